Background: an optimization exercise with open tools, aiming at a short achievable clock period and few clock cycles per item. Do not read the settings as production practice. The RTL was checked by simulation tests, not by an equivalence proof against the original design. Order is by start time. A run may have started before the one above it ended, and the first run may already hold edits. The series may have gaps, and a smaller design here may also do less where the tests do not look.

===== constraint.sdc =====
create_clock -name core_clock -period 8.0 [get_ports {clk}]
set_input_delay 1.6000 -clock core_clock [delete_from_list [all_inputs] [get_ports {clk}]]
set_output_delay 1.6000 -clock core_clock [all_outputs]
set_load 0.01 [all_outputs]

===== run.sh =====
#!/bin/bash
# synth_recipe.tcl (not shown) runs the flow's synth.tcl, then flattens the netlist and writes it again
# the make line also repeats each setting of config.mk as NAME=value (left out here)
make -C /OpenROAD-flow-scripts/flow DESIGN_CONFIG=/design/flow/config.mk WORK_HOME=/design/flow/orfs CLKGATE_MAP_FILE= SYNTH_SCRIPT=/design/flow/synth_recipe.tcl finish

===== config.mk =====
export PLATFORM = sky130hd
export DESIGN_NAME = ALU
export DESIGN_NICKNAME = ALU
export VERILOG_FILES = /design/flow/design.v
export SDC_FILE = /design/flow/constraint.sdc
export NUM_CORES = 4
export LEC_CHECK = 0
export CAP_MARGIN = 20
export CORE_MARGIN = 2
export CORE_UTILIZATION = 40
export SLEW_MARGIN = 20

===== design.v =====
module ALU(
    clk,
    rst_n,
    valid,
    ready,
    mode,
    in_A,
    in_B,
    out
);
    input         clk, rst_n;
    input         valid;
    input  [1:0]  mode;  
    output        ready;
    input  [31:0] in_A, in_B;
    output [63:0] out;
    parameter IDLE = 3'd0;
    parameter MUL  = 3'd1;
    parameter DIV  = 3'd2;
    parameter AND = 3'd3;
    parameter OR = 3'd4;
    parameter OUT  = 3'd5;
    reg  [ 2:0] state, state_nxt;
    reg  [ 4:0] counter, counter_nxt;
    reg  [63:0] shreg, shreg_nxt;
    reg  [31:0] alu_in, alu_in_nxt;
    reg  [32:0] alu_out;
    reg         ready;
    assign out = shreg;
    always @(*) begin
        if(state==OUT) ready = 1;
        else ready = 0;
    end
    always @(*) begin
        case(state)
            IDLE: begin
                if(!valid)                state_nxt = IDLE;
                else if(valid && mode==0) state_nxt = MUL;
                else if(valid && mode==1) state_nxt = DIV;
                else if(valid && mode==2) state_nxt = AND;
                else                      state_nxt = OR;
            end
            MUL : state_nxt = (counter==31) ? OUT : MUL;
            DIV : state_nxt = (counter==31) ? OUT : DIV;
            AND : state_nxt = OUT;
            OR  : state_nxt = OUT;
            OUT : state_nxt = IDLE;
            default : state_nxt = IDLE;
        endcase
    end
    always @(*) begin
        if(state==MUL && counter<31) begin
            counter_nxt = counter + 1;
        end
        else if(state==DIV && counter<31) begin
            counter_nxt = counter + 1;
        end
        else begin
            counter_nxt = 0;
        end
    end
    always @(*) begin
        case(state)
            IDLE: begin
                if (valid) begin
                    alu_in_nxt = in_B;
                end
                else begin
                    alu_in_nxt = 0;
                end
            end
            OUT : begin
                alu_in_nxt = 0;
            end
            default: begin
                alu_in_nxt = alu_in;
            end
        endcase
    end
    always @(*) begin
        case(state)
            IDLE: alu_out = 0;
            MUL : begin
                if(shreg[0]==1)
                    alu_out = alu_in + shreg[63:32];
                else
                    alu_out = shreg[63:32];
            end
            DIV : begin
                if(shreg[62:31]>=alu_in) begin
                    alu_out = shreg[62:31] - alu_in;
                end
                else begin 
                    alu_out = shreg[62:31];
                end
            end
            AND : alu_out = shreg[31:0] & alu_in;
            OR  : alu_out = shreg[31:0] | alu_in;
            OUT : alu_out = 0;
            default : alu_out = 0;
        endcase
    end
    always @(*) begin
        case(state)
            IDLE: begin
                if (valid) begin
                    shreg_nxt[31:0] = in_A;
                    shreg_nxt[63:32] = 32'b0;
                end
                else begin
                    shreg_nxt[31:0] = 0;
                    shreg_nxt[63:32] = 32'b0;
                end
            end
            MUL : begin
                shreg_nxt = {alu_out, shreg[31:1]};
            end
            DIV : begin
                shreg_nxt = {alu_out[31:0], shreg[30:0], (shreg[62:31]>=alu_in)};
            end
            AND : shreg_nxt = {31'b0, alu_out};
            OR  : shreg_nxt = {31'b0, alu_out};
            OUT :  
            shreg_nxt = shreg;
            default :  
            shreg_nxt = shreg;
        endcase
    end
    always @(posedge clk or negedge rst_n) begin
        if (!rst_n) begin
            state <= IDLE;
            counter <= 0;
            shreg <= 0;
            alu_in <= 0;
        end
        else begin
            state <= state_nxt;
            counter <= counter_nxt;
            shreg <= shreg_nxt;
            alu_in <= alu_in_nxt;
        end
    end
endmodule

==> results.py, run 1 <==
metrics = {
    "setup_path": {
        "end_kind": "output port",
        "reg2reg_setup_slack_ns": 4.37,
        "worst_path_max_delay_cell": "sky130_fd_sc_hd__dfrtp_1",
        "cp_cell_sequence": "inv_1 > nor3_1 > clkdlybuf4s50_1",
        "worstPathBufferInverterCount": 2,
        "timing.critical_path.slowest_cell_delay_ns": 0.91,
        "cp_data_arrival_time_ns": 2.90,
        "startpoint_type": "register",
        "reg_to_reg_startpoint": "alu_in[18]",
        "crit_required_ns": 6.40,
        "worstPathMaxFanout": 25,
        "critical_path.top_delay_family": "buffers and inverters",
        "r2r_end": "shreg[39]",
        "critPathKind": "register to output port",
        "worst-r2r-cell-count": 11,
    },
    "yosys": {
        "synthesized_netlist_cell_count": 1129,
        "most_area_consuming_cells_after_synthesis": "sky130_fd_sc_hd__dfrtp_1 28%, sky130_fd_sc_hd__ha_1 9.0%, sky130_fd_sc_hd__a21oi_1 8.4%",
        "synth.ff_latch_count": 104,
        "postSynthAreaPerCell_um2": 8.12,
        "yosysSeqAreaShare": 0.284,
        "ys_dominant_reg_cell": "sky130_fd_sc_hd__dfrtp_1",
        "post-synth-top-area-fraction": 0.284,
        "synth-edff-count": 0,
        "mappedNetlistArea_um2": 9160,
        "ys_types": 67,
        "cell_taking_the_most_area_after_synthesis": "sky130_fd_sc_hd__dfrtp_1",
        "async_reset_ff_frac": 1.00,
        "yosys_warnings": 1,
        "synth_fp_nets": 1266,
    },
    "timing": {
        "final-hold-violation-count": 0,
        "minimum_setup_slack_in_the_final_design_ns": 3.50,
        "skew_ns": 0.0161,
        "setup_repair_after_global_routing_missed_its_margin": "no",
        "slew_headroom": 0.318,
        "finalSetupViolations": 0,
        "period_minus_slack_ns": 4.50,
        "final_max_slew_viol_count": 0,
        "final_critical_path_share_of_the_clock_period": 0.563,
        "highest_attainable_clock_frequency_ghz": 0.222,
        "fin_tns_setup_ns": 0,
        "worst_pin_slew_ns": 1.02,
    },
    "place": {
        "place.gp.congestion": 0.890,
        "detailed_place_hpwl_um": 22900,
        "numPortBuffers": 133,
        "dp_worst_setup_slack_ns": 3.96,
    },
    "clocking": {
        "cts_hold_repair.buffers": 0,
        "clock_tree_from_tritoncts": "yes",
        "htree_levels": 3,
        "clkTransAtPathRegs_ns": 0.09,
        "post_cts_resized": 0,
        "cts_buffer_count": 9,
        "numClockSinks": 104,
        "clk_latency_ns": 0.38,
        "clk_root_buffer_cell": "sky130_fd_sc_hd__clkbuf_16",
        "cts.path.max_buffers": 2,
        "post-cts-setup-buffers": 0,
    },
    "run": {
        "maxCapViolCount": 0,
    },
    "layout": {
        "layout.nets": 1361,
        "mostFrequentLayoutCells": "153 x sky130_fd_sc_hd__a21oi_1, 132 x sky130_fd_sc_hd__clkdlybuf4s50_1, 106 x sky130_fd_sc_hd__nand2_1, 104 x sky130_fd_sc_hd__dfrtp_1, 79 x sky130_fd_sc_hd__nor2_1",
        "final_layout_size_suffix_gt1_frac": 0.0464,
        "fillerInstances": 2232,
        "most_common_cell_after_layout_fill_and_taps_aside": "sky130_fd_sc_hd__a21oi_1",
        "antenna_cells_inserted": 0,
        "final_util": 0.489,
        "area_growth_pct": 20.6,
    },
    "route": {
        "drt_iter0_markers": 650,
        "firstDrtPassIters": 5,
        "ant_nets": 0,
        "wire_per_inst_um": 20.9,
        "vias": 9245,
        "avgViaCountPerCell": 6.11,
        "drc_errors": 0,
        "routed_wl_um": 31600,
    },
    "global_routing": {
        "globalRouteOverflowTotal": 0,
        "grt_util_all_layers": 0.261,
        "grt_max_degree": 74,
        "grt_first_pass_wirelength_um": 49700,
        "antenna_found_initial": 0,
        "grt_pass1_vias": 8707,
    },
    "floorplanning": {
        "die_area_um2": 24100,
        "design.portCount": 134,
        "floorplan.initialDensity": 0.406,
        "chipWidth_um": 155,
        "fp.coreArea_um2": 22600,
        "die_height_um": 155,
        "floorplan.rows": 55,
    },
    "worst_hold_path": {
        "hold_path_class": "register to register",
        "hp-start": "counter[0]",
        "hold_depth": 1,
        "hold-path-endpoint": "counter[0]",
    },
    "outcome": {
        "status": "finished clean",
    },
}
cell usage after synthesis (all sizes together), types with 4 or more instances:
cell type and n:
dfrtp 104, nand4 9, clkbuf 56, nand3 14
o221ai 16, and2 10, nand2 106, mux2i 24
a22oi 6, a21o 21, nand2b 10, o41ai 4
nor2b 5, o21ai 82, o21a 16, xnor2 33
nor3 17, o22ai 17, a31oi 11, nor2 81
o2111ai 5, a211oi 16, a22o 35, o211ai 32
a21oi 154, a221o 21, o31ai 4, a32oi 7
ha 66, and3 22, inv 51, a221oi 5
buf 10, xor2 24
cell families after synthesis:
family / synth area share
and+or+nand+nor: 0.142
muxes: 0.0274
AOI/OAI and AO/OA: 0.347
buffers and inverters: 0.0505
adders and majority gates: 0.0945
xor gates and xnor gates: 0.0545
DFF: 0.284
sequential cells by signal (all words and copies together) (netlist names):
| signal | cells |
|---|---|
| shreg | 64 |
| alu_in | 32 |
| counter | 5 |
| state | 3 |
worst max-delay path by stage:
stage              from  endpoint  slack [ns]  cells after the start
6_report       state[0]     ready        3.50                      3
5_1_grt        state[0]     ready        3.37                      3
4_1_cts        state[0]     ready        3.56                      3
3_5_place_dp   state[0]     ready        3.96                      3
3_3_place_gp   state[0]     ready        4.04                      3
2_1_floorplan  state[0]     ready        5.03                      5
layer usage:
layer	up-vias	track usage	part of all wire
li1	4435	-	-
met1	4483	0.388	0.48
met2	292	0.397	0.44
met3	35	0.0326	0.056
met4	0	0.0738	0.021
met5	-	0	0
stage by stage:
step | cells | hold slack [ns] | instance area [um2]
5_1_grt | 1514 | 0.508 | 11000
3_5_place_dp | 1497 | 0.474 | 10700
2_1_floorplan | 1129 | 0.447 | 9160
4_1_cts | 1513 | 0.486 | 11000
6_report | 1514 | 0.485 | 11000
3_3_place_gp | 1497 | 0.471 | 10700
area by class of cell:
class                           count  area, um2  area share
Multi-Input combinational cell    908       6120       0.554
Timing Repair Buffer              150       1480       0.134
Clock buffer                        9        225      0.0204
Inverter                           51        191      0.0173
Clock inverter                      7       70.1     0.00634
Sequential cell                   104       2600       0.236
Tap cell                          285        357      0.0323
Testbench counts, summed over its fixed seeds: cycles 35,675, items 1,920.
Power of run 1 is not shown: the default activity estimate is doubtful for this run.
## Run 2: large edit since run 1, in outline
design.v: 143 -> 1914 lines; modules unchanged: 0
  ALU: edited, 143 -> 1914 lines, shown in part
==> module ALU, changes in run 2, first 52 of 2011 lines <==
@@ -16,126 +16,1897 @@
     output [63:0] out;
-    parameter IDLE = 3'd0;
-    parameter MUL  = 3'd1;
-    parameter DIV  = 3'd2;
-    parameter AND = 3'd3;
-    parameter OR = 3'd4;
-    parameter OUT  = 3'd5;
-    reg  [ 2:0] state, state_nxt;
-    reg  [ 4:0] counter, counter_nxt;
-    reg  [63:0] shreg, shreg_nxt;
-    reg  [31:0] alu_in, alu_in_nxt;
-    reg  [32:0] alu_out;
-    reg         ready;
-    assign out = shreg;
-    always @(*) begin
-        if(state==OUT) ready = 1;
-        else ready = 0;
-    end
-    always @(*) begin
-        case(state)
-            IDLE: begin
-                if(!valid)                state_nxt = IDLE;
-                else if(valid && mode==0) state_nxt = MUL;
-                else if(valid && mode==1) state_nxt = DIV;
-                else if(valid && mode==2) state_nxt = AND;
-                else                      state_nxt = OR;
-            end
-            MUL : state_nxt = (counter==31) ? OUT : MUL;
-            DIV : state_nxt = (counter==31) ? OUT : DIV;
-            AND : state_nxt = OUT;
-            OR  : state_nxt = OUT;
-            OUT : state_nxt = IDLE;
-            default : state_nxt = IDLE;
-        endcase
-    end
-    always @(*) begin
-        if(state==MUL && counter<31) begin
-            counter_nxt = counter + 1;
+    localparam IDLE = 2'd0, MUL2 = 2'd1, DIVN = 2'd2, DIVD = 2'd3;
+    reg  [1:0]  state;
+    reg         ready_r;
+    reg  [63:0] out_r;
+    reg  [3:0]  cnt;
+    wire idle = (state == IDLE);
+    wire [34:0] bx = {2'b00, in_B, 1'b0};
+    wire [33:0] ax = {1'b0, in_A, 1'b0};   
+    wire [16:0] bone, btwo, bneg;
+    genvar gi;
+    generate
+        for (gi = 0; gi < 17; gi = gi + 1) begin : g_booth
+            assign bone[gi] = bx[2*gi+1] ^ bx[2*gi];
--- a/config.mk
+++ b/config.mk
@@ -7,5 +7,7 @@
 export LEC_CHECK = 0
-export CAP_MARGIN = 20
+export CAP_MARGIN = 30
 export CORE_MARGIN = 2
-export CORE_UTILIZATION = 40
-export SLEW_MARGIN = 20
+export CORE_UTILIZATION = 55
+export PLACE_DENSITY = 0.7
+export SETUP_SLACK_MARGIN = 3.5
+export SLEW_MARGIN = 30
==> results.py, run 2 <==
metrics = {
    "floorplanning": {
        "floorplan.initialDensity": 0.555,
        "design.portCount": 134,
        "die_height_um": 413,
        "chipWidth_um": 413,
        "floorplan.rows": 149,
        "fp.coreArea_um2": 165000,
        "die_area_um2": 170000,
    },
    "run": {
        "maxCapViolCount": 0,
    },
    "route": {
        "ant_nets": 0,
        "vias": 99400,
        "drt_iter0_markers": 16600,
        "wire_per_inst_um": 32.5,
        "firstDrtPassIters": 17,
        "avgViaCountPerCell": 7.15,
        "routed_wl_um": 452000,
        "drc_errors": 0,
    },
    "global_routing": {
        "grt_max_degree": 64,
        "grt_first_pass_wirelength_um": 642000,
        "busiest_layer": "met2",
        "grt_use_met2": 0.763,
        "grt_pass1_vias": 95700,
        "use_met3": 0.195,
        "antenna_found_initial": 31,
        "globalRouteMet1Util": 0.582,
        "globalRouteOverflowTotal": 0,
        "grt_util_all_layers": 0.513,
    },
    "setup_path": {
        "worstPathMaxFanout": 6,
        "worst-r2r-cell-count": 18,
        "critPathCapture": "out_r[63]",
        "critPathKind": "register to register",
        "reg_to_reg_startpoint": "mp_31_0",
        "cp_cell_sequence": "inv_1 > fa_1 > fa_1 > inv_1 > fa_1 > ha_2 > and3_1 > nand4_1 > o22ai_2 > a31oi_2 > nor4bb_4 > o311ai_2 > buf_4 > a31oi_4 > a211oi_2 > xnor2_1 > a221oi_2 > a31oi_1",
        "startpoint_type": "register",
        "timing.critical_path.slowest_cell_delay_ns": 0.56,
        "reg2reg_setup_slack_ns": 2.63,
        "r2r_end": "out_r[63]",
        "crit_required_ns": 8.62,
        "cpMostUsedCell": "sky130_fd_sc_hd__fa_1",
        "worst_path_max_delay_cell": "sky130_fd_sc_hd__fa_1",
        "critical_path.startpoint": "mp_31_0",
        "end_kind": "register",
        "cp_data_arrival_time_ns": 6.00,
    },
    "yosys": {
        "synth.most_common_cell": "sky130_fd_sc_hd__inv_1",
        "yosys_warnings": 1,
        "synth_fp_nets": 13200,
        "postSynthAreaPerCell_um2": 7.94,
        "post-synth-top-area-fraction": 0.146,
        "ys_types": 106,
        "synth.ff_latch_count": 716,
        "synth_top_cells_by_count": "1120 x sky130_fd_sc_hd__inv_1, 1074 x sky130_fd_sc_hd__ha_1, 1054 x sky130_fd_sc_hd__a21oi_1",
        "synthesized_netlist_cell_count": 11600,
        "most_area_consuming_cells_after_synthesis": "sky130_fd_sc_hd__ha_1 15%, sky130_fd_sc_hd__dfxtp_1 14%, sky130_fd_sc_hd__fa_1 12%",
        "yosysSeqAreaShare": 0.164,
        "cell_taking_the_most_area_after_synthesis": "sky130_fd_sc_hd__ha_1",
        "async_reset_ff_frac": 0.00978,
        "mappedNetlistArea_um2": 91800,
        "synth-edff-count": 71,
        "ys_dominant_reg_cell": "sky130_fd_sc_hd__dfxtp_1",
    },
    "outcome": {
        "status": "finished clean",
    },
    "place": {
        "numPortBuffers": 133,
        "detailed_place_hpwl_um": 323000,
        "place.gp.congestion": 1.11,
    },
    "layout": {
        "most_common_cell_after_layout_fill_and_taps_aside": "sky130_fd_sc_hd__inv_1",
        "final_layout_size_suffix_gt1_frac": 0.126,
        "top_register": "out_r",
        "area_growth_pct": 14.4,
        "largest_reg_flops": 64,
        "layout.nets": 13300,
        "mostFrequentLayoutCells": "1076 x sky130_fd_sc_hd__inv_1, 1017 x sky130_fd_sc_hd__ha_1, 993 x sky130_fd_sc_hd__nor2_1, 987 x sky130_fd_sc_hd__a21oi_1, 649 x sky130_fd_sc_hd__o21ai_0",
        "biggestRegsByFlops": "out_r: 64 flops, m15_r: 36 flops, m13_r: 35 flops",
    },
    "clocking": {
        "clkTransAtPathRegs_ns": 0.07,
        "cts_hold_repair.buffers": 0,
        "numClockSinks": 716,
        "clk_latency_ns": 0.80,
        "cts_buffer_count": 94,
        "cts.path.max_buffers": 3,
        "clk_root_buffer_cell": "sky130_fd_sc_hd__clkbuf_16",
        "clock_tree_from_tritoncts": "yes",
        "htree_levels": 3,
    },
    "timing": {
        "slew_headroom": 0.234,
        "skew_ns": 0.0377,
        "final_critical_path_share_of_the_clock_period": 0.672,
        "fin_tns_setup_ns": 0,
        "final_max_slew_viol_count": 0,
        "worst_pin_slew_ns": 1.14,
        "final-hold-violation-count": 0,
        "setup_repair_after_global_routing_missed_its_margin": "yes",
        "finalSetupViolations": 0,
        "highest_attainable_clock_frequency_ghz": 0.186,
        "period_minus_slack_ns": 5.37,
    },
    "worst_hold_path": {
        "hold_path_class": "register to register",
    },
}
[run 2: per-stage QoR]
step / util / instance area (um2) / hold slack (ns) / cells / setup slack [ns]
2_1_floorplan: - / 92300 / 0.472 / 11600 / 3.01
3_3_place_gp: 0.579 / 95800 / 0.442 / 13500 / 1.15
3_5_place_dp: 0.580 / 95900 / 0.444 / 13500 / 1.13
4_1_cts: 0.624 / 103000 / 0.440 / 13800 / 2.75
5_1_grt: 0.635 / 105000 / 0.469 / 13900 / 2.46
6_report: 0.635 / 105000 / 0.432 / 13900 / 2.63
[run 2: timing repair]
action                     4_1_cts  5_1_grt
buffers inserted               160       79
gates resized for setup        632      251
setup endpoints to repair      224      143
gates cloned                     5        3
hold endpoints to repair         0        0
pin swaps                      189      162
[run 2: how the worst min path moves through the flow]
stage / cells after the start / endpoint / start / slack, ns
6_report: 2 / out_r[22] / out_r[18] / 0.43
5_1_grt: 2 / out_r[12] / out_r[8] / 0.47
4_1_cts: 2 / out_r[22] / out_r[18] / 0.44
3_5_place_dp: 2 / out_r[17] / out_r[13] / 0.44
3_3_place_gp: 2 / out_r[11] / out_r[7] / 0.44
2_1_floorplan: 2 / out_r[6] / out_r[2] / 0.47
[run 2: cell families after synthesis]
group,Yosys count,synth area share
XOR/XNOR,736,0.0702
multiplexers,17,0.00191
AND/OR/NAND/NOR,2414,0.120
AO/OA/AOI/OAI,4145,0.302
buffers and inverters,1921,0.0792
adder cells (fa/ha/maj),1609,0.263
flip-flops,716,0.164
[run 2: final cells by class]
cell class | instances | area, um2
timing repair inverter | 2 | 13.8
clock inverter | 51 | 568
antenna | 20 | 50.0
tap | 2189 | 2740
timing repair buffer | 731 | 6200
sequential | 716 | 15100
clock buffer | 123 | 2650
multi-input combinational | 8927 | 73300
fill | 14300 | 60300
inverter | 1145 | 4450
[run 2: metal layers]
layer  wire length, um  vias to the layer above
met1            151000                    46700
li1                  -                    41700
met5               268                        -
met4             49300                       24
met3             64600                     2725
met2            186000                     8157
[run 2: worst max-delay path, delay by kind of cell, from the launching register on]
kind | cells | cell delay (ns)
compound gates | 7 | 1.31
flops | 1 | 0.34
buf+inv | 3 | 0.33
simple gates | 3 | 1.06
xor+xnor | 1 | 0.15
fa+ha+maj | 4 | 1.97
Testbench counts for the RTL of run 2, summed over its fixed seeds: cycles 5,002, items 1,920.
Power of run 2 is left out: the tool's default activity adds up to more than one toggle a clock period on the data nets, which glitch-free logic cannot reach.
==> run 3, diff against run 2 <==
--- a/design.v
+++ b/design.v
@@ -16,3 +16,3 @@
     output [63:0] out;
-    localparam IDLE = 2'd0, MUL2 = 2'd1, DIVN = 2'd2, DIVD = 2'd3;
+    localparam IDLE = 2'd0, MUL2 = 2'd1, DIVD = 2'd2;
     reg  [1:0]  state;
@@ -1787,31 +1787,31 @@
     wire [63:0] mul_res = mrow_a + mrow_b;
-    reg  [31:0] a_r;
-    reg  [35:0] b_r;
-    reg  [6:0]  fits_r;
-    wire [6:0]  fits;    
-    generate
-        for (gi = 1; gi < 8; gi = gi + 1) begin : g_fit
-            assign fits[gi-1] = (in_A >> (4*gi)) < in_B;
-        end
-    endgenerate
+    wire [34:0] b1 = {3'b0, in_B};
+    reg  [34:0] b_r, m3_r, m5_r, m7_r;
     always @(posedge clk) begin
         if (idle) begin
-            a_r    <= in_A;
-            b_r    <= {4'b0, in_B};
-            fits_r <= fits;
+            b_r  <= b1;
+            m3_r <= (b1 << 1) + b1;
+            m5_r <= (b1 << 2) + b1;
+            m7_r <= (b1 << 3) - b1;
         end
     end
-    reg  [35:0] m3_r, m5_r, m7_r, m9_r, m11_r, m13_r, m15_r;
-    always @(posedge clk) begin
-        m3_r  <= (b_r << 1) + b_r;
-        m5_r  <= (b_r << 2) + b_r;
-        m7_r  <= (b_r << 3) - b_r;
-        m9_r  <= (b_r << 3) + b_r;
-        m11_r <= (b_r << 3) + (b_r << 1) + b_r;
-        m13_r <= (b_r << 3) + (b_r << 2) + b_r;
-        m15_r <= (b_r << 4) - b_r;
-    end
-    wire [7:0] fa8  = {1'b1, fits_r};
-    wire [7:0] dsel = fa8 & ~{fa8[6:0], 1'b0};    
-    reg  [63:0] ashift;
+    wire [31:0] bhi;    
+    generate
+        for (gi = 0; gi < 32; gi = gi + 1) begin : g_bhi
+            if (gi == 31) begin : g_top
+                assign bhi[gi] = 1'b0;
+            end else begin : g_rest
+                assign bhi[gi] = |in_B[31:gi+1];
+            end
+        end
+    endgenerate
+    wire [10:0] fits;    
+    generate
+        for (gi = 1; gi < 11; gi = gi + 1) begin : g_fit
+            assign fits[gi-1] = ~|((in_A >> (3*gi)) & ~bhi) & |in_B;
+        end
+    endgenerate
+    assign fits[10] = 1'b1;
+    wire [10:0] dsel = fits & ~{fits[9:0], 1'b0};    
+    reg  [64:0] ashift;     
     reg  [3:0]  ndig;
@@ -1819,6 +1819,6 @@
     always @(*) begin
-        ashift = 64'b0;
+        ashift = 65'b0;
         ndig   = 4'd0;
-        for (dk = 0; dk < 8; dk = dk + 1) begin
-            ashift = ashift | ({64{dsel[dk]}} & ({32'b0, a_r} << (28 - 4*dk)));
+        for (dk = 0; dk < 11; dk = dk + 1) begin
+            ashift = ashift | ({65{dsel[dk]}} & ({33'b0, in_A} << (30 - 3*dk)));
             ndig   = ndig   | ({4{dsel[dk]}} & (dk + 1));
@@ -1829,34 +1829,19 @@
     wire [31:0] a_minus_b = in_A - in_B;
-    wire [63:0] div0_val = {(ge1 ? a_minus_b : in_A), 31'b0, ge1};
-    wire [35:0] w = {out_r[63:32], out_r[31:28]};
-    wire [36:0] t1  = {1'b0, w} - {1'b0, b_r};
-    wire [36:0] t2  = {1'b0, w} - {1'b0, b_r << 1};
-    wire [36:0] t3  = {1'b0, w} - {1'b0, m3_r};
-    wire [36:0] t4  = {1'b0, w} - {1'b0, b_r << 2};
-    wire [36:0] t5  = {1'b0, w} - {1'b0, m5_r};
-    wire [36:0] t6  = {1'b0, w} - {1'b0, m3_r << 1};
-    wire [36:0] t7  = {1'b0, w} - {1'b0, m7_r};
-    wire [36:0] t8  = {1'b0, w} - {1'b0, b_r << 3};
-    wire [36:0] t9  = {1'b0, w} - {1'b0, m9_r};
-    wire [36:0] t10 = {1'b0, w} - {1'b0, m5_r << 1};
-    wire [36:0] t11 = {1'b0, w} - {1'b0, m11_r};
-    wire [36:0] t12 = {1'b0, w} - {1'b0, m3_r << 2};
-    wire [36:0] t13 = {1'b0, w} - {1'b0, m13_r};
-    wire [36:0] t14 = {1'b0, w} - {1'b0, m7_r << 1};
-    wire [36:0] t15 = {1'b0, w} - {1'b0, m15_r};
-    wire [15:0] ge = {~t15[36], ~t14[36], ~t13[36], ~t12[36], ~t11[36], ~t10[36], ~t9[36], ~t8[36],
-                      ~t7[36], ~t6[36], ~t5[36], ~t4[36], ~t3[36], ~t2[36], ~t1[36], 1'b1};
-    wire [15:0] sel = ge & ~{1'b0, ge[15:1]};
-    wire [3:0]  qd = {ge[8], ge[12] | (ge[4] & ~ge[8]),
-                      ge[14] | (ge[10] & ~ge[12]) | (ge[6] & ~ge[8]) | (ge[2] & ~ge[4]),
-                      sel[15] | sel[13] | sel[11] | sel[9] | sel[7] | sel[5] | sel[3] | sel[1]};
-    wire [31:0] rd = ({32{sel[0]}}  & w[31:0])    | ({32{sel[1]}}  & t1[31:0])  |
-                     ({32{sel[2]}}  & t2[31:0])   | ({32{sel[3]}}  & t3[31:0])  |
-                     ({32{sel[4]}}  & t4[31:0])   | ({32{sel[5]}}  & t5[31:0])  |
-                     ({32{sel[6]}}  & t6[31:0])   | ({32{sel[7]}}  & t7[31:0])  |
-                     ({32{sel[8]}}  & t8[31:0])   | ({32{sel[9]}}  & t9[31:0])  |
-                     ({32{sel[10]}} & t10[31:0])  | ({32{sel[11]}} & t11[31:0]) |
-                     ({32{sel[12]}} & t12[31:0])  | ({32{sel[13]}} & t13[31:0]) |
-                     ({32{sel[14]}} & t14[31:0])  | ({32{sel[15]}} & t15[31:0]);
-    wire [63:0] divd_val = {rd, out_r[27:0], qd};
+    wire [64:0] div0_val = qsmall ? {(ge1 ? a_minus_b : in_A), 32'b0, ge1} : ashift;
+    reg         qtop_r;
+    wire [34:0] w = {out_r[63:32], qtop_r, out_r[31:30]};
+    wire [35:0] t1 = {1'b0, w} - {1'b0, b_r};
+    wire [35:0] t2 = {1'b0, w} - {1'b0, b_r << 1};
+    wire [35:0] t3 = {1'b0, w} - {1'b0, m3_r};
+    wire [35:0] t4 = {1'b0, w} - {1'b0, b_r << 2};
+    wire [35:0] t5 = {1'b0, w} - {1'b0, m5_r};
+    wire [35:0] t6 = {1'b0, w} - {1'b0, m3_r << 1};
+    wire [35:0] t7 = {1'b0, w} - {1'b0, m7_r};
+    wire [7:0]  ge = {~t7[35], ~t6[35], ~t5[35], ~t4[35], ~t3[35], ~t2[35], ~t1[35], 1'b1};
+    wire [7:0]  sel = ge & ~{1'b0, ge[7:1]};
+    wire [2:0]  qd = {ge[4], ge[6] | (ge[2] & ~ge[4]), sel[7] | sel[5] | sel[3] | sel[1]};
+    wire [31:0] rd = ({32{sel[0]}} & w[31:0])  | ({32{sel[1]}} & t1[31:0]) |
+                     ({32{sel[2]}} & t2[31:0]) | ({32{sel[3]}} & t3[31:0]) |
+                     ({32{sel[4]}} & t4[31:0]) | ({32{sel[5]}} & t5[31:0]) |
+                     ({32{sel[6]}} & t6[31:0]) | ({32{sel[7]}} & t7[31:0]);
     wire [31:0] logic_res;
@@ -1867,12 +1852,22 @@
     endgenerate
+    reg [63:0] mul_r;
     always @(posedge clk) begin
         case (state)
-            IDLE:    out_r <= mode[1] ? {32'b0, logic_res} : div0_val;
-            MUL2:    out_r <= mul_res;
-            DIVN:    out_r <= ashift;
-            default: out_r <= divd_val;
+            IDLE: begin
+                out_r  <= mode[1] ? {32'b0, logic_res} : {div0_val[64:33], div0_val[31:0]};
+                qtop_r <= div0_val[32];
+            end
+            MUL2: begin
+                out_r  <= 64'b0;
+                qtop_r <= 1'b0;
+            end
+            default: begin
+                out_r  <= {rd, out_r[28:0], qd};
+                qtop_r <= out_r[29];
+            end
         endcase
+        mul_r <= (state == MUL2) ? mul_res : 64'b0;
     end
     assign ready = ready_r;
-    assign out   = out_r;
+    assign out   = out_r | mul_r;
     always @(posedge clk or negedge rst_n) begin
@@ -1886,2 +1881,3 @@
                 IDLE: begin
+                    cnt <= ndig;
                     if (valid) begin
@@ -1890,3 +1886,3 @@
                         else if (mode == 2'd1 && !qsmall)
-                            state <= DIVN;
+                            state <= DIVD;
                         else
@@ -1899,6 +1895,2 @@
                 end
-                DIVN: begin
-                    state <= DIVD;
-                    cnt   <= ndig;
-                end
                 default: begin
--- a/config.mk
+++ b/config.mk
@@ -9,4 +9,4 @@
 export CORE_MARGIN = 2
-export CORE_UTILIZATION = 55
-export PLACE_DENSITY = 0.7
+export CORE_UTILIZATION = 45
+export PLACE_DENSITY = 0.6
 export SETUP_SLACK_MARGIN = 3.5
==> results.py, run 3 <==
metrics = {
    "timing": {
        "finalSetupViolations": 0,
        "final_critical_path_share_of_the_clock_period": 0.601,
        "final-hold-violation-count": 0,
        "slew_headroom": 0.156,
        "highest_attainable_clock_frequency_ghz": 0.208,
        "setup_repair_after_global_routing_missed_its_margin": "yes",
        "final_max_slew_viol_count": 0,
        "skew_ns": 0.0369,
        "period_minus_slack_ns": 4.81,
        "holdWs_ns": 0.479,
        "worst_pin_slew_ns": 1.25,
        "fin_tns_setup_ns": 0,
    },
    "yosys": {
        "postSynthAreaPerCell_um2": 8.79,
        "synth_fp_nets": 8601,
        "synth_top_cells_by_count": "818 x sky130_fd_sc_hd__inv_1, 730 x sky130_fd_sc_hd__xnor2_1, 632 x sky130_fd_sc_hd__ha_1",
        "yosys_warnings": 1,
        "most_area_consuming_cells_after_synthesis": "sky130_fd_sc_hd__dfxtp_1 14%, sky130_fd_sc_hd__fa_1 14%, sky130_fd_sc_hd__ha_1 12%",
        "mappedNetlistArea_um2": 65300,
        "post-synth-top-area-fraction": 0.143,
        "synth-edff-count": 131,
        "async_reset_ff_frac": 0.0116,
        "ys_types": 100,
        "synthesized_netlist_cell_count": 7433,
        "synth.ff_latch_count": 606,
        "cell_taking_the_most_area_after_synthesis": "sky130_fd_sc_hd__dfxtp_1",
        "synth.most_common_cell": "sky130_fd_sc_hd__inv_1",
        "ys_dominant_reg_cell": "sky130_fd_sc_hd__dfxtp_1",
        "yosysSeqAreaShare": 0.206,
    },
    "floorplanning": {
        "chipWidth_um": 385,
        "die_height_um": 385,
        "die_area_um2": 148000,
        "fp.coreArea_um2": 144000,
        "design.portCount": 134,
        "floorplan.initialDensity": 0.454,
        "floorplan.rows": 139,
    },
    "route": {
        "drc_errors": 0,
        "routed_wl_um": 304000,
        "drt_iter0_markers": 8794,
        "vias": 62300,
        "wire_per_inst_um": 31.9,
        "ant_nets": 0,
        "avgViaCountPerCell": 6.53,
        "firstDrtPassIters": 10,
    },
    "clocking": {
        "clk_root_buffer_cell": "sky130_fd_sc_hd__clkbuf_16",
        "clkTransAtPathRegs_ns": 0.06,
        "cts.path.max_buffers": 3,
        "htree_levels": 3,
        "cts_hold_repair.buffers": 0,
        "clock_tree_from_tritoncts": "yes",
        "clk_latency_ns": 0.74,
        "cts_buffer_count": 79,
        "numClockSinks": 606,
    },
    "global_routing": {
        "grt_max_degree": 62,
        "grt_pass1_vias": 60500,
        "globalRouteOverflowTotal": 0,
        "grt_first_pass_wirelength_um": 432000,
        "grt_util_all_layers": 0.402,
        "antenna_found_initial": 29,
    },
    "setup_path": {
        "crit_required_ns": 8.66,
        "end_kind": "register",
        "cp_data_arrival_time_ns": 5.47,
        "startpoint_type": "register",
        "worst-r2r-cell-count": 19,
        "critPathKind": "register to register",
        "worstPathMaxFanout": 4,
    },
    "run": {
        "maxCapViolCount": 0,
    },
    "layout": {
        "most_common_cell_after_layout_fill_and_taps_aside": "sky130_fd_sc_hd__inv_1",
        "area_growth_pct": 17.1,
        "layout.nets": 8729,
        "area.sequential_um2": 13500,
        "multi_input_area_um2": 49800,
        "final_layout_size_suffix_gt1_frac": 0.152,
        "biggestRegsByFlops": "mul_r: 64 flops, out_r: 64 flops, m5_r: 35 flops",
        "mostFrequentLayoutCells": "776 x sky130_fd_sc_hd__inv_1, 728 x sky130_fd_sc_hd__xnor2_1, 557 x sky130_fd_sc_hd__ha_1, 528 x sky130_fd_sc_hd__a22oi_1, 456 x sky130_fd_sc_hd__fa_1",
        "fillerInstances": 13300,
    },
    "place": {
        "place.gp.congestion": 1.04,
        "numPortBuffers": 133,
        "detailed_place_hpwl_um": 215000,
    },
    "worst_hold_path": {
        "hold_depth": 1,
        "hold_path_class": "register to register",
    },
    "outcome": {
        "status": "finished clean",
    },
}
run 3: changes by cell type in the layout (fill, tap and decap cells not counted), sizes merged, moves of 305 or more:
cell,before,now
ha,1074,632
o21ai,735,305
nor2,1030,372
a21oi,1056,394
a211oi,364,59
inv,1121,805
a221oi,509,45
run 3: routing by layer:
metal / track usage / vias to the layer above / part of all wire
met3: 0.119 / 1005 / 0.13
met5: 0 / - / 0.00070
met1: 0.540 / 30600 / 0.40
li1: - / 26400 / -
met2: 0.576 / 4208 / 0.41
met4: 0.217 / 24 / 0.065
run 3: area by class of cell:
| type | instances | area share |
|---|---|---|
| multi-input cells | 5524 | 0.651 |
| well taps | 1903 | 0.0311 |
| clock buffers | 104 | 0.0300 |
| clock inverters | 43 | 0.00646 |
| repair buffers | 521 | 0.0611 |
| repair inverters | 2 | 0.000327 |
| flip-flops and latches | 606 | 0.177 |
| inverters | 827 | 0.0435 |
| diodes | 8 | 0.000262 |
run 3: timing repair:
item / in CTS / in global routing
setup buffers: 133 / 65
gates resized for setup: 511 / 223
endpoints found under the setup margin: 305 / 147
gates cloned: 7 / 2
pin swaps: 148 / 116
run 3: final timing paths:
check,slack [ns],endpoint,from
hold / removal,0.48,out_r[29],out_r[26]
min in group asynchronous,1.39,ready_r,rst_n
setup reg to reg,3.19,mul_r[60],mp_16_1
setup / recovery,3.19,mul_r[60],mp_16_1
max in group asynchronous,5.97,state[1],rst_n
hold reg to reg,0.48,out_r[29],out_r[26]
run 3: logic make-up (layout without fill, tap and decap cells):
logic type                 after synthesis  in the layout  synth area share
AOI/OAI and AO/OA                     2143           2144             0.229
xor gates and xnor gates               863            863             0.116
adders and majority gates             1101           1101             0.264
buffers and inverters                 1306           1497            0.0758
DFF                                    606            606             0.206
muxes                                   24             24           0.00406
other                                    0              8                 0
and+or+nand+nor                       1390           1392             0.105
run 3: stage by stage:
stage / cells / util / setup slack, ns / area (um2)
finish: 9538 / 0.532 / 3.19 / 76500
global route: 9533 / 0.532 / 3.05 / 76500
CTS: 9463 / 0.522 / 3.28 / 75100
detailed placement: 9176 / 0.479 / 1.18 / 68900
global placement: 9175 / 0.479 / 1.19 / 68800
floorplan: 7433 / - / 3.06 / 66500
run 3: critical path, stage by stage, from the launching register on:
cell                        delay (ns)
sky130_fd_sc_hd__dfxtp_2          0.32
sky130_fd_sc_hd__inv_2            0.04
sky130_fd_sc_hd__fa_1             0.53
sky130_fd_sc_hd__fa_1             0.56
sky130_fd_sc_hd__inv_1            0.05
sky130_fd_sc_hd__fa_1             0.50
sky130_fd_sc_hd__ha_4             0.30
sky130_fd_sc_hd__nand4_1          0.15
sky130_fd_sc_hd__nor2_2           0.17
sky130_fd_sc_hd__nand3_2          0.14
sky130_fd_sc_hd__a211oi_4         0.40
sky130_fd_sc_hd__o211ai_1         0.14
sky130_fd_sc_hd__buf_4            0.22
sky130_fd_sc_hd__a2111oi_4        0.32
sky130_fd_sc_hd__buf_4            0.21
sky130_fd_sc_hd__nor3_4           0.06
sky130_fd_sc_hd__o21ai_2          0.20
sky130_fd_sc_hd__nor3b_2          0.08
sky130_fd_sc_hd__a21oi_2          0.17
sky130_fd_sc_hd__mux2i_1          0.20
Testbench counts for the RTL of run 3, summed over its fixed seeds: cycles 5,003, items 1,920.
Power of run 3 is not shown: the default activity estimate is doubtful for this run.
==> run 4, diff against run 3 <==
--- a/design.v
+++ b/design.v
@@ -1786,3 +1786,6 @@
     wire [63:0] mrow_b = {s1053, s1051, s1049, s1047, s1045, s1043, s1041, s1039, s1037, s1035, s1033, s1031, s1029, s1027, s1025, s1023, s1021, s1019, s1017, s1015, s1013, s1011, s1009, s1007, s1005, s1003, s1001, s999, s997, s995, s993, s991, s989, s987, s985, s983, s981, s979, s977, s975, s973, s971, s969, s967, s965, s963, s961, s959, s957, s955, s953, s951, s949, s947, s945, s943, s941, s939, s937, s935, s933, mp_2_2, 1'b0, mp_0_1};
-    wire [63:0] mul_res = mrow_a + mrow_b;
+    wire [32:0] mul_lo  = {1'b0, mrow_a[31:0]} + {1'b0, mrow_b[31:0]};
+    wire [31:0] mul_hi0 = mrow_a[63:32] + mrow_b[63:32];
+    wire [32:0] mul_hi1x = {mrow_a[63:32], 1'b1} + {mrow_b[63:32], 1'b1};
+    wire [31:0] mul_hi1 = mul_hi1x[32:1];
     wire [34:0] b1 = {3'b0, in_B};
@@ -1852,3 +1855,4 @@
     endgenerate
-    reg [63:0] mul_r;
+    reg [31:0] mlo_r, mhi0_r, mhi1_r;
+    reg        mc_r;
     always @(posedge clk) begin
@@ -1868,6 +1872,9 @@
         endcase
-        mul_r <= (state == MUL2) ? mul_res : 64'b0;
+        mlo_r  <= (state == MUL2) ? mul_lo[31:0] : 32'b0;
+        mhi0_r <= (state == MUL2) ? mul_hi0 : 32'b0;
+        mhi1_r <= (state == MUL2) ? mul_hi1 : 32'b0;
+        mc_r   <= mul_lo[32];
     end
     assign ready = ready_r;
-    assign out   = out_r | mul_r;
+    assign out   = out_r | {(mc_r ? mhi1_r : mhi0_r), mlo_r};
     always @(posedge clk or negedge rst_n) begin
--- a/config.mk
+++ b/config.mk
@@ -11,3 +11,3 @@
 export PLACE_DENSITY = 0.6
-export SETUP_SLACK_MARGIN = 3.5
+export SETUP_SLACK_MARGIN = 4
 export SLEW_MARGIN = 30
==> results.py, run 4 <==
metrics = {
    "clocking": {
        "cts.path.max_buffers": 3,
        "cts_hold_repair.buffers": 0,
        "cts_buffer_count": 79,
        "numClockSinks": 639,
        "clk_root_buffer_cell": "sky130_fd_sc_hd__clkbuf_16",
        "clkTransAtPathRegs_ns": 0.06,
        "htree_levels": 3,
        "clock_tree_from_tritoncts": "yes",
        "clk_latency_ns": 0.74,
    },
    "route": {
        "firstDrtPassIters": 14,
        "wire_per_inst_um": 32.6,
        "routed_wl_um": 330000,
        "ant_nets": 0,
        "drt_iter0_markers": 9160,
        "avgViaCountPerCell": 6.52,
        "drc_errors": 0,
        "vias": 66100,
    },
    "setup_path": {
        "timing.critical_path.slowest_cell_delay_ns": 0.56,
        "crit_required_ns": 8.58,
        "critical_path.top_delay_family": "compound AO/OA/AOI/OAI gates",
        "reg2reg_setup_slack_ns": 3.33,
        "worst_path_max_delay_cell": "sky130_fd_sc_hd__fa_1",
        "cp_data_arrival_time_ns": 5.25,
        "critPathKind": "register to register",
        "cp_cell_sequence": "fa_1 > inv_2 > fa_1 > inv_2 > fa_1 > ha_4 > a21o_1 > a21o_1 > a21oi_2 > o41ai_4 > a31oi_4 > o21ai_4 > o41a_1 > a41o_1 > o41a_1 > xnor2_2 > nor2_1",
        "end_kind": "register",
        "worstPathMaxFanout": 3,
        "worstPathBufferInverterCount": 2,
        "startpoint_type": "register",
        "cpMostUsedCell": "sky130_fd_sc_hd__fa_1",
    },
    "timing": {
        "setup_repair_after_global_routing_missed_its_margin": "yes",
        "final_max_slew_viol_count": 0,
        "finalSetupViolations": 0,
        "worst_pin_slew_ns": 1.32,
        "final_critical_path_share_of_the_clock_period": 0.584,
        "highest_attainable_clock_frequency_ghz": 0.214,
        "slew_headroom": 0.113,
        "final-hold-violation-count": 0,
        "fin_tns_setup_ns": 0,
        "skew_ns": 0.0376,
        "period_minus_slack_ns": 4.67,
    },
    "floorplanning": {
        "fp.coreArea_um2": 148000,
        "floorplan.rows": 141,
        "chipWidth_um": 390,
        "design.portCount": 134,
        "die_area_um2": 152000,
        "floorplan.initialDensity": 0.454,
        "die_height_um": 390,
    },
    "layout": {
        "largest_reg_flops": 64,
        "fillerInstances": 12900,
        "biggestRegsByFlops": "out_r: 64 flops, m5_r: 35 flops",
        "layout.nets": 9303,
        "multi_input_area_um2": 54300,
        "area_growth_pct": 29.0,
        "final_layout_size_suffix_gt1_frac": 0.255,
        "top_register": "out_r",
        "mostFrequentLayoutCells": "742 x sky130_fd_sc_hd__inv_1, 731 x sky130_fd_sc_hd__xnor2_1, 489 x sky130_fd_sc_hd__buf_4, 478 x sky130_fd_sc_hd__dfxtp_1, 474 x sky130_fd_sc_hd__ha_1",
        "most_common_cell_after_layout_fill_and_taps_aside": "sky130_fd_sc_hd__inv_1",
        "area.sequential_um2": 14200,
    },
    "run": {
        "maxCapViolCount": 0,
    },
    "yosys": {
        "synth.ff_latch_count": 639,
        "ys_dominant_reg_cell": "sky130_fd_sc_hd__dfxtp_1",
        "synth_mux_area_frac": 0.00427,
        "cell_taking_the_most_area_after_synthesis": "sky130_fd_sc_hd__dfxtp_1",
        "synthesized_netlist_cell_count": 7657,
        "synth.most_common_cell": "sky130_fd_sc_hd__inv_1",
        "area_share_of_fa_ha_maj_cells_after_synthesis": 0.258,
        "most_area_consuming_cells_after_synthesis": "sky130_fd_sc_hd__dfxtp_1 15%, sky130_fd_sc_hd__fa_1 14%, sky130_fd_sc_hd__ha_1 12%",
        "yosys_warnings": 1,
        "yosys.area_share.xor_xnor": 0.118,
        "post-synth-top-area-fraction": 0.149,
        "ys_types": 108,
        "synth_compound_gate_area_share": 0.231,
        "synth-edff-count": 131,
        "synthesized_area_fraction_occupied_by_and_or_nand_nor_cells": 0.101,
        "async_reset_ff_frac": 0.0110,
        "mappedNetlistArea_um2": 67200,
        "combinational_family_with_the_most_area_after_synthesis": "adder cells",
        "yosysSeqAreaShare": 0.210,
        "synth_fp_nets": 8827,
        "synth_top_cells_by_count": "848 x sky130_fd_sc_hd__inv_1, 765 x sky130_fd_sc_hd__xnor2_1, 632 x sky130_fd_sc_hd__ha_1",
        "postSynthAreaPerCell_um2": 8.77,
    },
    "global_routing": {
        "grt_pass1_vias": 64200,
        "antenna_found_initial": 29,
        "grt_first_pass_wirelength_um": 464000,
        "globalRouteOverflowTotal": 0,
        "grt_max_degree": 77,
        "grt_util_all_layers": 0.421,
    },
    "place": {
        "detailed_place_hpwl_um": 221000,
        "place.gp.congestion": 1.01,
        "numPortBuffers": 133,
    },
    "outcome": {
        "status": "finished clean",
    },
    "worst_hold_path": {
        "hold_path_class": "register to register",
    },
}
==> run 4: layout make-up <==
| type | count | area share |
|---|---|---|
| Timing Repair Buffer | 872 | 0.106 |
| Inverter | 858 | 0.0422 |
| Multi-Input combinational cell | 5677 | 0.627 |
| Tap cell | 1930 | 0.0279 |
| Antenna cell | 18 | 0.000520 |
| Clock buffer | 106 | 0.0260 |
| Clock inverter | 38 | 0.00637 |
| Timing Repair inverter | 6 | 0.000693 |
| Sequential cell | 639 | 0.164 |
==> run 4: stage by stage <==
stage / setup WS [ns] / util / area, um2 / std cells / hold WS [ns]
global placement: 1.74 / 0.486 / 71900 / 9382 / 0.472
detailed placement: 1.68 / 0.486 / 71900 / 9382 / 0.461
finish: 3.33 / 0.586 / 86700 / 10100 / 0.490
CTS: 3.29 / 0.561 / 83000 / 9957 / 0.489
global route: 3.18 / 0.585 / 86600 / 10100 / 0.508
floorplan: 3.52 / - / 70700 / 7657 / 0.423
==> run 4: logic make-up (layout without fill, tap and decap cells) <==
group           after synthesis  count (layout)
flops                       639             639
compound gates             2222            2222
buf+inv                    1360            1880
xor+xnor                    906             906
mux                          26              38
fa+ha+maj                  1103            1103
simple gates               1401            1408
other cells                   0              18
==> run 4: path summary, 6_finish.rpt <==
path,startpoint,end,cells after the start
max,mp_9_0,mlo_r[30],17
min,out_r[5],out_r[8],1
max reg2reg,mp_9_0,mlo_r[30],17
min reg2reg,out_r[5],out_r[8],1
max in group asynchronous,rst_n,state[1],1
min in group asynchronous,rst_n,cnt[2],1
==> run 4: metal layers <==
layer  GRT usage  share of wire  vias to the layer above
met4       0.288          0.086                       22
met1       0.544           0.38                    32500
met3       0.115           0.12                     1247
met5     0.00287        0.00060                        -
li1            -              -                    27900
met2       0.610           0.41                     4476
==> run 4: timing repair <==
action / in CTS / in global routing
setup buffers: 392 / 164
cloned: 39 / 5
pin swaps: 304 / 359
endpoints found under the setup margin: 399 / 210
gates resized for setup: 955 / 489
Testbench counts for the RTL of run 4, summed over its fixed seeds: cycles 5,003, items 1,920.
Power of run 4 is not shown: default switching activity piles up to over one toggle a cycle in this logic, so the estimate is an artifact.
==> run 5, diff against run 4 <==
--- a/design.v
+++ b/design.v
@@ -20,3 +20,3 @@
     reg  [63:0] out_r;
-    reg  [3:0]  cnt;
+    reg  [10:0] cnt;    
     wire idle = (state == IDLE);
@@ -1819,3 +1819,2 @@
     reg  [64:0] ashift;     
-    reg  [3:0]  ndig;
     integer dk;
@@ -1823,6 +1822,4 @@
         ashift = 65'b0;
-        ndig   = 4'd0;
         for (dk = 0; dk < 11; dk = dk + 1) begin
             ashift = ashift | ({65{dsel[dk]}} & ({33'b0, in_A} << (30 - 3*dk)));
-            ndig   = ndig   | ({4{dsel[dk]}} & (dk + 1));
         end
@@ -1832,3 +1829,3 @@
     wire [31:0] a_minus_b = in_A - in_B;
-    wire [64:0] div0_val = qsmall ? {(ge1 ? a_minus_b : in_A), 32'b0, ge1} : ashift;
+    wire [64:0] div0_val = ashift;
     reg         qtop_r;
@@ -1855,26 +1852,28 @@
     endgenerate
-    reg [31:0] mlo_r, mhi0_r, mhi1_r;
-    reg        mc_r;
+    reg [31:0] lg_r;                   
+    reg [31:0] amb_r, a_r;             
+    reg [31:0] mlo_r, mhi0_r, mhi1_r;  
+    reg        os_lg, os_s0, os_s1, os_dv, os_m, os_m0, os_m1;
     always @(posedge clk) begin
-        case (state)
-            IDLE: begin
-                out_r  <= mode[1] ? {32'b0, logic_res} : {div0_val[64:33], div0_val[31:0]};
-                qtop_r <= div0_val[32];
-            end
-            MUL2: begin
-                out_r  <= 64'b0;
-                qtop_r <= 1'b0;
-            end
-            default: begin
-                out_r  <= {rd, out_r[28:0], qd};
-                qtop_r <= out_r[29];
-            end
-        endcase
-        mlo_r  <= (state == MUL2) ? mul_lo[31:0] : 32'b0;
-        mhi0_r <= (state == MUL2) ? mul_hi0 : 32'b0;
-        mhi1_r <= (state == MUL2) ? mul_hi1 : 32'b0;
-        mc_r   <= mul_lo[32];
+        lg_r   <= logic_res;
+        amb_r  <= a_minus_b;
+        a_r    <= in_A;
+        mlo_r  <= mul_lo[31:0];
+        mhi0_r <= mul_hi0;
+        mhi1_r <= mul_hi1;
+        if (idle) begin
+            out_r  <= {div0_val[64:33], div0_val[31:0]};
+            qtop_r <= div0_val[32];
+        end else begin
+            out_r  <= {rd, out_r[28:0], qd};
+            qtop_r <= out_r[29];
+        end
     end
     assign ready = ready_r;
-    assign out   = out_r | {(mc_r ? mhi1_r : mhi0_r), mlo_r};
+    assign out[63:32] = ({32{os_s1}} & amb_r) | ({32{os_s0}} & a_r) |
+                        ({32{os_dv}} & out_r[63:32]) |
+                        ({32{os_m0}} & mhi0_r) | ({32{os_m1}} & mhi1_r);
+    assign out[31:0]  = ({32{os_lg}} & lg_r) | {31'b0, os_s1} |
+                        ({32{os_dv}} & out_r[31:0]) | ({32{os_m}} & mlo_r);
+    wire go = idle & valid;
     always @(posedge clk or negedge rst_n) begin
@@ -1883,4 +1882,18 @@
             ready_r <= 1'b0;
-            cnt     <= 4'd0;
+            cnt     <= 11'd0;
+            os_lg   <= 1'b0;
+            os_s0   <= 1'b0;
+            os_s1   <= 1'b0;
+            os_m    <= 1'b0;
+            os_dv   <= 1'b0;
+            os_m0   <= 1'b0;
+            os_m1   <= 1'b0;
         end else begin
+            os_lg <= go & mode[1];
+            os_s0 <= go & (mode == 2'd1) & qsmall & ~ge1;
+            os_s1 <= go & (mode == 2'd1) & qsmall & ge1;
+            os_m  <= (state == MUL2);
+            os_dv <= (state == DIVD) & cnt[0];
+            os_m0 <= (state == MUL2) & ~mul_lo[32];
+            os_m1 <= (state == MUL2) & mul_lo[32];
             ready_r <= 1'b0;
@@ -1888,3 +1901,3 @@
                 IDLE: begin
-                    cnt <= ndig;
+                    cnt <= dsel;
                     if (valid) begin
@@ -1903,4 +1916,4 @@
                 default: begin
-                    cnt <= cnt - 4'd1;
-                    if (cnt == 4'd1) begin
+                    cnt <= cnt >> 1;
+                    if (cnt[0]) begin
                         state   <= IDLE;
==> results.py, run 5 <==
metrics = {
    "outcome": {
        "status": "finished clean",
    },
    "layout": {
        "final_layout_size_suffix_gt1_frac": 0.223,
        "layout.nets": 9204,
        "biggestRegsByFlops": "out_r: 64 flops, m5_r: 35 flops, m7_r: 34 flops",
        "mostFrequentLayoutCells": "835 x sky130_fd_sc_hd__inv_1, 760 x sky130_fd_sc_hd__xnor2_1, 567 x sky130_fd_sc_hd__dfxtp_1, 514 x sky130_fd_sc_hd__ha_1, 463 x sky130_fd_sc_hd__a22oi_1",
        "most_common_cell_after_layout_fill_and_taps_aside": "sky130_fd_sc_hd__inv_1",
        "area_growth_pct": 25.0,
        "largest_reg_flops": 64,
        "top_register": "out_r",
    },
    "yosys": {
        "cell_taking_the_most_area_after_synthesis": "sky130_fd_sc_hd__dfxtp_1",
        "most_area_consuming_cells_after_synthesis": "sky130_fd_sc_hd__dfxtp_1 17%, sky130_fd_sc_hd__fa_1 14%, sky130_fd_sc_hd__ha_1 11%",
        "synthesized_netlist_cell_count": 7660,
        "synth.ff_latch_count": 748,
        "yosysSeqAreaShare": 0.237,
        "ys_dominant_reg_cell": "sky130_fd_sc_hd__dfxtp_1",
        "ys_types": 117,
        "mappedNetlistArea_um2": 69000,
        "synth_top_cells_by_count": "906 x sky130_fd_sc_hd__inv_1, 775 x sky130_fd_sc_hd__xnor2_1, 631 x sky130_fd_sc_hd__ha_1",
        "yosys_warnings": 1,
        "async_reset_ff_frac": 0.0281,
        "synth_fp_nets": 8829,
        "synth.most_common_cell": "sky130_fd_sc_hd__inv_1",
        "postSynthAreaPerCell_um2": 9.01,
        "synth-edff-count": 131,
        "post-synth-top-area-fraction": 0.173,
    },
    "floorplanning": {
        "die_height_um": 396,
        "chipWidth_um": 396,
        "fp.coreArea_um2": 152000,
        "floorplan.rows": 143,
        "floorplan.initialDensity": 0.454,
        "die_area_um2": 157000,
        "design.portCount": 134,
    },
    "route": {
        "firstDrtPassIters": 10,
        "ant_nets": 0,
        "vias": 66400,
        "routed_wl_um": 339000,
        "drt_iter0_markers": 9524,
        "wire_per_inst_um": 33.3,
        "drc_errors": 0,
        "avgViaCountPerCell": 6.53,
    },
    "clocking": {
        "clock_tree_from_tritoncts": "yes",
        "cts.path.max_buffers": 3,
        "numClockSinks": 748,
        "clk_root_buffer_cell": "sky130_fd_sc_hd__clkbuf_16",
        "cts_buffer_count": 95,
        "clk_latency_ns": 0.77,
        "clkTransAtPathRegs_ns": 0.06,
        "cts_hold_repair.buffers": 0,
        "htree_levels": 3,
    },
    "setup_path": {
        "reg_to_reg_startpoint": "mp_10_0",
        "reg2reg_setup_slack_ns": 3.73,
        "worstPathMaxFanout": 11,
        "cp_data_arrival_time_ns": 2.89,
        "cp_cell_sequence": "buf_12 > a222oi_1 > nand2_1 > buf_2",
        "timing.critical_path.slowest_cell_delay_ns": 0.82,
        "startpoint_type": "register",
        "critPathKind": "register to output port",
        "worstPathBufferInverterCount": 2,
        "crit_required_ns": 6.40,
        "worst_path_max_delay_cell": "sky130_fd_sc_hd__a222oi_1",
        "critical_path.top_delay_family": "compound AO/OA/AOI/OAI gates",
        "critical_path.startpoint": "os_s1",
        "end_kind": "output port",
    },
    "global_routing": {
        "grt_pass1_vias": 63100,
        "grt_util_all_layers": 0.409,
        "grt_max_degree": 84,
        "grt_first_pass_wirelength_um": 463000,
        "globalRouteOverflowTotal": 0,
        "antenna_found_initial": 30,
    },
    "timing": {
        "worst_pin_slew_ns": 1.03,
        "setup_repair_after_global_routing_missed_its_margin": "yes",
        "final-hold-violation-count": 0,
        "final_critical_path_share_of_the_clock_period": 0.562,
        "slew_headroom": 0.315,
        "highest_attainable_clock_frequency_ghz": 0.223,
        "finalSetupViolations": 0,
        "period_minus_slack_ns": 4.49,
        "fin_tns_setup_ns": 0,
        "skew_ns": 0.0506,
        "final_max_slew_viol_count": 0,
    },
    "worst_hold_path": {
        "hold_path_class": "register to register",
        "hp-start": "mp_0_1",
    },
    "place": {
        "place.gp.congestion": 1.00,
        "detailed_place_hpwl_um": 218000,
        "numPortBuffers": 133,
    },
    "run": {
        "maxCapViolCount": 0,
    },
}
-- run 5: final timing paths --
path | endpoint | cells after the start
worst min register to register | mlo_r[0] | 1
max in group asynchronous | os_m1 | 2
worst min-delay path | mlo_r[0] | 1
worst max register to register | os_m0 | 14
min in group asynchronous | ready_r | 2
worst max-delay path | out[40] | 4
-- run 5: through the flow --
stage,hold WS (ns),setup slack [ns],instance area [um2],std cells,utilization
floorplan,0.420,3.47,72200,7660,-
global placement,0.427,1.67,73500,9479,0.484
detailed placement,0.440,1.65,73600,9482,0.484
CTS,0.455,3.59,82400,9930,0.542
global route,0.474,3.59,86200,10200,0.567
finish,0.453,3.51,86300,10200,0.567
-- run 5: cells by family (layout without fill, tap and decap cells) --
logic type	after synthesis	after routing	share of synthesized area
AOI/OAI and AO/OA	2275	2277	0.231
xor gates and xnor gates	896	896	0.114
adders and majority gates	1102	1102	0.251
buffers and inverters	1407	1838	0.0797
DFF	748	748	0.237
muxes	31	46	0.00484
other	0	20	0
and+or+nand+nor	1201	1208	0.0825
-- run 5: worst register-to-register path: cells and delay by family (launching register included) --
family                   cells  cell delay, ns
buffers and inverters        2            0.10
AO/OA/AOI/OAI                6            1.53
AND/OR/NAND/NOR              2            0.49
adder cells (fa/ha/maj)      4            1.71
flip-flops                   1            0.32
-- run 5: cell type report --
| class | count | area [um2] |
|---|---|---|
| Clock inverter | 47 | 642 |
| Sequential cell | 748 | 16500 |
| Tap cell | 2030 | 2540 |
| Timing Repair Buffer | 741 | 7740 |
| Timing Repair inverter | 5 | 53.8 |
| Inverter | 915 | 3790 |
| Clock buffer | 130 | 2790 |
| Multi-Input combinational cell | 5529 | 52200 |
| Fill cell | 13500 | 65800 |
| Antenna cell | 20 | 50.0 |
-- run 5: metal layers --
metal,up-vias,wire (um),GRT usage
met2,4876,136000,0.582
met5,-,319,0.00185
li1,27700,-,-
met4,18,28300,0.277
met3,1296,45400,0.131
met1,32500,128000,0.527
-- run 5: what timing repair did --
action | CTS | global route
resized for setup | 851 | 507
pin swaps | 224 | 306
setup endpoints to repair | 448 | 229
setup buffers | 232 | 196
endpoints found under the hold margin | 0 | 0
cloned | 39 | 19
Testbench counts for the RTL of run 5, summed over its fixed seeds: cycles 5,003, items 1,920.
Power of run 5 is not shown: the default activity estimate is doubtful for this run.
==> run 6, diff against run 5 <==
--- a/config.mk
+++ b/config.mk
@@ -11,3 +11,3 @@
 export PLACE_DENSITY = 0.6
-export SETUP_SLACK_MARGIN = 4
+export SETUP_SLACK_MARGIN = 4.6
 export SLEW_MARGIN = 30
==> results.py, run 6 <==
metrics = {
    "yosys": {
        "most_area_consuming_cells_after_synthesis": "sky130_fd_sc_hd__dfxtp_1 17%, sky130_fd_sc_hd__fa_1 14%, sky130_fd_sc_hd__ha_1 11%",
        "synthesized_netlist_cell_count": 7660,
        "synth-edff-count": 131,
        "mappedNetlistArea_um2": 69000,
        "yosys_warnings": 1,
        "synth_fp_nets": 8829,
        "synth.most_common_cell": "sky130_fd_sc_hd__inv_1",
        "synth_top_cells_by_count": "906 x sky130_fd_sc_hd__inv_1, 775 x sky130_fd_sc_hd__xnor2_1, 631 x sky130_fd_sc_hd__ha_1",
        "post-synth-top-area-fraction": 0.173,
        "postSynthAreaPerCell_um2": 9.01,
        "synth.ff_latch_count": 748,
        "ys_dominant_reg_cell": "sky130_fd_sc_hd__dfxtp_1",
        "ys_types": 117,
        "yosysSeqAreaShare": 0.237,
        "cell_taking_the_most_area_after_synthesis": "sky130_fd_sc_hd__dfxtp_1",
        "async_reset_ff_frac": 0.0281,
    },
    "run": {
        "maxCapViolCount": 0,
    },
    "worst_hold_path": {
        "hold-path-endpoint": "mlo_r[0]",
        "hold_path_class": "register to register",
        "hold_depth": 1,
        "hp-start": "mp_0_1",
    },
    "floorplanning": {
        "die_area_um2": 157000,
        "floorplan.rows": 143,
        "die_height_um": 396,
        "floorplan.initialDensity": 0.454,
        "fp.coreArea_um2": 152000,
        "chipWidth_um": 396,
        "design.portCount": 134,
    },
    "timing": {
        "highest_attainable_clock_frequency_ghz": 0.217,
        "fin_tns_setup_ns": 0,
        "setup_repair_after_global_routing_missed_its_margin": "yes",
        "slew_headroom": 0.210,
        "final-hold-violation-count": 0,
        "worst_pin_slew_ns": 1.18,
        "period_minus_slack_ns": 4.60,
        "final_max_slew_viol_count": 0,
        "skew_ns": 0.0657,
        "finalSetupViolations": 0,
        "final_critical_path_share_of_the_clock_period": 0.576,
    },
    "clocking": {
        "numClockSinks": 748,
        "clkTransAtPathRegs_ns": 0.07,
        "cts_buffer_count": 91,
        "clk_root_buffer_cell": "sky130_fd_sc_hd__clkbuf_16",
        "clk_latency_ns": 0.79,
        "clock_tree_from_tritoncts": "yes",
        "cts.path.max_buffers": 3,
        "htree_levels": 3,
        "cts_hold_repair.buffers": 0,
    },
    "route": {
        "drc_errors": 0,
        "ant_nets": 0,
        "avgViaCountPerCell": 6.66,
        "drt_iter0_markers": 11000,
        "vias": 70600,
        "wire_per_inst_um": 35.6,
        "firstDrtPassIters": 17,
        "routed_wl_um": 377000,
    },
    "global_routing": {
        "grt_max_degree": 77,
        "grt_first_pass_wirelength_um": 510000,
        "globalRouteOverflowTotal": 0,
        "grt_pass1_vias": 66700,
        "antenna_found_initial": 34,
        "grt_util_all_layers": 0.459,
    },
    "setup_path": {
        "r2r_end": "os_m0",
        "worst-r2r-cell-count": 18,
        "worstPathBufferInverterCount": 2,
        "end_kind": "output port",
        "cp_data_arrival_time_ns": 3.00,
        "startpoint_type": "register",
        "worstPathMaxFanout": 11,
        "worst_path_max_delay_cell": "sky130_fd_sc_hd__a222oi_1",
        "timing.critical_path.slowest_cell_delay_ns": 1.02,
        "crit_required_ns": 6.40,
        "cp_cell_sequence": "buf_12 > a222oi_1 > nand2_2 > buf_6",
        "reg_to_reg_startpoint": "mp_13_2",
        "critical_path.top_delay_family": "compound AO/OA/AOI/OAI gates",
        "critPathKind": "register to output port",
        "reg2reg_setup_slack_ns": 3.72,
    },
    "place": {
        "place.gp.congestion": 0.995,
        "detailed_place_hpwl_um": 220000,
        "numPortBuffers": 133,
    },
    "layout": {
        "final_layout_size_suffix_gt1_frac": 0.347,
        "biggestRegsByFlops": "out_r: 64 flops, m5_r: 35 flops, m7_r: 34 flops",
        "fillerInstances": 12300,
        "largest_reg_flops": 64,
        "top_register": "out_r",
        "area.sequential_um2": 16500,
        "mostFrequentLayoutCells": "737 x sky130_fd_sc_hd__inv_1, 681 x sky130_fd_sc_hd__xnor2_1, 558 x sky130_fd_sc_hd__dfxtp_1, 558 x sky130_fd_sc_hd__buf_4, 467 x sky130_fd_sc_hd__ha_1",
        "multi_input_area_um2": 56400,
        "layout.nets": 9628,
        "area_growth_pct": 38.8,
        "most_common_cell_after_layout_fill_and_taps_aside": "sky130_fd_sc_hd__inv_1",
    },
    "outcome": {
        "status": "finished clean",
    },
}
run 6: cell counts after synthesis:
Identical to the previous run, type by type.
run 6: routing by layer:
metal / vias to the layer above / global-route usage / wire (um)
li1: 28600 / - / -
met4: 37 / 0.319 / 34000
met2: 5679 / 0.638 / 149000
met3: 1693 / 0.191 / 56300
met5: - / 0.0523 / 917
met1: 34600 / 0.569 / 137000
run 6: repair_timing:
| item | CTS | global route |
|---|---|---|
| buffers inserted | 617 | 208 |
| endpoints found under the setup margin | 613 | 467 |
| resized for setup | 1723 | 589 |
| pin swaps | 716 | 551 |
| hold endpoints to repair | 0 | 0 |
| gates cloned | 76 | 11 |
run 6: cells by family (layout without fill, tap and decap cells):
group           after synthesis  count (layout)  synth area share
compound gates             2275            2277             0.231
buf+inv                    1407            2250            0.0797
simple gates               1201            1211            0.0825
fa+ha+maj                  1102            1102             0.251
xor+xnor                    896             896             0.114
flops                       748             748             0.237
mux                          31              52           0.00484
other cells                   0              44                 0
run 6: worst max path at each step:
stage	start	end	slack [ns]	cells after the start
floorplan	in_A[0]	os_s0	3.48	17
global placement	in_B[10]	out_r[45]	1.82	14
detailed placement	in_B[2]	m5_r[32]	1.82	15
CTS	os_s1	out[40]	3.64	4
global route	mp_13_2	os_m0	3.54	18
finish	os_s1	out[34]	3.40	4
run 6: final cells by class:
class	count	share of cell area
diodes	44	0.00115
inverters	915	0.0394
repair inverters	6	0.000679
repair buffers	1159	0.138
multi-input cells	5538	0.589
clock inverters	43	0.00601
well taps	2030	0.0265
flip-flops and latches	748	0.172
clock buffers	127	0.0271
run 6: per-stage QoR:
stage	hold WS [ns]	setup slack [ns]	utilization	instances	area, um2
global route	0.475	3.54	0.630	10600	95800
global placement	0.428	1.82	0.493	9479	74900
detailed placement	0.443	1.82	0.493	9482	75000
CTS	0.457	3.64	0.600	10300	91200
finish	0.453	3.40	0.630	10600	95800
floorplan	0.420	3.48	-	7660	74200
Power of run 6 is not shown: default switching activity piles up to over one toggle a cycle in this logic, so the estimate is an artifact.
==> run 7, diff against run 6 <==
--- a/design.v
+++ b/design.v
@@ -1853,9 +1853,8 @@
     reg [31:0] lg_r;                   
-    reg [31:0] amb_r, a_r;             
+    reg [31:0] scr_r;                  
     reg [31:0] mlo_r, mhi0_r, mhi1_r;  
-    reg        os_lg, os_s0, os_s1, os_dv, os_m, os_m0, os_m1;
+    reg        os_lg, os_sc, os_s1, os_dv, os_m, os_m0, os_m1;
     always @(posedge clk) begin
         lg_r   <= logic_res;
-        amb_r  <= a_minus_b;
-        a_r    <= in_A;
+        scr_r  <= ge1 ? a_minus_b : in_A;
         mlo_r  <= mul_lo[31:0];
@@ -1872,3 +1871,3 @@
     assign ready = ready_r;
-    assign out[63:32] = ({32{os_s1}} & amb_r) | ({32{os_s0}} & a_r) |
+    assign out[63:32] = ({32{os_sc}} & scr_r) |
                         ({32{os_dv}} & out_r[63:32]) |
@@ -1884,3 +1883,3 @@
             os_lg   <= 1'b0;
-            os_s0   <= 1'b0;
+            os_sc   <= 1'b0;
             os_s1   <= 1'b0;
@@ -1892,3 +1891,3 @@
             os_lg <= go & mode[1];
-            os_s0 <= go & (mode == 2'd1) & qsmall & ~ge1;
+            os_sc <= go & (mode == 2'd1) & qsmall;
             os_s1 <= go & (mode == 2'd1) & qsmall & ge1;
--- a/config.mk
+++ b/config.mk
@@ -11,3 +11,3 @@
 export PLACE_DENSITY = 0.6
-export SETUP_SLACK_MARGIN = 4.6
+export SETUP_SLACK_MARGIN = 4
 export SLEW_MARGIN = 30
==> results.py, run 7 <==
metrics = {
    "clocking": {
        "cts_buffer_count": 91,
        "clkTransAtPathRegs_ns": 0.06,
        "cts_hold_repair.buffers": 0,
        "numClockSinks": 716,
        "htree_levels": 3,
        "cts.path.max_buffers": 3,
        "clock_tree_from_tritoncts": "yes",
        "clk_latency_ns": 0.78,
        "clk_root_buffer_cell": "sky130_fd_sc_hd__clkbuf_16",
    },
    "timing": {
        "finalSetupViolations": 0,
        "worst_pin_slew_ns": 1.06,
        "final_critical_path_share_of_the_clock_period": 0.535,
        "final-hold-violation-count": 0,
        "final_max_slew_viol_count": 0,
        "highest_attainable_clock_frequency_ghz": 0.234,
        "skew_ns": 0.0586,
        "slew_headroom": 0.291,
        "minimum_setup_slack_in_the_final_design_ns": 3.72,
        "fin_tns_setup_ns": 0,
        "setup_repair_after_global_routing_missed_its_margin": "yes",
        "period_minus_slack_ns": 4.28,
    },
    "floorplanning": {
        "fp.coreArea_um2": 152000,
        "die_height_um": 395,
        "chipWidth_um": 395,
        "floorplan.initialDensity": 0.453,
        "floorplan.rows": 143,
        "design.portCount": 134,
        "die_area_um2": 156000,
    },
    "layout": {
        "area_growth_pct": 24.4,
        "largest_reg_flops": 64,
        "final_layout_size_suffix_gt1_frac": 0.215,
        "top_register": "out_r",
        "layout.nets": 9259,
        "biggestRegsByFlops": "out_r: 64 flops, m5_r: 35 flops",
        "mostFrequentLayoutCells": "860 x sky130_fd_sc_hd__inv_1, 772 x sky130_fd_sc_hd__xnor2_1, 534 x sky130_fd_sc_hd__dfxtp_1, 496 x sky130_fd_sc_hd__ha_1, 472 x sky130_fd_sc_hd__a22oi_1",
        "most_common_cell_after_layout_fill_and_taps_aside": "sky130_fd_sc_hd__inv_1",
        "final_util": 0.563,
        "layout.cell_area.non_filler_um2": 85600,
        "fillerInstances": 13400,
    },
    "place": {
        "dp_worst_setup_slack_ns": 1.49,
        "postPlaceCellArea_um2": 73300,
        "numPortBuffers": 133,
        "place.gp.congestion": 1.01,
        "detailed_place_hpwl_um": 222000,
    },
    "route": {
        "wire_per_inst_um": 33.4,
        "ant_nets": 0,
        "drt_iter0_markers": 9361,
        "firstDrtPassIters": 13,
        "avgViaCountPerCell": 6.57,
        "routed_wl_um": 341000,
        "vias": 67100,
        "drc_errors": 0,
    },
    "yosys": {
        "async_reset_ff_frac": 0.0293,
        "ys_dominant_reg_cell": "sky130_fd_sc_hd__dfxtp_1",
        "synth_fp_nets": 8892,
        "most_area_consuming_cells_after_synthesis": "sky130_fd_sc_hd__dfxtp_1 16%, sky130_fd_sc_hd__fa_1 14%, sky130_fd_sc_hd__ha_1 11%",
        "synth_top_cells_by_count": "929 x sky130_fd_sc_hd__inv_1, 786 x sky130_fd_sc_hd__xnor2_1, 631 x sky130_fd_sc_hd__ha_1",
        "postSynthAreaPerCell_um2": 8.90,
        "synth.ff_latch_count": 716,
        "synth.most_common_cell": "sky130_fd_sc_hd__inv_1",
        "yosys_warnings": 1,
        "ys_types": 98,
        "synth-edff-count": 131,
        "synthesized_netlist_cell_count": 7723,
        "post-synth-top-area-fraction": 0.164,
        "yosysSeqAreaShare": 0.229,
        "mappedNetlistArea_um2": 68800,
        "cell_taking_the_most_area_after_synthesis": "sky130_fd_sc_hd__dfxtp_1",
    },
    "global_routing": {
        "globalRouteOverflowTotal": 0,
        "grt_max_degree": 99,
        "antenna_found_initial": 27,
        "grt_first_pass_wirelength_um": 472000,
        "grt_util_all_layers": 0.419,
        "grt_pass1_vias": 64300,
    },
    "setup_path": {
        "end_kind": "output port",
        "cp_data_arrival_time_ns": 2.68,
        "worst_path_max_delay_cell": "sky130_fd_sc_hd__a222oi_1",
        "reg2reg_setup_slack_ns": 3.81,
        "worstPathBufferInverterCount": 5,
        "worstPathMaxFanout": 3,
        "startpoint_type": "register",
        "crit_required_ns": 6.40,
        "worst-r2r-cell-count": 17,
        "critical_path.top_delay_family": "compound AO/OA/AOI/OAI gates",
        "cp_cell_sequence": "buf_12 > buf_16 > buf_8 > a222oi_1 > inv_1 > buf_2",
        "reg_to_reg_startpoint": "mp_8_2",
        "critPathKind": "register to output port",
        "r2r_end": "mlo_r[31]",
        "timing.critical_path.slowest_cell_delay_ns": 0.79,
    },
    "outcome": {
        "status": "finished clean",
    },
    "worst_hold_path": {
        "hold-path-endpoint": "mlo_r[0]",
        "hold_path_class": "register to register",
        "hp-start": "mp_0_1",
        "hold_depth": 1,
    },
    "run": {
        "maxCapViolCount": 0,
    },
}
==> run 7: repair_timing <==
| action | CTS | global route |
|---|---|---|
| endpoints found under the setup margin | 494 | 238 |
| cloned | 30 | 10 |
| resized for setup | 810 | 506 |
| setup buffers | 257 | 165 |
| pin swaps | 205 | 304 |
==> run 7: area by class of cell <==
cell class / count / area (um2) / area share
diodes: 18 / 45.0 / 0.000526
repair buffers: 747 / 7630 / 0.0891
multi-input cells: 5594 / 52400 / 0.613
clock inverters: 31 / 455 / 0.00532
well taps: 2030 / 2540 / 0.0297
clock buffers: 135 / 2710 / 0.0317
inverters: 937 / 3930 / 0.0460
repair inverters: 3 / 36.3 / 0.000424
flip-flops and latches: 716 / 15800 / 0.185
==> run 7: how the worst max path moves through the flow <==
stage / startpoint / slack (ns) / cells after the start / endpoint
finish: os_dv / 3.72 / 6 / out[28]
global route: mp_8_2 / 3.73 / 17 / mlo_r[31]
CTS: os_dv / 3.66 / 4 / out[17]
detailed placement: in_B[2] / 1.49 / 14 / scr_r[12]
global placement: in_B[2] / 1.59 / 12 / out_r[54]
floorplan: in_A[0] / 3.45 / 17 / scr_r[0]
==> run 7: logic make-up after synthesis <==
group                    share of synthesized area
AO/OA/AOI/OAI                                0.231
XOR/XNOR                                     0.113
adder cells (fa/ha/maj)                      0.252
buffers and inverters                       0.0797
flip-flops                                   0.229
multiplexers                               0.00937
AND/OR/NAND/NOR                             0.0856
==> run 7: per-stage QoR <==
stage / std cells / hold WS, ns
2_1_floorplan: 7723 / 0.420
3_3_place_gp: 9557 / 0.432
3_5_place_dp: 9563 / 0.427
4_1_cts: 10000 / 0.448
5_1_grt: 10200 / 0.478
6_report: 10200 / 0.448
==> run 7: metal layers <==
metal	track usage	wire length, um	vias up
li1	-	-	27900
met1	0.527	126000	32500
met2	0.597	137000	5089
met3	0.136	45600	1508
met4	0.308	32200	24
met5	0.00739	287	-
Testbench counts for the RTL of run 7, summed over its fixed seeds: cycles 5,003, items 1,920.
Power of run 7 is not shown: the default activity estimate is doubtful for this run.
==> run 8, diff against run 7 <==
--- a/config.mk
+++ b/config.mk
@@ -9,4 +9,4 @@
 export CORE_MARGIN = 2
-export CORE_UTILIZATION = 45
-export PLACE_DENSITY = 0.6
+export CORE_UTILIZATION = 40
+export PLACE_DENSITY = 0.55
 export SETUP_SLACK_MARGIN = 4
==> results.py, run 8 <==
metrics = {
    "setup_path": {
        "end_kind": "output port",
        "cp_cell_sequence": "buf_12 > buf_12 > buf_16 > a222oi_1 > inv_1 > buf_6",
        "critPathKind": "register to output port",
        "worstPathMaxFanout": 4,
        "crit_required_ns": 6.40,
        "timing.critical_path.slowest_cell_delay_ns": 0.89,
        "startpoint_type": "register",
        "cp_data_arrival_time_ns": 2.82,
        "cpMostUsedCell": "sky130_fd_sc_hd__buf_12",
        "worst_path_max_delay_cell": "sky130_fd_sc_hd__a222oi_1",
    },
    "global_routing": {
        "grt_first_pass_wirelength_um": 476000,
        "grt_max_degree": 95,
        "globalRouteOverflowTotal": 0,
        "antenna_found_initial": 13,
        "grt_util_all_layers": 0.378,
        "grt_pass1_vias": 64800,
    },
    "layout": {
        "top_register": "out_r",
        "most_common_cell_after_layout_fill_and_taps_aside": "sky130_fd_sc_hd__inv_1",
        "largest_reg_flops": 64,
        "area_growth_pct": 24.5,
        "layout.nets": 9261,
        "mostFrequentLayoutCells": "857 x sky130_fd_sc_hd__inv_1, 765 x sky130_fd_sc_hd__xnor2_1, 532 x sky130_fd_sc_hd__dfxtp_1, 520 x sky130_fd_sc_hd__ha_1, 475 x sky130_fd_sc_hd__a22oi_1",
        "final_layout_size_suffix_gt1_frac": 0.212,
        "biggestRegsByFlops": "out_r: 64 flops, m5_r: 35 flops",
    },
    "yosys": {
        "synth.most_common_cell": "sky130_fd_sc_hd__inv_1",
        "synth_top_cells_by_count": "929 x sky130_fd_sc_hd__inv_1, 786 x sky130_fd_sc_hd__xnor2_1, 631 x sky130_fd_sc_hd__ha_1",
        "mappedNetlistArea_um2": 68800,
        "postSynthAreaPerCell_um2": 8.90,
        "cell_taking_the_most_area_after_synthesis": "sky130_fd_sc_hd__dfxtp_1",
        "ys_dominant_reg_cell": "sky130_fd_sc_hd__dfxtp_1",
        "combinational_family_with_the_most_area_after_synthesis": "adder cells",
        "area_share_of_fa_ha_maj_cells_after_synthesis": 0.252,
        "synthesized_area_fraction_occupied_by_and_or_nand_nor_cells": 0.0856,
        "yosys.area_share.xor_xnor": 0.113,
        "synth.ff_latch_count": 716,
        "most_area_consuming_cells_after_synthesis": "sky130_fd_sc_hd__dfxtp_1 16%, sky130_fd_sc_hd__fa_1 14%, sky130_fd_sc_hd__ha_1 11%",
        "synth_compound_gate_area_share": 0.231,
        "post-synth-top-area-fraction": 0.164,
        "yosys_warnings": 1,
        "synth-edff-count": 131,
        "yosysSeqAreaShare": 0.229,
        "ys_types": 98,
        "synth_mux_area_frac": 0.00937,
        "async_reset_ff_frac": 0.0293,
        "synth_fp_nets": 8892,
        "synthesized_netlist_cell_count": 7723,
    },
    "clocking": {
        "htree_levels": 3,
        "numClockSinks": 716,
        "clk_root_buffer_cell": "sky130_fd_sc_hd__clkbuf_16",
        "clk_latency_ns": 0.76,
        "cts.path.max_buffers": 3,
        "clkTransAtPathRegs_ns": 0.06,
        "clock_tree_from_tritoncts": "yes",
        "cts_buffer_count": 92,
    },
    "timing": {
        "skew_ns": 0.0463,
        "holdWs_ns": 0.450,
        "final_max_slew_viol_count": 0,
        "final_critical_path_share_of_the_clock_period": 0.552,
        "finalSetupViolations": 0,
        "worst_pin_slew_ns": 1.10,
        "period_minus_slack_ns": 4.42,
        "setup_repair_after_global_routing_missed_its_margin": "yes",
        "slew_headroom": 0.268,
        "fin_tns_setup_ns": 0,
        "final-hold-violation-count": 0,
        "highest_attainable_clock_frequency_ghz": 0.226,
    },
    "floorplanning": {
        "floorplan.rows": 152,
        "fp.coreArea_um2": 171000,
        "design.portCount": 134,
        "floorplan.initialDensity": 0.402,
        "die_height_um": 419,
        "die_area_um2": 175000,
        "chipWidth_um": 419,
    },
    "route": {
        "firstDrtPassIters": 11,
        "drc_errors": 0,
        "wire_per_inst_um": 33.2,
        "vias": 66000,
        "drt_iter0_markers": 8840,
        "avgViaCountPerCell": 6.34,
        "routed_wl_um": 346000,
        "ant_nets": 0,
    },
    "place": {
        "place.gp.congestion": 1.02,
        "detailed_place_hpwl_um": 230000,
        "numPortBuffers": 133,
    },
    "run": {
        "maxCapViolCount": 0,
    },
    "outcome": {
        "status": "finished clean",
    },
    "worst_hold_path": {
        "hold_path_class": "register to register",
    },
}
==> run 8: cell counts after synthesis <==
Identical to the previous run, type by type.
==> run 8: final timing paths <==
kind	end	slack (ns)	cells past startpoint	start
setup / recovery	out[22]	3.58	6	os_dv
hold / removal	mlo_r[0]	0.45	1	mp_0_1
setup reg to reg	mlo_r[25]	3.70	17	mp_8_2
hold reg to reg	mlo_r[0]	0.45	1	mp_0_1
max in group asynchronous	os_sc	6.29	2	rst_n
min in group asynchronous	os_m	1.29	2	rst_n
==> run 8: per-stage QoR <==
stage               setup slack (ns)  cells   util  area (um2)
detailed placement              1.48   9770  0.429       73500
CTS                             3.63  10200  0.477       81700
finish                          3.58  10400  0.500       85600
global placement                1.17   9756  0.429       73400
global route                    3.55  10400  0.500       85600
floorplan                       3.45   7723      -       71700
==> run 8: repair_timing <==
action / CTS / global route
setup endpoints to repair: 488 / 252
hold buffers: 0 / 0
buffers inserted: 217 / 196
gates cloned: 28 / 19
gates resized for setup: 793 / 532
pin swaps: 186 / 246
==> run 8: routing by layer <==
| layer | global-route usage | vias up | share of wire |
|---|---|---|---|
| met5 | 0.00389 | - | 0.00041 |
| met4 | 0.285 | 12 | 0.094 |
| met3 | 0.0905 | 1281 | 0.11 |
| met2 | 0.564 | 4310 | 0.42 |
| met1 | 0.473 | 32500 | 0.38 |
| li1 | - | 27900 | - |
==> run 8: critical path, delay by kind of cell (launching register included) <==
family                 cells  cell delay (ns)
buffers and inverters      5             0.73
flip-flops                 1             0.42
AO/OA/AOI/OAI              1             0.89
==> run 8: final cells by class <==
class | instances | area (um2)
fill | 15900 | 85500
multi-input combinational | 5597 | 52200
sequential | 716 | 15800
timing repair buffer | 739 | 7670
inverter | 937 | 3910
tap | 2233 | 2790
clock buffer | 132 | 2640
clock inverter | 36 | 453
timing repair inverter | 9 | 98.8
antenna | 13 | 32.5
==> run 8: logic make-up after synthesis <==
kind of cell	Yosys count
adders and majority gates	1102
AOI/OAI and AO/OA	2277
xor gates and xnor gates	891
muxes	62
buffers and inverters	1432
and+or+nand+nor	1243
DFF	716
Power of run 8 is not shown: the default activity estimate is doubtful for this run.
==> run 9, diff against run 8 <==
--- a/config.mk
+++ b/config.mk
@@ -9,4 +9,4 @@
 export CORE_MARGIN = 2
-export CORE_UTILIZATION = 40
-export PLACE_DENSITY = 0.55
+export CORE_UTILIZATION = 50
+export PLACE_DENSITY = 0.62
 export SETUP_SLACK_MARGIN = 4
==> results.py, run 9 <==
metrics = {
    "yosys": {
        "ys_dominant_reg_cell": "sky130_fd_sc_hd__dfxtp_1",
        "synthesized_netlist_cell_count": 7723,
        "yosys_warnings": 1,
        "post-synth-top-area-fraction": 0.164,
        "async_reset_ff_frac": 0.0293,
        "most_area_consuming_cells_after_synthesis": "sky130_fd_sc_hd__dfxtp_1 16%, sky130_fd_sc_hd__fa_1 14%, sky130_fd_sc_hd__ha_1 11%",
        "synth.ff_latch_count": 716,
        "synth-edff-count": 131,
        "cell_taking_the_most_area_after_synthesis": "sky130_fd_sc_hd__dfxtp_1",
        "ys_types": 98,
        "synth_fp_nets": 8892,
        "synth_top_cells_by_count": "929 x sky130_fd_sc_hd__inv_1, 786 x sky130_fd_sc_hd__xnor2_1, 631 x sky130_fd_sc_hd__ha_1",
        "mappedNetlistArea_um2": 68800,
        "postSynthAreaPerCell_um2": 8.90,
        "yosysSeqAreaShare": 0.229,
        "synth.most_common_cell": "sky130_fd_sc_hd__inv_1",
    },
    "layout": {
        "biggestRegsByFlops": "out_r: 64 flops, m5_r: 35 flops",
        "area_growth_pct": 25.1,
        "top_register": "out_r",
        "largest_reg_flops": 64,
        "final_layout_size_suffix_gt1_frac": 0.223,
        "mostFrequentLayoutCells": "860 x sky130_fd_sc_hd__inv_1, 759 x sky130_fd_sc_hd__xnor2_1, 533 x sky130_fd_sc_hd__dfxtp_1, 495 x sky130_fd_sc_hd__ha_1, 465 x sky130_fd_sc_hd__a22oi_1",
        "layout.nets": 9280,
        "most_common_cell_after_layout_fill_and_taps_aside": "sky130_fd_sc_hd__inv_1",
    },
    "route": {
        "ant_nets": 0,
        "routed_wl_um": 341000,
        "vias": 67600,
        "avgViaCountPerCell": 6.77,
        "firstDrtPassIters": 14,
        "wire_per_inst_um": 34.2,
        "drc_errors": 0,
        "drt_iter0_markers": 10200,
    },
    "clocking": {
        "cts.path.max_buffers": 3,
        "clock_tree_from_tritoncts": "yes",
        "clkTransAtPathRegs_ns": 0.06,
        "clk_root_buffer_cell": "sky130_fd_sc_hd__clkbuf_16",
        "cts_buffer_count": 90,
        "numClockSinks": 716,
        "htree_levels": 3,
        "clk_latency_ns": 0.76,
    },
    "timing": {
        "final_max_slew_viol_count": 0,
        "slew_headroom": 0.262,
        "holdWs_ns": 0.461,
        "highest_attainable_clock_frequency_ghz": 0.234,
        "fin_tns_setup_ns": 0,
        "skew_ns": 0.0377,
        "period_minus_slack_ns": 4.27,
        "final-hold-violation-count": 0,
        "worst_pin_slew_ns": 1.10,
        "finalSetupViolations": 0,
        "setup_repair_after_global_routing_missed_its_margin": "yes",
        "final_critical_path_share_of_the_clock_period": 0.534,
    },
    "setup_path": {
        "critPathKind": "register to output port",
        "timing.critical_path.slowest_cell_delay_ns": 0.71,
        "worstPathMaxFanout": 9,
        "crit_required_ns": 6.40,
        "worst_path_max_delay_cell": "sky130_fd_sc_hd__a22oi_2",
        "end_kind": "output port",
        "cp_data_arrival_time_ns": 2.67,
        "number_of_cells_on_the_critical_path": 5,
        "critical_path.top_delay_family": "compound AO/OA/AOI/OAI gates",
        "startpoint_type": "register",
        "worst-r2r-cell-count": 16,
        "cp_cell_sequence": "buf_12 > buf_4 > a22oi_2 > nand2_1 > clkbuf_2",
        "worstPathBufferInverterCount": 3,
    },
    "place": {
        "detailed_place_hpwl_um": 221000,
        "numPortBuffers": 133,
        "place.gp.congestion": 1.01,
    },
    "worst_hold_path": {
        "hold_depth": 1,
        "hold_path_class": "register to register",
    },
    "global_routing": {
        "grt_util_all_layers": 0.467,
        "grt_pass1_vias": 65000,
        "grt_max_degree": 107,
        "antenna_found_initial": 20,
        "globalRouteOverflowTotal": 0,
        "grt_first_pass_wirelength_um": 473000,
    },
    "outcome": {
        "status": "finished clean",
    },
    "floorplanning": {
        "floorplan.rows": 136,
        "chipWidth_um": 375,
        "floorplan.initialDensity": 0.502,
        "fp.coreArea_um2": 137000,
        "die_height_um": 375,
        "design.portCount": 134,
        "die_area_um2": 141000,
    },
    "run": {
        "maxCapViolCount": 0,
    },
}
[run 9: changes by cell type in the layout (fill, tap and decap cells not counted), sizes merged, moves of 2 or more]
cell and delta:
nor2b -2, bufbuf +3, diode -6, inv +9, clkinv -4, buf -3, clkbuf +3, dlygate4sd2 +9
and2 -2, clkdlybuf4s15 +4, bufinv +5
[run 9: kinds of logic (layout without fill, tap and decap cells)]
group | after synthesis | count (layout) | share of synthesized area
compound gates | 2277 | 2278 | 0.231
xor+xnor | 891 | 891 | 0.113
fa+ha+maj | 1102 | 1102 | 0.252
buf+inv | 1432 | 1877 | 0.0797
flops | 716 | 716 | 0.229
mux | 62 | 79 | 0.00937
other cells | 0 | 7 | 0
simple gates | 1243 | 1243 | 0.0856
[run 9: area by class of cell]
class,count,area (um2)
tap,1794,2240
timing repair inverter,4,40.0
clock inverter,50,704
inverter,937,3830
multi-input combinational,5593,52900
sequential,716,15800
fill,11400,51000
clock buffer,117,2530
timing repair buffer,769,7970
antenna,7,17.5
[run 9: layer usage]
layer,track usage,share of wire,vias up
met3,0.164,0.14,1493
met5,0.00309,0.00057,-
met1,0.585,0.37,32900
li1,-,-,28000
met4,0.346,0.092,16
met2,0.660,0.40,5217
[run 9: what timing repair did]
| item | in CTS | in global routing |
|---|---|---|
| gates cloned | 31 | 15 |
| setup buffers | 308 | 137 |
| resized for setup | 882 | 457 |
| setup endpoints to repair | 472 | 254 |
| pin swaps | 308 | 308 |
| hold buffers | 0 | 0 |
[run 9: through the flow]
step / instances / area [um2] / setup WS, ns / util
finish: 9987 / 86000 / 3.73 / 0.628
global route: 9983 / 86000 / 3.74 / 0.628
CTS: 9827 / 82800 / 3.84 / 0.604
detailed placement: 9321 / 72900 / 1.94 / 0.532
global placement: 9317 / 72900 / 1.36 / 0.532
floorplan: 7723 / 71700 / 3.45 / -
[run 9: final timing paths]
check	start	end	slack (ns)
worst max register to register	mp_12_2	mlo_r[31]	3.82
worst min-delay path	mp_0_0	mlo_r[0]	0.46
min in group asynchronous	rst_n	os_m1	1.30
max in group asynchronous	rst_n	os_dv	6.30
worst min register to register	mp_0_0	mlo_r[0]	0.46
worst max-delay path	os_dv	out[35]	3.73
[run 9: worst reg2reg max path, delay by kind of cell (launching register included)]
family                     cells  cell delay (ns)
adders and majority gates      4             1.79
AOI/OAI and AO/OA              8             1.57
DFF                            1             0.31
buffers and inverters          3             0.29
xor gates and xnor gates       1             0.13
Power of run 9 is not shown: the default activity estimate is doubtful for this run.
==> run 10, diff against run 9 <==
--- a/config.mk
+++ b/config.mk
@@ -9,5 +9,5 @@
 export CORE_MARGIN = 2
-export CORE_UTILIZATION = 50
-export PLACE_DENSITY = 0.62
-export SETUP_SLACK_MARGIN = 4
+export CORE_UTILIZATION = 45
+export PLACE_DENSITY = 0.6
+export SETUP_SLACK_MARGIN = 3.7
 export SLEW_MARGIN = 30
==> results.py, run 10 <==
metrics = {
    "clocking": {
        "clkTransAtPathRegs_ns": 0.06,
        "clk_latency_ns": 0.74,
        "htree_levels": 3,
        "cts_buffer_count": 90,
        "cts_hold_repair.buffers": 0,
        "cts.path.max_buffers": 3,
        "numClockSinks": 716,
        "clock_tree_from_tritoncts": "yes",
        "clk_root_buffer_cell": "sky130_fd_sc_hd__clkbuf_16",
    },
    "yosys": {
        "synthesized_netlist_cell_count": 7723,
        "synth-edff-count": 131,
        "post-synth-top-area-fraction": 0.164,
        "async_reset_ff_frac": 0.0293,
        "ys_dominant_reg_cell": "sky130_fd_sc_hd__dfxtp_1",
        "synth.most_common_cell": "sky130_fd_sc_hd__inv_1",
        "synth_top_cells_by_count": "929 x sky130_fd_sc_hd__inv_1, 786 x sky130_fd_sc_hd__xnor2_1, 631 x sky130_fd_sc_hd__ha_1",
        "ys_types": 98,
        "synth.ff_latch_count": 716,
        "cell_taking_the_most_area_after_synthesis": "sky130_fd_sc_hd__dfxtp_1",
        "yosysSeqAreaShare": 0.229,
        "postSynthAreaPerCell_um2": 8.90,
        "most_area_consuming_cells_after_synthesis": "sky130_fd_sc_hd__dfxtp_1 16%, sky130_fd_sc_hd__fa_1 14%, sky130_fd_sc_hd__ha_1 11%",
        "synth_fp_nets": 8892,
        "yosys_warnings": 1,
        "mappedNetlistArea_um2": 68800,
    },
    "setup_path": {
        "cpMostUsedCell": "sky130_fd_sc_hd__fa_1",
        "reg_to_reg_startpoint": "mp_32_0",
        "reg2reg_setup_slack_ns": 3.71,
        "cp_cell_sequence": "buf_2 > buf_8 > ha_1 > mux2_8 > a22oi_2 > xnor2_1 > fa_1 > inv_1 > fa_1 > fa_2",
        "worst-r2r-cell-count": 12,
        "end_kind": "register",
        "worstPathMaxFanout": 33,
        "critPathKind": "input port to register",
        "cp_data_arrival_time_ns": 4.94,
        "worst_path_max_delay_cell": "sky130_fd_sc_hd__fa_1",
        "startpoint_type": "input port",
        "critical_path.startpoint": "in_B[19]",
        "timing.critical_path.slowest_cell_delay_ns": 0.56,
        "r2r_end": "mhi0_r[30]",
        "crit_required_ns": 8.60,
    },
    "route": {
        "wire_per_inst_um": 32.4,
        "routed_wl_um": 322000,
        "vias": 64600,
        "drt_iter0_markers": 9130,
        "firstDrtPassIters": 14,
        "ant_nets": 0,
        "avgViaCountPerCell": 6.51,
        "drc_errors": 0,
    },
    "timing": {
        "finalSetupViolations": 0,
        "setup_repair_after_global_routing_missed_its_margin": "yes",
        "final_max_slew_viol_count": 0,
        "final_critical_path_share_of_the_clock_period": 0.543,
        "fin_tns_setup_ns": 0,
        "skew_ns": 0.0501,
        "final-hold-violation-count": 0,
        "highest_attainable_clock_frequency_ghz": 0.230,
        "period_minus_slack_ns": 4.34,
        "slew_headroom": 0.317,
        "worst_pin_slew_ns": 1.02,
    },
    "worst_hold_path": {
        "hp-start": "mp_0_0",
        "hold-path-endpoint": "mlo_r[0]",
        "hold_path_class": "register to register",
        "hold_depth": 1,
    },
    "layout": {
        "biggestRegsByFlops": "out_r: 64 flops, m5_r: 35 flops",
        "mostFrequentLayoutCells": "890 x sky130_fd_sc_hd__inv_1, 785 x sky130_fd_sc_hd__xnor2_1, 564 x sky130_fd_sc_hd__ha_1, 539 x sky130_fd_sc_hd__dfxtp_1, 524 x sky130_fd_sc_hd__a22oi_1",
        "most_common_cell_after_layout_fill_and_taps_aside": "sky130_fd_sc_hd__inv_1",
        "top_register": "out_r",
        "largest_reg_flops": 64,
        "final_layout_size_suffix_gt1_frac": 0.133,
        "fillerInstances": 14100,
        "layout.nets": 8978,
        "area_growth_pct": 16.0,
    },
    "outcome": {
        "status": "finished clean",
    },
    "floorplanning": {
        "fp.coreArea_um2": 152000,
        "chipWidth_um": 395,
        "floorplan.initialDensity": 0.453,
        "design.portCount": 134,
        "floorplan.rows": 143,
        "die_area_um2": 156000,
        "die_height_um": 395,
    },
    "place": {
        "numPortBuffers": 133,
        "place.gp.congestion": 1.03,
        "detailed_place_hpwl_um": 223000,
    },
    "global_routing": {
        "grt_pass1_vias": 63500,
        "grt_util_all_layers": 0.398,
        "grt_max_degree": 109,
        "antenna_found_initial": 19,
        "globalRouteOverflowTotal": 0,
        "grt_first_pass_wirelength_um": 453000,
    },
    "run": {
        "maxCapViolCount": 0,
    },
}
## run 10: kinds of logic after synthesis
logic type | Yosys count | synth area share
AO/OA/AOI/OAI | 2277 | 0.231
XOR/XNOR | 891 | 0.113
adder cells (fa/ha/maj) | 1102 | 0.252
buffers and inverters | 1432 | 0.0797
flip-flops | 716 | 0.229
multiplexers | 62 | 0.00937
AND/OR/NAND/NOR | 1243 | 0.0856
## run 10: through the flow
stage	worst slack [ns]	cell area (um2)	instances	util	hold slack, ns
2_1_floorplan	3.45	70800	7723	-	0.420
3_3_place_gp	1.57	72700	9566	0.479	0.429
3_5_place_dp	1.49	72800	9571	0.479	0.436
4_1_cts	3.55	78500	9867	0.517	0.457
5_1_grt	3.58	79700	9915	0.525	0.486
6_report	3.66	79700	9925	0.525	0.460
## run 10: area by class of cell
type	count	area (um2)	area share
Timing Repair inverter	1	8.76	0.000110
Inverter	937	3770	0.0473
Clock buffer	130	2630	0.0329
Timing Repair Buffer	475	4330	0.0543
Clock inverter	38	641	0.00803
Antenna cell	10	25.0	0.000314
Sequential cell	716	15800	0.198
Multi-Input combinational cell	5588	50000	0.627
Tap cell	2030	2540	0.0319
## run 10: worst max-delay path by stage
stage          cells after the start          to
2_1_floorplan                     17    scr_r[0]
3_3_place_gp                      13   scr_r[27]
3_5_place_dp                      13   scr_r[30]
4_1_cts                            3     out[46]
5_1_grt                           12  mhi0_r[30]
6_report                          10     mp_35_5
## run 10: repair_timing
item / 4_1_cts / 5_1_grt
endpoints found under the setup margin: 420 / 203
pin swaps: 77 / 64
setup buffers: 117 / 43
resized for setup: 355 / 217
gates cloned: 11 / 4
hold endpoints to repair: 0 / 0
## run 10: critical path: cells and delay by family
kind	cells	cell delay (ns)
adder cells (fa/ha/maj)	4	1.83
buffers and inverters	3	0.71
multiplexers	1	0.40
XOR/XNOR	1	0.18
AO/OA/AOI/OAI	1	0.10
## run 10: layer usage
metal  track usage  vias up  wire [um]
met1         0.519    31600     126000
met3         0.101     1149      38500
met4         0.281       16      26900
met5             0        -        106
li1              -    27400          -
met2         0.573     4463     130000
Power of run 10 is not shown: the default activity estimate is doubtful for this run.
==> run 11, diff against run 10 <==
--- a/config.mk
+++ b/config.mk
@@ -9,5 +9,5 @@
 export CORE_MARGIN = 2
-export CORE_UTILIZATION = 45
-export PLACE_DENSITY = 0.6
-export SETUP_SLACK_MARGIN = 3.7
+export CORE_UTILIZATION = 54
+export PLACE_DENSITY = 0.65
+export SETUP_SLACK_MARGIN = 4
 export SLEW_MARGIN = 30
==> results.py, run 11 <==
metrics = {
    "outcome": {
        "status": "finished clean",
    },
    "timing": {
        "period_minus_slack_ns": 4.30,
        "setup_repair_after_global_routing_missed_its_margin": "yes",
        "slew_headroom": 0.276,
        "skew_ns": 0.0392,
        "finalSetupViolations": 0,
        "final_max_slew_viol_count": 0,
        "highest_attainable_clock_frequency_ghz": 0.233,
        "minimum_setup_slack_in_the_final_design_ns": 3.70,
        "final_critical_path_share_of_the_clock_period": 0.537,
        "worst_pin_slew_ns": 1.09,
        "fin_tns_setup_ns": 0,
        "final-hold-violation-count": 0,
    },
    "layout": {
        "largest_reg_flops": 64,
        "biggestRegsByFlops": "out_r: 64 flops, m5_r: 35 flops",
        "mostFrequentLayoutCells": "843 x sky130_fd_sc_hd__inv_1, 747 x sky130_fd_sc_hd__xnor2_1, 533 x sky130_fd_sc_hd__dfxtp_1, 496 x sky130_fd_sc_hd__ha_1, 456 x sky130_fd_sc_hd__a22oi_1",
        "layout.nets": 9271,
        "final_layout_size_suffix_gt1_frac": 0.230,
        "most_common_cell_after_layout_fill_and_taps_aside": "sky130_fd_sc_hd__inv_1",
        "top_register": "out_r",
        "fillerInstances": 10000,
        "area_growth_pct": 25.0,
    },
    "yosys": {
        "mappedNetlistArea_um2": 68800,
        "synth_top_cells_by_count": "929 x sky130_fd_sc_hd__inv_1, 786 x sky130_fd_sc_hd__xnor2_1, 631 x sky130_fd_sc_hd__ha_1",
        "ys_dominant_reg_cell": "sky130_fd_sc_hd__dfxtp_1",
        "synth.ff_latch_count": 716,
        "post-synth-top-area-fraction": 0.164,
        "cell_taking_the_most_area_after_synthesis": "sky130_fd_sc_hd__dfxtp_1",
        "yosysSeqAreaShare": 0.229,
        "yosys_warnings": 1,
        "async_reset_ff_frac": 0.0293,
        "synth_fp_nets": 8892,
        "synthesized_netlist_cell_count": 7723,
        "most_area_consuming_cells_after_synthesis": "sky130_fd_sc_hd__dfxtp_1 16%, sky130_fd_sc_hd__fa_1 14%, sky130_fd_sc_hd__ha_1 11%",
        "synth-edff-count": 131,
        "synth.most_common_cell": "sky130_fd_sc_hd__inv_1",
        "ys_types": 98,
        "postSynthAreaPerCell_um2": 8.90,
    },
    "route": {
        "drt_iter0_markers": 10200,
        "avgViaCountPerCell": 6.95,
        "routed_wl_um": 335000,
        "firstDrtPassIters": 14,
        "drc_errors": 0,
        "wire_per_inst_um": 34.1,
        "ant_nets": 0,
        "vias": 68300,
    },
    "floorplanning": {
        "design.portCount": 134,
        "chipWidth_um": 361,
        "die_area_um2": 130000,
        "fp.coreArea_um2": 126000,
        "floorplan.rows": 130,
        "floorplan.initialDensity": 0.545,
        "die_height_um": 361,
    },
    "clocking": {
        "clk_root_buffer_cell": "sky130_fd_sc_hd__clkbuf_16",
        "htree_levels": 3,
        "cts.path.max_buffers": 3,
        "clock_tree_from_tritoncts": "yes",
        "cts_hold_repair.buffers": 0,
        "cts_buffer_count": 89,
        "clk_latency_ns": 0.76,
        "numClockSinks": 716,
        "clkTransAtPathRegs_ns": 0.06,
    },
    "global_routing": {
        "grt_first_pass_wirelength_um": 463000,
        "globalRouteOverflowTotal": 0,
        "grt_pass1_vias": 65200,
        "antenna_found_initial": 19,
        "grt_util_all_layers": 0.492,
        "grt_max_degree": 88,
    },
    "setup_path": {
        "crit_required_ns": 6.40,
        "startpoint_type": "register",
        "critPathKind": "register to output port",
        "worstPathMaxFanout": 7,
        "end_kind": "output port",
        "cp_data_arrival_time_ns": 2.70,
    },
    "place": {
        "place.gp.congestion": 1.02,
        "numPortBuffers": 133,
        "detailed_place_hpwl_um": 218000,
        "dp_worst_setup_slack_ns": 1.46,
    },
    "worst_hold_path": {
        "hold_path_class": "register to register",
    },
    "run": {
        "maxCapViolCount": 0,
    },
}
[run 11: cell types whose count changed in the layout (fill, tap and decap cells not counted), moves of 70 or more]
cell                     delta
sky130_fd_sc_hd__buf_4    +137
sky130_fd_sc_hd__buf_12    +70
sky130_fd_sc_hd__fa_1      -71
sky130_fd_sc_hd__fa_2      +71
[run 11: routing by layer]
metal  track usage  vias up  routed length [um]
met5             0        -                 162
met4         0.380       18               32400
met3         0.193     1689               50800
met2         0.684     5587              132000
met1         0.606    33100              119000
li1              -    28000                   -
[run 11: layout make-up]
class                      count  area [um2]  share of cell area
antenna                       12        30.0            0.000349
clock buffer                 114        2490              0.0290
clock inverter                49         577             0.00671
inverter                     937        3870              0.0450
multi-input combinational   5590       52900               0.616
sequential                   716       15800               0.184
tap                         1650        2060              0.0240
timing repair buffer         766        8130              0.0946
timing repair inverter         2        20.0            0.000233
[run 11: worst max-delay path, stage by stage (launching register included)]
cell and delay, ns:
sky130_fd_sc_hd__dfrtp_4 0.57, sky130_fd_sc_hd__buf_6 0.16, sky130_fd_sc_hd__buf_16 0.14, sky130_fd_sc_hd__buf_4 0.14, sky130_fd_sc_hd__a22oi_2 0.54, sky130_fd_sc_hd__nand2_2 0.22
sky130_fd_sc_hd__buf_6 0.18
[run 11: timing repair]
| action | CTS | global route |
|---|---|---|
| endpoints found under the hold margin | 0 | 0 |
| pin swaps | 268 | 319 |
| setup buffers | 274 | 180 |
| resized for setup | 918 | 577 |
| endpoints found under the setup margin | 477 | 265 |
| cloned | 29 | 12 |
[run 11: kinds of logic after synthesis]
kind of cell,Yosys count,share of synthesized area
mux,62,0.00937
fa+ha+maj,1102,0.252
flops,716,0.229
buf+inv,1432,0.0797
compound gates,2277,0.231
xor+xnor,891,0.113
simple gates,1243,0.0856
[run 11: worst paths after layout]
check,start,endpoint,slack [ns],depth (start not counted)
hold / removal,mp_0_1,mlo_r[0],0.46,1
min in group asynchronous,rst_n,os_m0,1.27,2
hold reg to reg,mp_0_1,mlo_r[0],0.46,1
max in group asynchronous,rst_n,os_dv,6.30,2
setup / recovery,os_dv,out[37],3.70,6
setup reg to reg,mp_10_0,mlo_r[31],3.82,16
[run 11: metrics by stage]
step	utilization	area (um2)	instances	hold WS (ns)
after floorplan	-	71700	7723	0.420
after global placement	0.576	72600	9164	0.432
after detailed placement	0.576	72600	9166	0.444
after CTS	0.650	82000	9632	0.461
after global routing	0.682	85900	9826	0.463
final	0.682	85900	9836	0.456
Power of run 11 is not shown: the default activity estimate is doubtful for this run.

==> what the ideal ports hide <==
No port has a modelled driver above. Below, the same layouts with a new extraction and two added sets of constraints.
Step 1: set_driving_cell puts a clkbuf_16 on clk and a buf_2 on each other input, an assumption about the parent block.
Step 2 adds t to the input delays and takes it off the output delays; t is the mean of the earliest and latest rising clock arrival at the registers after step 1. Input paths then give back, and output paths get back, about the clock's delay inside the block.
Three values: ideal ports, drivers, drivers and shift; two values: the first two.
run | t (ns) | setup WS [ns] | worst setup path at the end | slew at the worst register clock pin (ns) | pins driven straight from the clock port
run 1 | 0.416 | 3.497 / 3.448 / 3.865 | register to output | 0.09 / 0.09 | 1
run 2 | 0.873 | 2.626 / 2.626 / 1.979 | input to register | 0.07 / 0.07 | 1
run 3 | 0.808 | 3.188 / 3.188 / 2.717 | input to register | 0.07 / 0.07 | 1
run 4 | 0.801 | 3.328 / 3.328 / 2.908 | input to register | 0.07 / 0.07 | 1
run 5 | 0.833 | 3.507 / 3.420 / 2.952 | input to register | 0.07 / 0.07 | 1
run 6 | 0.843 | 3.396 / 3.308 / 2.947 | input to register | 0.08 / 0.08 | 1
run 7 | 0.835 | 3.722 / 3.635 / 2.972 | input to register | 0.07 / 0.07 | 1
run 8 | 0.823 | 3.583 / 3.498 / 2.857 | input to register | 0.07 / 0.07 | 1
run 9 | 0.835 | 3.727 / 3.640 / 3.083 | input to register | 0.07 / 0.07 | 1
run 10 | 0.795 | 3.658 / 3.577 / 2.782 | input to register | 0.07 / 0.07 | 1
run 11 | 0.832 | 3.702 / 3.589 / 2.757 | input to register | 0.07 / 0.07 | 1
After both steps setup and hold are still met in every run listed. The setup slack of run 11, which loses most, moves by -0.113 ns with the drivers and by -0.945 ns with both steps.
